What follows belongs to an exercise in optimizing a design on an open flow for a short achievable clock period and few clock cycles; a production flow would make more cautious choices. Only simulation tests tie the RTL to the original design; equivalence was not proved. Runs are listed by start time; runs that overlapped did not see each other's results, and the first one shown may already differ from the original design. Some runs may be left out. An edit can pass the tests and still lose a function that they never use. Power and IR drop assume default switching activity.

==> design/flow/design.v <==
module RV32I_CPU (
     input         I_CLK
    ,input         I_RST_N
    ,input  [31:0] I_INSTR
    ,input  [31:0] I_MEM_RD_DATA
    ,output [31:0] O_PC
    ,output        O_MEM_WR
    ,output [ 3:0] O_MEM_WR_STRB
    ,output [31:0] O_MEM_ADDR
    ,output [31:0] O_MEM_WR_DATA
);
    reg  [31:0] r_pc_f;      
    reg         r_v_x;       
    reg  [31:0] r_ir_x;
    reg  [31:0] r_pc_x;
    reg         r_m_wr;      
    reg         r_m_ld;      
    reg  [ 4:0] r_m_rd;
    reg  [ 2:0] r_m_f3;
    reg  [31:0] r_m_addr;
    reg  [31:0] r_m_wdata;
    reg  [ 3:0] r_m_strb;
    wire [6:0] w_op  = r_ir_x[6:0];
    wire [2:0] w_f3  = r_ir_x[14:12];
    wire [4:0] w_rd  = r_ir_x[11:7];
    wire [4:0] w_rs1 = r_ir_x[19:15];
    wire [4:0] w_rs2 = r_ir_x[24:20];
    wire w_lui    = (w_op == 7'b0110111);
    wire w_auipc  = (w_op == 7'b0010111);
    wire w_jal    = (w_op == 7'b1101111);
    wire w_jalr   = (w_op == 7'b1100111);
    wire w_br     = (w_op == 7'b1100011);
    wire w_ld     = (w_op == 7'b0000011);
    wire w_st     = (w_op == 7'b0100011);
    wire w_opimm  = (w_op == 7'b0010011);
    wire w_oprr   = (w_op == 7'b0110011);
    wire w_use_rs1 = w_jalr | w_br | w_ld | w_st | w_opimm | w_oprr;
    wire w_use_rs2 = w_br | w_st | w_oprr;
    wire [31:0] w_imm_i = {{20{r_ir_x[31]}}, r_ir_x[31:20]};
    wire [31:0] w_imm_s = {{20{r_ir_x[31]}}, r_ir_x[31:25], r_ir_x[11:7]};
    wire [31:0] w_imm_b = {{19{r_ir_x[31]}}, r_ir_x[31], r_ir_x[7], r_ir_x[30:25], r_ir_x[11:8], 1'b0};
    wire [31:0] w_imm_u = {r_ir_x[31:12], 12'h0};
    wire [31:0] w_imm_j = {{11{r_ir_x[31]}}, r_ir_x[31], r_ir_x[19:12], r_ir_x[20], r_ir_x[30:21], 1'b0};
    wire [1023:0] w_rf;
    assign w_rf[31:0] = 32'h0;
    wire [31:0] w_a = w_rf[32*w_rs1 +: 32];
    wire [31:0] w_b = w_rf[32*w_rs2 +: 32];
    wire w_stall = r_v_x & r_m_ld &
                   ((w_use_rs1 & (w_rs1 == r_m_rd)) | (w_use_rs2 & (w_rs2 == r_m_rd)));
    wire w_go    = r_v_x & ~w_stall;
    wire [31:0] w_op2  = w_opimm ? w_imm_i : w_b;
    wire [31:0] w_sum  = w_a + w_op2;
    wire [31:0] w_diff = w_a - w_op2;
    wire        w_slt  = $signed(w_a) < $signed(w_op2);
    wire        w_sltu = w_a < w_op2;
    wire [ 4:0] w_sh   = w_op2[4:0];
    wire [31:0] w_sll  = w_a << w_sh;
    wire [31:0] w_srl  = w_a >> w_sh;
    wire [31:0] w_sra  = $signed(w_a) >>> w_sh;
    reg  [31:0] w_alu;
    always @(*) begin
        case (w_f3)
            3'd0: w_alu = (w_oprr & r_ir_x[30]) ? w_diff : w_sum;
            3'd1: w_alu = w_sll;
            3'd2: w_alu = {31'h0, w_slt};
            3'd3: w_alu = {31'h0, w_sltu};
            3'd4: w_alu = w_a ^ w_op2;
            3'd5: w_alu = r_ir_x[30] ? w_sra : w_srl;
            3'd6: w_alu = w_a | w_op2;
            default: w_alu = w_a & w_op2;
        endcase
    end
    wire [31:0] w_res_x = w_lui            ? w_imm_u :
                          w_auipc          ? r_pc_x + w_imm_u :
                          (w_jal | w_jalr) ? r_pc_x + 32'd4 :
                          w_alu;
    wire w_we_x = w_go & (w_rd != 5'd0) & (w_lui | w_auipc | w_jal | w_jalr | w_opimm | w_oprr);
    wire w_beq  = (w_a == w_b);
    wire w_blt  = $signed(w_a) < $signed(w_b);
    wire w_bltu = w_a < w_b;
    reg  w_cond;
    always @(*) begin
        case (w_f3)
            3'd0: w_cond = w_beq;
            3'd1: w_cond = ~w_beq;
            3'd4: w_cond = w_blt;
            3'd5: w_cond = ~w_blt;
            3'd6: w_cond = w_bltu;
            3'd7: w_cond = ~w_bltu;
            default: w_cond = 1'b0;
        endcase
    end
    wire        w_redirect = w_go & (w_jal | w_jalr | (w_br & w_cond));
    wire [31:0] w_jalr_t   = w_a + w_imm_i;
    wire [31:0] w_target   = w_jalr ? {w_jalr_t[31:1], 1'b0} :
                             w_jal  ? r_pc_x + w_imm_j :
                                      r_pc_x + w_imm_b;
    wire [31:0] w_addr = w_a + (w_st ? w_imm_s : w_imm_i);
    wire        w_ld_sext = ~r_m_f3[2];
    wire [31:0] w_ld_data = (r_m_f3[1:0] == 2'd0) ? {{24{w_ld_sext & I_MEM_RD_DATA[ 7]}}, I_MEM_RD_DATA[ 7:0]} :
                            (r_m_f3[1:0] == 2'd1) ? {{16{w_ld_sext & I_MEM_RD_DATA[15]}}, I_MEM_RD_DATA[15:0]} :
                                                    I_MEM_RD_DATA;
    genvar gi;
    generate
        for (gi = 1; gi < 32; gi = gi + 1) begin : g_rf
            reg [31:0] r_x;
            always @(posedge I_CLK) begin
                if (w_we_x && w_rd == gi)
                    r_x <= w_res_x;
                else if (r_m_ld && r_m_rd == gi)
                    r_x <= w_ld_data;
            end
            assign w_rf[32*gi +: 32] = r_x;
        end
    endgenerate
    always @(posedge I_CLK, negedge I_RST_N) begin
        if (!I_RST_N) begin
            r_pc_f <= 32'h0;
            r_v_x  <= 1'b0;
            r_m_wr <= 1'b0;
            r_m_ld <= 1'b0;
        end else begin
            if (w_redirect) begin
                r_pc_f <= w_target;
                r_v_x  <= 1'b0;
            end else if (!w_stall) begin
                r_pc_f <= r_pc_f + 32'd4;
                r_v_x  <= 1'b1;
            end
            r_m_wr <= w_go & w_st;
            r_m_ld <= w_go & w_ld & (w_rd != 5'd0);
        end
    end
    always @(posedge I_CLK) begin
        if (!w_stall) begin
            r_ir_x <= I_INSTR;
            r_pc_x <= r_pc_f;
        end
        r_m_rd    <= w_rd;
        r_m_f3    <= w_f3;
        r_m_addr  <= w_addr;
        r_m_wdata <= w_b;
        r_m_strb  <= w_f3[1] ? 4'b1111 : w_f3[0] ? 4'b0011 : 4'b0001;
    end
    assign O_PC          = r_pc_f;
    assign O_MEM_WR      = r_m_wr;
    assign O_MEM_WR_STRB = r_m_strb;
    assign O_MEM_ADDR    = r_m_addr;
    assign O_MEM_WR_DATA = r_m_wdata;
endmodule
==> design/flow/run.sh <==
#!/bin/bash
# synth_recipe.tcl (not shown) runs the flow's synth.tcl, then flattens the netlist and writes it again
# the make line also repeats each setting of config.mk as NAME=value (left out here)
make -C /OpenROAD-flow-scripts/flow DESIGN_CONFIG=/design/flow/config.mk WORK_HOME=/design/flow/orfs CLKGATE_MAP_FILE= SYNTH_SCRIPT=/design/flow/synth_recipe.tcl finish
==> design/flow/config.mk <==
export PLATFORM = sky130hd
export DESIGN_NAME = RV32I_CPU
export DESIGN_NICKNAME = RV32I_CPU
export VERILOG_FILES = /design/flow/design.v
export SDC_FILE = /design/flow/constraint.sdc
export NUM_CORES = 4
export LEC_CHECK = 0
export CAP_MARGIN = 20
export CORE_MARGIN = 2
export CORE_UTILIZATION = 30
export SLEW_MARGIN = 20
==> design/flow/constraint.sdc <==
create_clock -name core_clock -period 28.0 [get_ports {I_CLK}]
set_input_delay 5.6000 -clock core_clock [delete_from_list [all_inputs] [get_ports {I_CLK}]]
set_output_delay 5.6000 -clock core_clock [all_outputs]
set_load 0.01 [all_outputs]
==> out/metrics.cfg, run 1 <==
[logic_synthesis]
synth-edff-count=1056
syn-instance-count=7952
synth_area_per_cell_um2=10.1
ys.flop_type=edfxtp_1
ys_ff_latch=1165
async_flop_share_pct=3.00
synth_top_area_share_pct=39.6
netlist_area_um2=80000
synth_commonest_cells=edfxtp_1 (1,056), a21oi_1 (955), nor2_1 (943)
yosysTopAreaCell=edfxtp_1
post-synth-top-count-cell=edfxtp_1
yosysUniqueCellTypes=101
syn_nets=8235
yosys_warnings=1
synthTopCellsByArea=edfxtp_1 (40%), mux4_2 (10%), a21oi_1 (6.0%)
yosysSeqAreaShare_pct=42.6

[setup_path]
endpoint=g_rf[25].r_x[0]
r2r-start=r_ir_x[20]
path_depth=21
crit_chain=buf_4 -> buf_4 -> buf_4 -> mux4_2 -> mux4_2 -> mux2i_1 -> inv_1 -> o21ai_0 -> ha_1 -> inv_1 -> a21oi_1 -> o31ai_1 -> a21oi_1 -> o21bai_1 -> a211oi_1 -> o221ai_1 -> or3_1 -> a211oi_1 -> o31ai_4 -> buf_4 -> o21ai_0
cp.required_ns=28.66
crit-reg2reg-capture=g_rf[25].r_x[0]
critPathTopFamily=compound AO/OA/AOI/OAI gates
cp_max_fo=45
max_stage_delay_ns=1.00
rr_worst_depth=21
ff2ff_setup_slack_ns=18.08
arrival_ns=10.58
end_kind=flip-flop
crit_buf_inv=6
startpoint_type=flip-flop
critPathKind=flip-flop to flip-flop
worst_path_max_delay_cell=edfxtp_1
crit_start=r_ir_x[20]
cpMostUsedCell=buf_4

[timing]
tightest_slew_ns=1.20
hold_viol=0
timing.final.crit_share_pct=35.4
fmaxAchievable_mhz=101
setup_viol_count_final=0
drv_slew=0
fin_crit_ns=9.92
fin_skew_ns=0.0447
tns_ns=0
rsz0062_at_grt=no
slew_headroom_pct=18.9

[place]
place.gp.congestion=1.03
portBuffers=165
dp_hpwl_um=252000

[floorplanning]
die_area_um2=271000
die_x_um=521
design.core.area_um2=265000
start_util_pct=30.2
rows=189
ios=167
fp.dieH_um=521

[clocking]
root_buffer=clkbuf_16
cts_hold_buf=0
clk_pin_slew_ns=0.06
cts.sinks=1165
cts_setup_buffers=0
cts_resized=0
clk_latency_ns=0.84
cts_made_buffers=133
cts_max_level=4
cts_tree=done
cts_max_path_buffers=3

[power_and_ir_drop]
powerDensity_nw_per_um2=63.6
sw_frac_of_total_pct=36.8
switchingPower_uw=2110
ir_worst_vdd_v=0.0000696
p_int_uw=3630
pwr-share-clk_pct=30.9
leakage_uw=0.0326
pwr-share-comb_pct=32.1
pwr-share-seq_pct=37.1

[routing]
routedWlPerCell_um=33.0
wl_met3_um=41300
vias_per_cell=6.19
met2_wirelength_um=167000
drtIter0Drc=11000
firstDrtPassIters=7
via_count=70500
m1WireLength_um=133000
final_antenna_net_count=0
routed_wl_um=376000
drc_errors=0
maxUsedRoutingLayer=met5

[run]
maxCapViolCount=0

[status]
status=complete, no violations

[global_routing]
grt-ovfl-total=0
grt_pass1_vias=67500
grt_max_degree=111
antenna_found_initial=20
grt_pass1_wl_um=520000
grt.total_usage_pct=26.8

[cells_and_area]
multi_input_area_um2=43000
nFillCells=26600
nets=8025
syn_to_final_growth_pct=12.8
regArea_um2=34100
layout-drive-gt1-share_pct=14.6
postLayoutCoreUtil_pct=34.0

[hold_path]
hp-class=flip-flop to flip-flop

==> cell type report <==
| type | count | share of cell area, % |
|---|---|---|
| tap | 3533 | 4.90 |
| timing repair buffer | 433 | 4.12 |
| inverter | 188 | 0.785 |
| multi-input combinational | 5821 | 47.7 |
| sequential | 1165 | 37.7 |
| clock inverter | 59 | 0.726 |
| clock buffer | 175 | 4.02 |
| antenna | 16 | 0.0444 |
==> registers in the layout, summed over array words and instances (netlist names), 2 cells and up <==
| signal | cells |
|---|---|
| r_pc_f | 32 |
| r_pc_x | 32 |
| r_m_rd | 5 |
| g_rf.r_x | 992 |
| r_ir_x | 32 |
| r_m_strb | 2 |
| r_m_addr | 32 |
| r_m_f3 | 3 |
| r_m_wdata | 32 |
==> placed cells by master, fill, tap and decap left out, drive strengths merged, types with 27 or more instances in the layout <==
cell	count
a211oi	48
a21o	113
a21oi	956
a22o	38
a22oi	149
a31oi	33
and3	28
buf	269
clkbuf	175
clkdlybuf4s50	164
clkinv	44
dfrtp	35
dfxtp	74
edfxtp	1056
ha	213
inv	192
mux2	134
mux2i	440
mux4	373
nand2	677
nand3	103
nand4	77
nor2	943
nor2b	50
nor3	79
o211ai	41
o21a	57
o21ai	550
o21bai	39
o22ai	80
o31ai	33
or3	27
xnor2	108
xor2	63
==> layer usage <==
metal  global-route usage (%)  up-vias
met5                        0        -
li1                         -    29400
met4                     20.5       14
met3                     6.08     1391
met1                     32.1    34500
met2                     41.8     5190
==> kinds of logic (layout without fill, tap and decap cells) <==
kind of cell	Yosys count	count (layout)	synth area share, %
AO/OA/AOI/OAI	2354	2354	17.8
AND/OR/NAND/NOR	2131	2131	11.5
flip-flops	1165	1165	42.6
buffers and inverters	966	855	4.99
multiplexers	947	947	17.9
adder cells (fa/ha/maj)	217	217	3.43
XOR/XNOR	171	171	1.87
other	1	17	0.00468
==> metrics by stage <==
step	total power [uW]	cells	hold slack [ns]	setup WS, ns	cell area (um^2)
2_1_floorplan	3200	7952	0.375	20.85	80000
3_3_place_gp	3930	11100	0.363	18.41	85900
3_5_place_dp	3930	11100	0.363	18.28	85900
4_1_cts	5690	11400	0.363	18.26	90200
5_1_grt	5910	11400	0.372	17.71	90200
6_report	5740	11400	0.364	18.08	90300
==> power by group through the flow <==
stage	combinational, uW	clock (uW)	sequential (uW)
2_1_floorplan	1090	0	2100
3_3_place_gp	1770	0	2160
3_5_place_dp	1780	0	2160
4_1_cts	1780	1780	2120
5_1_grt	1940	1840	2130
6_report	1840	1770	2130
==> worst min-delay path by stage <==
stage,from,to,slack [ns],depth (start not counted)
floorplan,r_ir_x[14],r_m_f3[2],0.37,0
global placement,r_ir_x[13],r_m_strb[2],0.36,0
detailed placement,r_ir_x[13],r_m_strb[2],0.36,0
CTS,r_ir_x[13],r_m_strb[2],0.36,0
global route,r_ir_x[13],r_m_strb[2],0.37,0
finish,r_ir_x[13],r_m_strb[2],0.36,0
Testbench counts, summed over its fixed seeds: cycles 89,140.
==> run 2: changes to the inputs <==
==> design/flow/design.v (replaced) <==
module RV32I_CPU (
     input         I_CLK
    ,input         I_RST_N
    ,input  [31:0] I_INSTR
    ,input  [31:0] I_MEM_RD_DATA
    ,output [31:0] O_PC
    ,output        O_MEM_WR
    ,output [ 3:0] O_MEM_WR_STRB
    ,output [31:0] O_MEM_ADDR
    ,output [31:0] O_MEM_WR_DATA
);
    localparam [6:0] OP_LUI   = 7'b0110111;
    localparam [6:0] OP_AUIPC = 7'b0010111;
    localparam [6:0] OP_JAL   = 7'b1101111;
    localparam [6:0] OP_JALR  = 7'b1100111;
    localparam [6:0] OP_BR    = 7'b1100011;
    localparam [6:0] OP_LD    = 7'b0000011;
    localparam [6:0] OP_ST    = 7'b0100011;
    localparam [6:0] OP_IMM   = 7'b0010011;
    localparam [6:0] OP_RR    = 7'b0110011;
    reg  [31:0] r_pc_o;      
    reg  [31:0] r_pc_n;      
    wire [31:0] w_pc_f = ~r_pc_n;
    reg         r_v_x;       
    reg         r_haz_x;     
    reg         r_pred_x;    
    reg  [31:0] r_ir_x;
    reg  [31:0] r_pc_x;
    reg  [31:0] r_rs1_x;     
    reg  [31:0] r_rs2_x;
    reg  [31:0] r_rd_x;      
    reg         r_lui_x, r_auipc_x, r_jal_x, r_jalr_x, r_br_x, r_ld_x, r_st_x, r_imm_x, r_rr_x;
    reg         r_wb_x;      
    reg         r_sub_x;     
    reg         r_m_wr;      
    reg         r_m_ld;      
    reg  [31:0] r_m_rd;      
    reg  [ 2:0] r_m_f3;
    reg  [31:0] r_m_addr;
    reg  [31:0] r_m_wdata;
    reg  [ 3:0] r_m_strb;
    reg         r_w_ld;      
    reg  [31:0] r_w_rd;      
    reg  [ 2:0] r_w_f3;
    reg  [31:0] r_w_raw;     
    reg         r_fwd1_x;    
    reg         r_fwd2_x;
    wire [2:0] w_f3 = r_ir_x[14:12];
    wire [31:0] w_imm_i = {{20{r_ir_x[31]}}, r_ir_x[31:20]};
    wire [31:0] w_imm_s = {{20{r_ir_x[31]}}, r_ir_x[31:25], r_ir_x[11:7]};
    wire [31:0] w_imm_b = {{19{r_ir_x[31]}}, r_ir_x[31], r_ir_x[7], r_ir_x[30:25], r_ir_x[11:8], 1'b0};
    wire [31:0] w_imm_u = {r_ir_x[31:12], 12'h0};
    wire [31:0] w_imm_j = {{11{r_ir_x[31]}}, r_ir_x[31], r_ir_x[19:12], r_ir_x[20], r_ir_x[30:21], 1'b0};
    wire [31:0] w_rf [1:31];
    reg  [31:0] w_rf_a, w_rf_b;
    integer k;
    always @(*) begin
        w_rf_a = 32'h0;
        w_rf_b = 32'h0;
        for (k = 1; k < 32; k = k + 1) begin
            w_rf_a = w_rf_a | ({32{r_rs1_x[k]}} & w_rf[k]);
            w_rf_b = w_rf_b | ({32{r_rs2_x[k]}} & w_rf[k]);
        end
    end
    wire        w_ld_sext = ~r_w_f3[2];
    wire [31:0] w_ld_data = (r_w_f3[1:0] == 2'd0) ? {{24{w_ld_sext & r_w_raw[ 7]}}, r_w_raw[ 7:0]} :
                            (r_w_f3[1:0] == 2'd1) ? {{16{w_ld_sext & r_w_raw[15]}}, r_w_raw[15:0]} :
                                                    r_w_raw;
    wire [31:0] w_a = r_fwd1_x ? w_ld_data : w_rf_a;
    wire [31:0] w_b = r_fwd2_x ? w_ld_data : w_rf_b;
    wire w_go = r_v_x & ~r_haz_x;
    wire [31:0] w_op2  = r_imm_x ? w_imm_i : w_b;
    wire [32:0] w_add  = {1'b0, w_a} + {1'b0, w_op2 ^ {32{r_sub_x}}} + {32'h0, r_sub_x};
    wire [31:0] w_sum  = w_add[31:0];
    wire        w_ltu  = ~w_add[32];
    wire        w_lt   = (w_a[31] ^ w_op2[31]) ? w_a[31] : w_sum[31];
    wire [31:0] w_xor  = w_a ^ w_op2;
    wire        w_eq   = (w_xor == 32'h0);
    wire        w_left = (w_f3 == 3'd1);
    wire [31:0] w_a_rev;
    wire [31:0] w_shr_rev;
    wire [31:0] w_sh_in  = w_left ? w_a_rev : w_a;
    wire        w_fill   = r_ir_x[30] & w_a[31] & ~w_left;
    wire [32:0] w_shr_x  = $signed({w_fill, w_sh_in}) >>> w_op2[4:0];
    wire [31:0] w_shr    = w_shr_x[31:0];
    genvar gr;
    generate
        for (gr = 0; gr < 32; gr = gr + 1) begin : g_rev
            assign w_a_rev[gr]   = w_a[31-gr];
            assign w_shr_rev[gr] = w_shr[31-gr];
        end
    endgenerate
    wire [31:0] w_shift = w_left ? w_shr_rev : w_shr;
    reg  [31:0] w_alu;
    always @(*) begin
        case (w_f3)
            3'd0: w_alu = w_sum;
            3'd2: w_alu = {31'h0, w_lt};
            3'd3: w_alu = {31'h0, w_ltu};
            3'd4: w_alu = w_xor;
            3'd6: w_alu = w_a | w_op2;
            3'd7: w_alu = w_a & w_op2;
            default: w_alu = w_shift;
        endcase
    end
    wire [31:0] w_pc_x4 = r_pc_x + 32'd4;
    wire [31:0] w_res_x = r_lui_x              ? w_imm_u :
                          r_auipc_x            ? r_pc_x + w_imm_u :
                          (r_jal_x | r_jalr_x) ? w_pc_x4 :
                          w_alu;
    wire [31:0] w_addr = w_a + (r_st_x ? w_imm_s : w_imm_i);
    reg  w_cond;
    always @(*) begin
        case (w_f3)
            3'd0: w_cond = w_eq;
            3'd1: w_cond = ~w_eq;
            3'd4: w_cond = w_lt;
            3'd5: w_cond = ~w_lt;
            3'd6: w_cond = w_ltu;
            3'd7: w_cond = ~w_ltu;
            default: w_cond = 1'b0;
        endcase
    end
    wire [31:0] w_jalr_t   = w_addr;         
    wire [31:0] w_target_s = r_pc_x + (r_jal_x ? w_imm_j : w_imm_b);
    wire        w_tgt_ok   = (w_target_s == w_pc_f);     
    wire        w_taken_s  = r_jal_x | (r_br_x & w_cond);
    wire        w_redirect = w_go & (r_jalr_x | (w_taken_s ? ~(r_pred_x & w_tgt_ok) : r_pred_x));
    wire [31:0] w_redir_pc = r_jalr_x  ? {w_jalr_t[31:1], 1'b0} :
                             w_taken_s ? w_target_s : w_pc_x4;
    wire w_we_x = w_go & r_wb_x;
    genvar gi;
    generate
        for (gi = 1; gi < 32; gi = gi + 1) begin : g_rf
            reg [31:0] r_x;
            always @(posedge I_CLK) begin
                if (w_we_x & r_rd_x[gi])
                    r_x <= w_res_x;
                else if (r_w_ld & r_w_rd[gi])
                    r_x <= w_ld_data;
            end
            assign w_rf[gi] = r_x;
        end
    endgenerate
    wire [6:0] w_fop  = I_INSTR[6:0];
    wire [4:0] w_frd  = I_INSTR[11:7];
    wire [4:0] w_frs1 = I_INSTR[19:15];
    wire [4:0] w_frs2 = I_INSTR[24:20];
    wire [2:0] w_ff3  = I_INSTR[14:12];
    wire f_lui   = (w_fop == OP_LUI);
    wire f_auipc = (w_fop == OP_AUIPC);
    wire f_jal   = (w_fop == OP_JAL);
    wire f_jalr  = (w_fop == OP_JALR);
    wire f_br    = (w_fop == OP_BR);
    wire f_ld    = (w_fop == OP_LD);
    wire f_st    = (w_fop == OP_ST);
    wire f_imm   = (w_fop == OP_IMM);
    wire f_rr    = (w_fop == OP_RR);
    wire f_use1  = f_jalr | f_br | f_ld | f_st | f_imm | f_rr;
    wire f_use2  = f_br | f_st | f_rr;
    wire f_wb    = (w_frd != 5'd0) & (f_lui | f_auipc | f_jal | f_jalr | f_imm | f_rr);
    wire f_sub   = f_br | ((f_imm | f_rr) & (w_ff3 == 3'd2 || w_ff3 == 3'd3)) |
                   (f_rr & (w_ff3 == 3'd0) & I_INSTR[30]);
    wire [31:0] w_frs1_oh = 32'd1 << w_frs1;
    wire [31:0] w_frs2_oh = 32'd1 << w_frs2;
    wire [31:0] w_frd_oh  = (32'd1 << w_frd) & 32'hFFFF_FFFE;
    wire w_fhaz = w_go & r_ld_x &
                  (((r_rd_x & w_frs1_oh) != 32'h0 && f_use1) || ((r_rd_x & w_frs2_oh) != 32'h0 && f_use2));
    wire w_m_live = r_m_ld & ~(w_we_x & ((r_rd_x & r_m_rd) != 32'h0));
    localparam BTB_IW = 4;
    localparam BTB_N  = 1 << BTB_IW;
    reg  [BTB_N-1:0]   r_btb_v;
    reg  [11:BTB_IW+2] r_btb_tag [0:BTB_N-1];
    reg  [11:1]        r_btb_tgt [0:BTB_N-1];
    wire [BTB_IW-1:0] w_idx_f  = w_pc_f[BTB_IW+1:2];
    wire              w_bpred  = r_btb_v[w_idx_f] & (r_btb_tag[w_idx_f] == w_pc_f[11:BTB_IW+2]);
    wire [BTB_IW-1:0] w_idx_x  = r_pc_x[BTB_IW+1:2];
    reg                r_bu_v;       
    reg                r_bu_taken;
    reg  [BTB_IW-1:0]  r_bu_idx;
    reg  [11:BTB_IW+2] r_bu_tag;
    reg  [11:1]        r_bu_tgt;
    always @(posedge I_CLK) begin
        r_bu_taken <= w_taken_s;
        r_bu_idx   <= w_idx_x;
        r_bu_tag   <= r_pc_x[11:BTB_IW+2];
        r_bu_tgt   <= w_target_s[11:1];
        if (r_bu_v & r_bu_taken) begin
            r_btb_tag[r_bu_idx] <= r_bu_tag;
            r_btb_tgt[r_bu_idx] <= r_bu_tgt;
        end
    end
    wire [31:0] w_npc_f = w_bpred ? {w_pc_f[31:12], r_btb_tgt[w_idx_f], 1'b0} : w_pc_f + 32'd4;
    wire        w_hold  = r_v_x & r_haz_x;       
    wire [31:0] w_next_pc = w_redirect ? w_redir_pc : w_hold ? w_pc_f : w_npc_f;
    always @(posedge I_CLK, negedge I_RST_N) begin
        if (!I_RST_N) begin
            r_pc_o  <= 32'h0;
            r_pc_n  <= 32'hFFFF_FFFF;
            r_v_x   <= 1'b0;
            r_haz_x <= 1'b0;
            r_m_wr  <= 1'b0;
            r_m_ld  <= 1'b0;
            r_w_ld  <= 1'b0;
            r_btb_v <= {BTB_N{1'b0}};
            r_bu_v  <= 1'b0;
        end else begin
            r_pc_o <= w_next_pc;
            r_pc_n <= ~w_next_pc;
            if (w_redirect) begin
                r_v_x   <= 1'b0;
                r_haz_x <= 1'b0;
            end else if (!w_hold) begin
                r_v_x   <= 1'b1;
                r_haz_x <= w_fhaz;
            end else begin
                r_haz_x <= 1'b0;
            end
            r_w_ld <= w_m_live;
            r_m_wr <= w_go & r_st_x;
            r_m_ld <= w_go & r_ld_x & (r_rd_x != 32'h0);
            r_bu_v <= w_go & (r_br_x | r_jal_x);
            if (r_bu_v)
                r_btb_v[r_bu_idx] <= r_bu_taken;
        end
    end
    always @(posedge I_CLK) begin
        if (!w_hold) begin
            r_ir_x    <= I_INSTR;
            r_pc_x    <= w_pc_f;
            r_pred_x  <= w_bpred;
            r_rs1_x   <= w_frs1_oh;
            r_rs2_x   <= w_frs2_oh;
            r_rd_x    <= w_frd_oh;
            r_lui_x   <= f_lui;
            r_auipc_x <= f_auipc;
            r_jal_x   <= f_jal;
            r_jalr_x  <= f_jalr;
            r_br_x    <= f_br;
            r_ld_x    <= f_ld;
            r_st_x    <= f_st;
            r_imm_x   <= f_imm;
            r_rr_x    <= f_rr;
            r_wb_x    <= f_wb;
            r_sub_x   <= f_sub;
        end
        if (!w_hold) begin
            r_fwd1_x <= w_m_live & ((w_frs1_oh & r_m_rd) != 32'h0);
            r_fwd2_x <= w_m_live & ((w_frs2_oh & r_m_rd) != 32'h0);
        end else begin
            r_fwd1_x <= r_m_ld & ((r_rs1_x & r_m_rd) != 32'h0);
            r_fwd2_x <= r_m_ld & ((r_rs2_x & r_m_rd) != 32'h0);
        end
        r_w_rd    <= r_m_rd;
        r_w_f3    <= r_m_f3;
        r_w_raw   <= I_MEM_RD_DATA;
        r_m_rd    <= r_rd_x;
        r_m_f3    <= w_f3;
        r_m_addr  <= w_addr;
        r_m_wdata <= w_b;
        r_m_strb  <= w_f3[1] ? 4'b1111 : w_f3[0] ? 4'b0011 : 4'b0001;
    end
    assign O_PC          = r_pc_o;
    assign O_MEM_WR      = r_m_wr;
    assign O_MEM_WR_STRB = r_m_strb;
    assign O_MEM_ADDR    = r_m_addr;
    assign O_MEM_WR_DATA = r_m_wdata;
endmodule
==> design/flow/flow/run.sh (new file) <==
#!/bin/bash
# Layout: the standard flow (standard.sh), with two changes to how the
# resizer works; the clock, the constraints and every step stay the same:
#  - timing repair aims at a shorter period than the 28 ns clock the design is
#    laid out and signed off at (a setup slack margin), so that it works on the
#    design's critical paths;
#  - ports are buffered with buf_4 cells rather than the resizer's default pick.
# make's full output goes to make.log here; ORFS's own per-step logs stay
# under orfs/logs/.
set -o pipefail
bash standard.sh SETUP_SLACK_MARGIN=21 TNS_END_PERCENT=100 \
    "BUFFER_PORTS_ARGS=-buffer_cell sky130_fd_sc_hd__buf_4" finish > make.log 2>&1
==> design/flow/standard.sh (new file) <==
#!/bin/bash
# synth_recipe.tcl (not shown) runs the flow's synth.tcl, then flattens the netlist and writes it again
# the make line also repeats each setting of config.mk as NAME=value (left out here)
make -C /OpenROAD-flow-scripts/flow DESIGN_CONFIG=/design/flow/config.mk WORK_HOME=/design/flow/orfs CLKGATE_MAP_FILE= SYNTH_SCRIPT=/design/flow/synth_recipe.tcl "${@:-finish}"
--- a/design/flow/config.mk
+++ b/design/flow/config.mk
@@ -5,7 +5,11 @@
 export SDC_FILE = /design/flow/constraint.sdc
 export NUM_CORES = 4
 export LEC_CHECK = 0
+export ABC_CLOCK_PERIOD_IN_PS = 5000
 export CAP_MARGIN = 20
+export CELL_PAD_IN_SITES_DETAIL_PLACEMENT = 1
+export CELL_PAD_IN_SITES_GLOBAL_PLACEMENT = 2
 export CORE_MARGIN = 2
-export CORE_UTILIZATION = 30
+export CORE_UTILIZATION = 35
+export PLACE_DENSITY = 0.5
 export SLEW_MARGIN = 20
removed: design/flow/run.sh
==> run 2 against run 1 <==
- design area up 20%
- clock power increased by 58%
- first-iteration DRC count is 46% higher
- combinational power grew 3%
- clock-buffer cell count up 100
- largest power group unchanged
- still clean
- worst hold slack lost 0.036 ns
==> out/metrics.cfg, run 2 <==
[status]
status=complete, no violations

[global_routing]
grt.total_usage_pct=42.7
grt_use_met1_pct=59.1
grt-ovfl-total=0
top_usage_layer=met1
antenna_found_initial=60
grt_max_degree=68
grtUsageMet3_pct=13.7
grt_pass1_vias=83900
grt_pass1_wl_um=785000
use_met2_pct=58.9

[routing]
drc_errors=0
final_antenna_net_count=0
routed_wl_um=600000
vias_per_cell=7.10
drtIter0Drc=16100
firstDrtPassIters=7
routedWlPerCell_um=47.7
via_count=89300

[floorplanning]
die_x_um=520
start_util_pct=35.2
ios=167
rows=189
fp.dieH_um=520
die_area_um2=270000
design.core.area_um2=265000

[cells_and_area]
largest_reg_flops=992
nFillCells=28500
layout_commonest_cell=edfxtp_1
postLayoutCoreUtil_pct=40.8
multi_input_area_um2=42000
syn_to_final_growth_pct=16.2
layout-drive-gt1-share_pct=15.3
mostFrequentLayoutCells=edfxtp_1 (1,425), nor2_1 (1,001), a21oi_1 (982)
regArea_um2=48900
nets=9106
top_register=g_rf.r_x
largest_registers=g_rf.r_x: 992 flops, r_btb_tgt: 176 flops, r_btb_tag: 96 flops
stdcell_count=12600

[power_and_ir_drop]
sw_frac_of_total_pct=33.8
pwr-share-clk_pct=36.2
switchingPower_uw=2610
ir_worst_vdd_v=0.0000638
leakage_uw=0.0381
powerDensity_nw_per_um2=71.5
pwr-share-comb_pct=24.6
pwr-share-seq_pct=39.2
p_int_uw=5120

[clocking]
cts_max_level=4
clk_pin_slew_ns=0.06
cts.sinks=1701
clk_latency_ns=0.94
root_buffer=clkbuf_16
cts_max_path_buffers=4
cts_hold_buf=0
cts_made_buffers=203
cts_tree=done

[logic_synthesis]
synth-edff-count=1425
post-synth-top-count-cell=edfxtp_1
syn-instance-count=8924
yosysSeqAreaShare_pct=52.4
synthTopCellsByArea=edfxtp_1 (46%), a21oi_1 (5.4%), nor2_1 (4.1%)
ys.flop_type=edfxtp_1
netlist_area_um2=93100
synth_commonest_cells=edfxtp_1 (1,425), nor2_1 (1,018), a21oi_1 (1,009)
async_flop_share_pct=5.06
syn_nets=9177
synth_area_per_cell_um2=10.4
yosysTopAreaCell=edfxtp_1
synth_top_area_share_pct=46.0
ys_ff_latch=1701
yosys_warnings=1
yosysUniqueCellTypes=100

[setup_path]
critPathKind=flip-flop to primary output
cp_max_fo=1
startpoint_type=flip-flop
critPathTopFamily=flip-flops
max_stage_delay_ns=0.46
crit_chain=buf_6
crit_buf_inv=1
cp.required_ns=22.40
worst_path_max_delay_cell=dfxtp_4
end_kind=primary output
arrival_ns=1.51

[place]
place.gp.congestion=1.00
dp_hpwl_um=383000
dp.cells=12100
dp_slack_ns=18.47
portBuffers=165

[hold_path]
hp-class=flip-flop to flip-flop

[timing]
fin_skew_ns=0.0810
slew_headroom_pct=12.2
rsz0062_at_grt=yes
setup_viol_count_final=0
drv_slew=0
hold_viol=0
setup_ws_ns=20.89
fin_crit_ns=7.11
fmaxAchievable_mhz=141
timing.hold.ws_ns=0.328
tightest_slew_ns=1.32
timing.final.crit_share_pct=25.4
tns_ns=0

[run]
maxCapViolCount=0

[run 2: what timing repair did]
item,4_1_cts,5_1_grt
pin swaps,11,38
setup buffers,23,31
resized for setup,249,177
setup endpoints to repair,621,297
gates cloned,4,8
[run 2: routing by layer]
metal	up-vias	part of all wire [%]
met5	-	0.078
met4	19	6.7
met3	1863	12
met2	7147	40
met1	45900	41
li1	34300	-
[run 2: per-stage QoR]
step / power, uW / cell area, um^2
after detailed placement: 4850 / 99000
after global routing: 7930 / 108000
after floorplan: 4030 / 93100
after CTS: 7650 / 107000
after global placement: 4830 / 98900
final: 7740 / 108000
[run 2: logic make-up after synthesis]
group / synth area share (%)
AO/OA/AOI/OAI: 23.0
multiplexers: 4.47
other: 0.00403
AND/OR/NAND/NOR: 11.4
adder cells (fa/ha/maj): 2.55
buffers and inverters: 4.18
XOR/XNOR: 2.02
flip-flops: 52.4
[run 2: cell type report]
class / count / area share, %
well taps: 3533 / 4.09
diodes: 25 / 0.0578
flip-flops and latches: 1701 / 45.2
repair buffers: 585 / 5.05
multi-input cells: 6212 / 38.8
clock buffers: 275 / 5.19
clock inverters: 98 / 1.10
inverters: 150 / 0.532
[run 2: path summary, 6_finish.rpt]
path,startpoint,to,slack (ns),depth (start not counted)
setup / recovery,r_m_wdata[7],O_MEM_WR_DATA[7],20.89,1
hold / removal,r_m_f3[2],r_w_f3[2],0.33,0
setup reg to reg,r_fwd1_x,r_pc_o[9],20.94,25
hold reg to reg,r_m_f3[2],r_w_f3[2],0.33,0
max in group asynchronous,I_RST_N,r_btb_v[5],22.15,2
min in group asynchronous,I_RST_N,r_pc_o[15],4.68,1
[run 2: power by group through the flow]
stage               clock network [uW]  logic, uW  registers [uW]
floorplan                            0       1020            3000
global placement                     0       1760            3080
detailed placement                   0       1770            3080
CTS                               2810       1810            3030
global route                      2900       1980            3050
finish                            2800       1900            3030
Testbench counts for the RTL of run 2, summed over its fixed seeds: cycles 83,468.
==> run 3: changes to the inputs <==
--- a/design/flow/design.v
+++ b/design/flow/design.v
@@ -51,17 +51,10 @@
     wire [31:0] w_imm_b = {{19{r_ir_x[31]}}, r_ir_x[31], r_ir_x[7], r_ir_x[30:25], r_ir_x[11:8], 1'b0};
     wire [31:0] w_imm_u = {r_ir_x[31:12], 12'h0};
     wire [31:0] w_imm_j = {{11{r_ir_x[31]}}, r_ir_x[31], r_ir_x[19:12], r_ir_x[20], r_ir_x[30:21], 1'b0};
-    wire [31:0] w_rf [1:31];
-    reg  [31:0] w_rf_a, w_rf_b;
-    integer k;
-    always @(*) begin
-        w_rf_a = 32'h0;
-        w_rf_b = 32'h0;
-        for (k = 1; k < 32; k = k + 1) begin
-            w_rf_a = w_rf_a | ({32{r_rs1_x[k]}} & w_rf[k]);
-            w_rf_b = w_rf_b | ({32{r_rs2_x[k]}} & w_rf[k]);
-        end
-    end
+    wire [31:0] w_rf [0:31];
+    assign w_rf[0] = 32'h0;
+    wire [31:0] w_rf_a = w_rf[r_ir_x[19:15]];
+    wire [31:0] w_rf_b = w_rf[r_ir_x[24:20]];
     wire        w_ld_sext = ~r_w_f3[2];
     wire [31:0] w_ld_data = (r_w_f3[1:0] == 2'd0) ? {{24{w_ld_sext & r_w_raw[ 7]}}, r_w_raw[ 7:0]} :
                             (r_w_f3[1:0] == 2'd1) ? {{16{w_ld_sext & r_w_raw[15]}}, r_w_raw[15:0]} :
==> run 3 against run 2 <==
- area after synthesis up 5.2%
- global-route usage grew 3.1 points
- worst setup slack worse by 0.16 ns
- worst hold slack barely moved
- clock power hardly changed
- sequential power barely moved
- maximum frequency down 2.2%
- largest cell class unchanged
- highest routed layer unchanged
==> out/metrics.cfg, run 3 <==
[routing]
drc_errors=0
via_count=99600
vias_per_cell=7.10
met2_wirelength_um=283000
final_antenna_net_count=0
drtIter0Drc=17700
wl_met3_um=78800
firstDrtPassIters=7
routedWlPerCell_um=48.3
routed_wl_um=677000
maxUsedRoutingLayer=met5
m1WireLength_um=250000

[setup_path]
cp_max_fo=40
startpoint_type=flip-flop
rr_worst_depth=25
crit-reg2reg-capture=r_pc_o[19]
critPathKind=flip-flop to flip-flop
worst_path_max_delay_cell=nor2_4
max_stage_delay_ns=0.58
critPathTopFamily=compound AO/OA/AOI/OAI gates
cp.required_ns=28.74
ff2ff_setup_slack_ns=20.73
r2r-start=r_ir_x[16]
crit_buf_inv=6
cpMostUsedCell=buf_12
arrival_ns=8.01
end_kind=flip-flop

[floorplanning]
fp.dieH_um=533
ios=167
die_area_um2=284000
start_util_pct=35.1
rows=194
design.core.area_um2=279000
die_x_um=533

[power_and_ir_drop]
powerDensity_nw_per_um2=67.1
pwr-share-seq_pct=38.3
pwr-share-comb_pct=26.4
ir_worst_vdd_v=0.0000647
pwr-share-clk_pct=35.3
switchingPower_uw=2730
sw_frac_of_total_pct=34.5
leakage_uw=0.0442
p_int_uw=5170

[cells_and_area]
layout-drive-gt1-share_pct=19.3
nFillCells=30200
largest_registers=g_rf.r_x: 992 flops, r_btb_tgt: 176 flops, r_btb_tag: 96 flops
layout_commonest_cell=edfxtp_1
largest_reg_flops=992
syn_to_final_growth_pct=20.1
top_register=g_rf.r_x
mostFrequentLayoutCells=edfxtp_1 (1,425), nor2_1 (985), nand2_1 (878)
nets=10300

[logic_synthesis]
synth_top_area_share_pct=43.7
yosysUniqueCellTypes=127
yosysSeqAreaShare_pct=49.8
synthTopCellsByArea=edfxtp_1 (44%), a21oi_1 (4.3%), nor2_1 (4.2%)
netlist_area_um2=98000
ys_ff_latch=1701
post-synth-top-count-cell=edfxtp_1
syn-instance-count=9992
synth_commonest_cells=edfxtp_1 (1,425), nor2_1 (1,086), nand2_1 (942)
synth_area_per_cell_um2=9.81
syn_nets=10200
ys.flop_type=edfxtp_1
yosysTopAreaCell=edfxtp_1
async_flop_share_pct=5.06
yosys_warnings=1
synth-edff-count=1425

[clocking]
cts_max_level=4
cts_tree=done
cts_made_buffers=203
clk_pin_slew_ns=0.06
cts.sinks=1701
clk_latency_ns=0.96
cts_hold_buf=0
root_buffer=clkbuf_16
cts_max_path_buffers=4

[global_routing]
grt-ovfl-total=0
grt_pass1_wl_um=881000
grt.total_usage_pct=45.7
antenna_found_initial=79
grt_pass1_vias=93400
grt_max_degree=73

[timing]
fin_crit_ns=7.27
setup_viol_count_final=0
fin_skew_ns=0.0912
slew_headroom_pct=7.71
timing.final.crit_share_pct=26.0
timing.hold.ws_ns=0.328
tightest_slew_ns=1.38
setup_ws_ns=20.73
hold_viol=0
fmaxAchievable_mhz=138
drv_slew=0
rsz0062_at_grt=yes
tns_ns=0

[hold_path]
hp-class=flip-flop to flip-flop
hold_end=r_w_f3[0]
worstHoldPathCells=0
hold_start=r_m_f3[0]

[place]
dp_hpwl_um=434000
portBuffers=165
dp_slack_ns=17.08
place.gp.congestion=1.00

[run]
maxCapViolCount=0

[status]
status=complete, no violations

run 3: repair_timing:
item                       4_1_cts  5_1_grt
setup endpoints to repair     1111      695
pin swaps                       80       83
buffers inserted               157       97
resized for setup              601      232
cloned                          22       12
run 3: layout make-up:
type	count	area (um^2)	area share, %
antenna	67	168	0.143
clock buffer	275	5750	4.89
clock inverter	98	1010	0.856
inverter	149	586	0.498
multi-input combinational	7171	48000	40.8
sequential	1701	48800	41.5
tap	3724	4660	3.96
timing repair buffer	841	8610	7.31
run 3: cell families after synthesis:
family	share of synthesized area (%)
AO/OA/AOI/OAI	21.0
XOR/XNOR	1.87
adder cells (fa/ha/maj)	2.42
buffers and inverters	4.67
flip-flops	49.8
multiplexers	3.77
other	0.00383
AND/OR/NAND/NOR	16.5
run 3: layer usage:
layer / up-vias / global-route usage [%]
met1: 50400 / 57.0
met4: 28 / 35.8
met5: - / 0.550
met2: 8284 / 66.6
li1: 38200 / -
met3: 2667 / 12.9
run 3: how the worst max path moves through the flow:
stage | cells past startpoint | to | start | slack [ns]
floorplan | 8 | r_haz_x | I_INSTR[20] | 21.00
global placement | 26 | r_pc_o[31] | r_ir_x[22] | 16.58
detailed placement | 25 | r_pc_o[31] | r_ir_x[22] | 17.08
CTS | 1 | O_PC[3] | r_pc_o[3] | 20.93
global route | 30 | g_rf[10].r_x[20] | r_ir_x[20] | 20.91
finish | 25 | r_pc_o[19] | r_ir_x[16] | 20.73
run 3: power groups by stage:
stage          logic, uW  clock network [uW]  registers [uW]
2_1_floorplan       1040                   0            2990
3_3_place_gp        1800                   0            3070
3_5_place_dp        1820                   0            3080
4_1_cts             1950                2790            3030
5_1_grt             2140                2880            3040
6_report            2080                2790            3030
run 3: stage by stage:
stage / power (uW) / util [%] / cell area, um^2 / instances
2_1_floorplan: 4040 / - / 98000 / 9992
3_3_place_gp: 4880 / 37.3 / 104000 / 13300
3_5_place_dp: 4890 / 37.3 / 104000 / 13300
4_1_cts: 7770 / 41.3 / 115000 / 13800
5_1_grt: 8060 / 42.1 / 118000 / 14000
6_report: 7900 / 42.2 / 118000 / 14000
Testbench counts for the RTL of run 3, summed over its fixed seeds: cycles 83,468.
==> run 4: changes to the inputs <==
--- a/design/flow/design.v
+++ b/design/flow/design.v
@@ -28,6 +28,8 @@
     reg  [31:0] r_pc_x;
     reg  [31:0] r_rs1_x;     
     reg  [31:0] r_rs2_x;
+    reg  [31:0] r_rs1n_x;    
+    reg  [31:0] r_rs2n_x;    
     reg  [31:0] r_rd_x;      
     reg         r_lui_x, r_auipc_x, r_jal_x, r_jalr_x, r_br_x, r_ld_x, r_st_x, r_imm_x, r_rr_x;
     reg         r_wb_x;      
@@ -51,10 +53,17 @@
     wire [31:0] w_imm_b = {{19{r_ir_x[31]}}, r_ir_x[31], r_ir_x[7], r_ir_x[30:25], r_ir_x[11:8], 1'b0};
     wire [31:0] w_imm_u = {r_ir_x[31:12], 12'h0};
     wire [31:0] w_imm_j = {{11{r_ir_x[31]}}, r_ir_x[31], r_ir_x[19:12], r_ir_x[20], r_ir_x[30:21], 1'b0};
-    wire [31:0] w_rf [0:31];
-    assign w_rf[0] = 32'h0;
-    wire [31:0] w_rf_a = w_rf[r_ir_x[19:15]];
-    wire [31:0] w_rf_b = w_rf[r_ir_x[24:20]];
+    wire [31:0] w_rf [1:31];
+    reg  [31:0] w_rf_a, w_rf_b;
+    integer k;
+    always @(*) begin
+        w_rf_a = 32'h0;
+        w_rf_b = 32'h0;
+        for (k = 1; k < 32; k = k + 1) begin
+            w_rf_a = w_rf_a | ({{16{~r_rs1n_x[k]}}, {16{r_rs1_x[k]}}} & w_rf[k]);
+            w_rf_b = w_rf_b | ({{16{~r_rs2n_x[k]}}, {16{r_rs2_x[k]}}} & w_rf[k]);
+        end
+    end
     wire        w_ld_sext = ~r_w_f3[2];
     wire [31:0] w_ld_data = (r_w_f3[1:0] == 2'd0) ? {{24{w_ld_sext & r_w_raw[ 7]}}, r_w_raw[ 7:0]} :
                             (r_w_f3[1:0] == 2'd1) ? {{16{w_ld_sext & r_w_raw[15]}}, r_w_raw[15:0]} :
@@ -224,6 +233,8 @@
             r_pred_x  <= w_bpred;
             r_rs1_x   <= w_frs1_oh;
             r_rs2_x   <= w_frs2_oh;
+            r_rs1n_x  <= ~w_frs1_oh;
+            r_rs2n_x  <= ~w_frs2_oh;
             r_rd_x    <= w_frd_oh;
             r_lui_x   <= f_lui;
             r_auipc_x <= f_auipc;
==> run 4 against run 3 <==
- power is 2.7% lower
- flip-flop and latch count up 62
- sequential power up 3%
- die area fell by 1.6%
- largest cell class unchanged
- synthesized cell count decreased by 9.4%
- area after synthesis is 1.6% lower
- worst setup slack better by 0.12 ns
==> out/metrics.cfg, run 4 <==
[setup_path]
crit_chain=buf_4 -> inv_1 -> buf_4 -> a2111o_1 -> a2111oi_0 -> a32oi_1 -> buf_4 -> mux2i_1 -> mux2i_1 -> mux2i_1 -> mux2i_1 -> mux2i_1 -> a21oi_1 -> a2111oi_0 -> o31a_1 -> or2_2 -> a21oi_1
worst_path_max_delay_cell=a2111oi_0
end_kind=flip-flop
cpMostUsedCell=mux2i_1
max_stage_delay_ns=0.69
startpoint_type=flip-flop
cp.required_ns=28.63
critPathKind=flip-flop to flip-flop
cp_max_fo=31
arrival_ns=7.78

[place]
place.gp.congestion=0.997
dp.cells=12400
portBuffers=165
dp_slack_ns=19.20
dp_hpwl_um=396000

[logic_synthesis]
ys.flop_type=edfxtp_1
synth_area_per_cell_um2=10.6
synth_commonest_cells=edfxtp_1 (1,487), nor2_1 (927), a21oi_1 (748)
yosysSeqAreaShare_pct=52.5
yosysTopAreaCell=edfxtp_1
synth-edff-count=1487
synth_top_area_share_pct=46.3
syn-instance-count=9057
syn_nets=9310
post-synth-top-count-cell=edfxtp_1
netlist_area_um2=96400
async_flop_share_pct=4.88
yosysUniqueCellTypes=120
yosys_warnings=1
ys_ff_latch=1763
synthTopCellsByArea=edfxtp_1 (46%), dfxtp_1 (3.9%), a21oi_1 (3.9%)

[cells_and_area]
top_register=g_rf.r_x
layout_commonest_cell=edfxtp_1
nets=9363
syn_to_final_growth_pct=15.2
layout-drive-gt1-share_pct=16.0
largest_registers=g_rf.r_x: 992 flops, r_btb_tgt: 176 flops, r_btb_tag: 96 flops
stdcell_count=12900
largest_reg_flops=992
postLayoutCoreUtil_pct=40.5
mostFrequentLayoutCells=edfxtp_1 (1,487), nor2_1 (893), a21oi_1 (736)
nFillCells=29400

[timing]
fin_crit_ns=7.15
fmaxAchievable_mhz=140
hold_viol=0
drv_slew=0
setup_ws_ns=20.85
tns_ns=0
timing.final.crit_share_pct=25.5
setup_viol_count_final=0
fin_skew_ns=0.0914
tightest_slew_ns=1.34
timing.hold.ws_ns=0.394
rsz0062_at_grt=yes
slew_headroom_pct=8.42

[floorplanning]
start_util_pct=35.2
rows=192
die_area_um2=280000
fp.dieH_um=529
ios=167
design.core.area_um2=274000
die_x_um=529

[global_routing]
antenna_found_initial=70
grt.total_usage_pct=43.1
grt-ovfl-total=0
grt_max_degree=113
grt_pass1_wl_um=808000
grt_pass1_vias=85300

[routing]
routedWlPerCell_um=48.3
via_count=89400
drtIter0Drc=15100
vias_per_cell=6.93
final_antenna_net_count=0
routed_wl_um=623000
firstDrtPassIters=9
drc_errors=0

[clocking]
cts.sinks=1763
cts_made_buffers=208
cts_tree=done
clk_pin_slew_ns=0.08
cts_max_path_buffers=4
cts_hold_buf=0
root_buffer=clkbuf_16
cts_max_level=4
clk_latency_ns=0.94

[power_and_ir_drop]
leakage_uw=0.0412
ir_worst_vdd_v=0.0000649
powerDensity_nw_per_um2=69.2

[status]
status=complete, no violations

[hold_path]
hp-class=flip-flop to flip-flop

[run]
maxCapViolCount=0

-- run 4: metrics by stage --
step	power, uW	cell area, um^2
after floorplan	4060	96400
after global placement	4830	102000
after detailed placement	4850	103000
after CTS	7650	110000
after global routing	7870	111000
final	7690	111000
-- run 4: cell type report --
cell class,count,area (um^2),share of cell area (%)
well taps,3589,4490,4.04
repair inverters,1,11.3,0.0101
clock inverters,79,871,0.784
clock buffers,303,5890,5.30
multi-input cells,6155,42300,38.1
flip-flops and latches,1763,50700,45.7
diodes,35,87.6,0.0789
inverters,350,1400,1.26
repair buffers,631,5310,4.78
-- run 4: logic make-up (layout without fill, tap and decap cells) --
family                   count (synthesis)  after routing  share of synthesized area (%)
flip-flops                            1763           1763                           52.5
multiplexers                           396            396                           5.49
adder cells (fa/ha/maj)                187            187                           2.46
AND/OR/NAND/NOR                       2544           2544                           12.4
other                                    1             36                        0.00389
XOR/XNOR                               205            205                           1.97
AO/OA/AOI/OAI                         2822           2822                           20.4
buffers and inverters                 1139           1364                           4.77
-- run 4: critical path: cells and delay by family, from the launching register on --
family / cells / cell delay, ns
multiplexers: 5 / 1.70
AO/OA/AOI/OAI: 7 / 2.87
flip-flops: 1 / 0.34
buffers and inverters: 4 / 1.27
AND/OR/NAND/NOR: 1 / 0.64
-- run 4: worst paths after layout --
path                             start             end  slack [ns]  depth (start not counted)
setup / recovery           r_rs1n_x[7]  g_rf[4].r_x[8]       20.85                         17
hold reg to reg              r_m_f3[2]       r_w_f3[2]        0.39                          0
setup reg to reg           r_rs1n_x[7]  g_rf[4].r_x[8]       20.85                         17
max in group asynchronous      I_RST_N      r_pc_o[24]       22.12                          2
hold / removal               r_m_f3[2]       r_w_f3[2]        0.39                          0
min in group asynchronous      I_RST_N     r_btb_v[14]        4.62                          1
-- run 4: per-layer routing --
layer  part of all wire (%)  global-route usage [%]
met2                     42                    63.1
met4                    7.4                    25.3
met1                     39                    55.5
met3                     12                    14.1
met5                   0.10                   0.571
-- run 4: power breakdown --
group	switching (uW)	internal (uW)
clock	1210	1590
sequential	156	2970
combinational	1160	599
-- run 4: what timing repair did --
item / in CTS / in global routing
gates resized for setup: 142 / 123
endpoints found under the setup margin: 707 / 483
setup buffers: 20 / 38
cloned: 1 / 1
pin swaps: 9 / 21
Testbench counts for the RTL of run 4, summed over its fixed seeds: cycles 83,468.
==> run 5: changes to the inputs <==
--- a/design/flow/design.v
+++ b/design/flow/design.v
@@ -37,6 +37,8 @@
     reg         r_m_wr;      
     reg         r_m_ld;      
     reg  [31:0] r_m_rd;      
+    reg  [ 4:0] r_m_rdb;     
+    reg         r_ldw_x;     
     reg  [ 2:0] r_m_f3;
     reg  [31:0] r_m_addr;
     reg  [31:0] r_m_wdata;
@@ -166,8 +168,8 @@
     wire [31:0] w_frs1_oh = 32'd1 << w_frs1;
     wire [31:0] w_frs2_oh = 32'd1 << w_frs2;
     wire [31:0] w_frd_oh  = (32'd1 << w_frd) & 32'hFFFF_FFFE;
-    wire w_fhaz = w_go & r_ld_x &
-                  (((r_rd_x & w_frs1_oh) != 32'h0 && f_use1) || ((r_rd_x & w_frs2_oh) != 32'h0 && f_use2));
+    wire w_fhaz = w_go & r_ldw_x &
+                  (((w_frs1 == r_ir_x[11:7]) & f_use1) | ((w_frs2 == r_ir_x[11:7]) & f_use2));
     wire w_m_live = r_m_ld & ~(w_we_x & ((r_rd_x & r_m_rd) != 32'h0));
     localparam BTB_IW = 4;
     localparam BTB_N  = 1 << BTB_IW;
@@ -246,11 +248,12 @@
             r_imm_x   <= f_imm;
             r_rr_x    <= f_rr;
             r_wb_x    <= f_wb;
+            r_ldw_x   <= f_ld & (w_frd != 5'd0);
             r_sub_x   <= f_sub;
         end
         if (!w_hold) begin
-            r_fwd1_x <= w_m_live & ((w_frs1_oh & r_m_rd) != 32'h0);
-            r_fwd2_x <= w_m_live & ((w_frs2_oh & r_m_rd) != 32'h0);
+            r_fwd1_x <= w_m_live & (w_frs1 == r_m_rdb);
+            r_fwd2_x <= w_m_live & (w_frs2 == r_m_rdb);
         end else begin
             r_fwd1_x <= r_m_ld & ((r_rs1_x & r_m_rd) != 32'h0);
             r_fwd2_x <= r_m_ld & ((r_rs2_x & r_m_rd) != 32'h0);
@@ -259,6 +262,7 @@
         r_w_f3    <= r_m_f3;
         r_w_raw   <= I_MEM_RD_DATA;
         r_m_rd    <= r_rd_x;
+        r_m_rdb   <= r_ir_x[11:7];
         r_m_f3    <= w_f3;
         r_m_addr  <= w_addr;
         r_m_wdata <= w_b;
==> run 5 against run 4 <==
- largest power group unchanged
- worst setup slack better by 0.0033 ns
- routed wire length grew 1.8%
- combinational power hardly changed
- critical endpoint is now O_MEM_WR_DATA[5]
- first-iteration DRC count increased by 2.7%
- still clean on timing, DRC and antenna
- flip-flop and latch count up 6
- sequential power is essentially flat
- via count grew 1.3%
- register-to-register slack better by 0.24 ns
- clock power about the same
- die area is 0.19% higher
- global-route usage increased by 0.91 points
- synthesized cell count grew 1.7%
==> out/metrics.cfg, run 5 <==
[status]
status=complete, no violations

[timing]
hold_viol=0
drv_slew=0
slew_headroom_pct=14.7
setup_viol_count_final=0
setup_ws_ns=20.86
fin_crit_ns=7.14
timing.final.crit_share_pct=25.5
timing.hold.ws_ns=0.330
tns_ns=0
fin_skew_ns=0.0727
rsz0062_at_grt=yes
tightest_slew_ns=1.27
fmaxAchievable_mhz=140

[routing]
final_antenna_net_count=0
firstDrtPassIters=9
via_count=90600
routedWlPerCell_um=48.4
drc_errors=0
vias_per_cell=6.91
routed_wl_um=634000
drtIter0Drc=15600

[hold_path]
hp-class=flip-flop to flip-flop

[logic_synthesis]
synth_area_per_cell_um2=10.5
netlist_area_um2=96600
syn-instance-count=9207
yosysTopAreaCell=edfxtp_1
yosysUniqueCellTypes=112
syn_nets=9460
async_flop_share_pct=4.86
post-synth-top-count-cell=edfxtp_1
synth-edff-count=1488
synth_commonest_cells=edfxtp_1 (1,488), nor2_1 (901), nand2_1 (817)
ys.flop_type=edfxtp_1
yosysSeqAreaShare_pct=52.6
synthTopCellsByArea=edfxtp_1 (46%), dfxtp_1 (4.0%), a21oi_1 (4.0%)
synth_top_area_share_pct=46.3
yosys_warnings=1
ys_ff_latch=1769

[cells_and_area]
postLayoutCoreUtil_pct=40.4
mostFrequentLayoutCells=edfxtp_1 (1,488), nor2_1 (879), nand2_1 (784)
layout_commonest_cell=edfxtp_1
top_register=g_rf.r_x
largest_registers=g_rf.r_x: 992 flops, r_btb_tgt: 176 flops, r_btb_tag: 96 flops
layout-drive-gt1-share_pct=15.6
nets=9466
syn_to_final_growth_pct=14.5
nFillCells=29700
largest_reg_flops=992
regArea_um2=50800
multi_input_area_um2=42300

[global_routing]
grt-ovfl-total=0
antenna_found_initial=60
grt.total_usage_pct=44.1
grt_pass1_wl_um=824000
grt_max_degree=75
grt_pass1_vias=86000

[clocking]
clk_pin_slew_ns=0.06
root_buffer=clkbuf_16
cts_max_path_buffers=4
cts.sinks=1769
cts_tree=done
cts_made_buffers=210
cts_hold_buf=0
clk_latency_ns=0.94
cts_max_level=4

[setup_path]
critPathKind=flip-flop to primary output
critPathTopFamily=flip-flops
cp.required_ns=22.40
max_stage_delay_ns=0.47
end_kind=primary output
startpoint_type=flip-flop
arrival_ns=1.54
crit_chain=buf_6
crit_buf_inv=1
cp_max_fo=1
worst_path_max_delay_cell=dfxtp_4

[run]
maxCapViolCount=0

[place]
place.gp.congestion=1.01
dp_hpwl_um=409000
dp_slack_ns=18.37
portBuffers=165

[floorplanning]
die_x_um=529
die_area_um2=280000
rows=192
start_util_pct=35.2
fp.dieH_um=529
design.core.area_um2=274000
ios=167

[power_and_ir_drop]
powerDensity_nw_per_um2=69.4
leakage_uw=0.0414
ir_worst_vdd_v=0.0000584

==> run 5: final timing paths <==
kind,start,end,cells past startpoint,slack (ns)
max,r_m_wdata[5],O_MEM_WR_DATA[5],1,20.86
min,r_m_f3[0],r_w_f3[0],0,0.33
max reg2reg,r_rs2n_x[20],r_pc_o[6],23,21.09
min reg2reg,r_m_f3[0],r_w_f3[0],0,0.33
max in group asynchronous,I_RST_N,r_pc_o[9],2,22.09
min in group asynchronous,I_RST_N,r_pc_o[24],1,4.67
==> run 5: cell type report <==
class                           instances  share of cell area (%)
Clock buffer                          282                    5.28
Clock inverter                        104                   0.795
Multi-Input combinational cell       6311                    38.2
Tap cell                             3686                    4.17
Antenna cell                           34                  0.0769
Sequential cell                      1769                    46.0
Timing Repair Buffer                  605                    4.37
Inverter                              316                    1.10
==> run 5: timing repair <==
item	CTS	global route
endpoints found under the setup margin	615	226
gates resized for setup	145	39
setup buffers	9	6
pin swaps	4	4
cloned	1	0
==> run 5: where the power goes <==
part	leakage, uW	switching, uW	internal, uW
Combinational	0.0214	1170	585
Sequential	0.0166	150	2980
Clock	0.00332	1230	1560
Total	0.0414	2550	5130
==> run 5: logic make-up after synthesis <==
family / after synthesis / synth area share (%)
AO/OA/AOI/OAI: 2863 / 20.3
AND/OR/NAND/NOR: 2720 / 13.1
flip-flops: 1769 / 52.6
buffers and inverters: 1127 / 4.69
multiplexers: 320 / 4.84
XOR/XNOR: 220 / 2.07
adder cells (fa/ha/maj): 187 / 2.45
other: 1 / 0.00388
==> run 5: metal layers <==
metal  vias up  wire, um  track usage (%)
li1      34700         -                -
met1     46400    237000             55.2
met2      7274    266000             64.7
met3      2108     78000             13.8
met4        28     52700             29.9
met5         -       257            0.225
==> run 5: through the flow <==
stage	std cells	power, uW	area, um^2
finish	13100	7680	111000
global route	13100	7850	111000
detailed placement	12700	4860	103000
floorplan	9207	4070	96600
CTS	13100	7640	110000
global placement	12700	4850	103000
==> run 5: worst reg2reg max path: stages (launching register included) <==
cell,delay [ns]
edfxtp_1,0.32
inv_1,0.42
buf_4,0.42
a22o_1,0.28
a221oi_1,0.22
nand4_1,0.24
o21ai_4,0.57
o21ai_0,0.34
inv_1,0.13
ha_1,0.25
nor4_1,0.41
nand4_1,0.36
o21ai_0,0.27
a21oi_1,0.13
o21a_1,0.20
nor2_2,0.24
inv_1,0.14
and4_1,0.22
mux2i_2,0.35
a2111oi_4,0.17
a211oi_4,0.31
buf_4,0.20
buf_16,0.25
mux2i_1,0.30
Testbench counts for the RTL of run 5, summed over its fixed seeds: cycles 83,468.
==> run 6: changes to the inputs <==
--- a/design/flow/design.v
+++ b/design/flow/design.v
@@ -80,21 +80,10 @@
     wire        w_lt   = (w_a[31] ^ w_op2[31]) ? w_a[31] : w_sum[31];
     wire [31:0] w_xor  = w_a ^ w_op2;
     wire        w_eq   = (w_xor == 32'h0);
-    wire        w_left = (w_f3 == 3'd1);
-    wire [31:0] w_a_rev;
-    wire [31:0] w_shr_rev;
-    wire [31:0] w_sh_in  = w_left ? w_a_rev : w_a;
-    wire        w_fill   = r_ir_x[30] & w_a[31] & ~w_left;
-    wire [32:0] w_shr_x  = $signed({w_fill, w_sh_in}) >>> w_op2[4:0];
+    wire [31:0] w_shl    = w_a << w_op2[4:0];
+    wire        w_fill   = r_ir_x[30] & w_a[31];
+    wire [32:0] w_shr_x  = $signed({w_fill, w_a}) >>> w_op2[4:0];
     wire [31:0] w_shr    = w_shr_x[31:0];
-    genvar gr;
-    generate
-        for (gr = 0; gr < 32; gr = gr + 1) begin : g_rev
-            assign w_a_rev[gr]   = w_a[31-gr];
-            assign w_shr_rev[gr] = w_shr[31-gr];
-        end
-    endgenerate
-    wire [31:0] w_shift = w_left ? w_shr_rev : w_shr;
     reg  [31:0] w_alu;
     always @(*) begin
         case (w_f3)
@@ -104,7 +93,8 @@
             3'd4: w_alu = w_xor;
             3'd6: w_alu = w_a | w_op2;
             3'd7: w_alu = w_a & w_op2;
-            default: w_alu = w_shift;
+            3'd1: w_alu = w_shl;
+            default: w_alu = w_shr;
         endcase
     end
     wire [31:0] w_pc_x4 = r_pc_x + 32'd4;
==> run 6 against run 5 <==
- still clean
- critical path depth is the same
- global-route usage shrank 1.3 points
- flip-flop and latch count unchanged
- worst hold slack worse by 0.0059 ns
- clock skew up 0.017 ns
==> out/metrics.cfg, run 6 <==
[timing]
tightest_slew_ns=1.45
timing.final.crit_share_pct=25.5
tns_ns=0
fmaxAchievable_mhz=140
drv_slew=0
fin_skew_ns=0.0899
fin_crit_ns=7.13
setup_viol_count_final=0
slew_headroom_pct=2.84
rsz0062_at_grt=yes
hold_viol=0

[logic_synthesis]
synth_area_per_cell_um2=10.3
syn-instance-count=9359
yosysSeqAreaShare_pct=52.5
ys.flop_type=edfxtp_1
async_flop_share_pct=4.86
ys_ff_latch=1769
synth_top_area_share_pct=46.2
yosysTopAreaCell=edfxtp_1
netlist_area_um2=96700
yosys_warnings=1
yosysUniqueCellTypes=112
synthTopCellsByArea=edfxtp_1 (46%), dfxtp_1 (4.0%), a21oi_1 (3.9%)
synth_commonest_cells=edfxtp_1 (1,488), nor2_1 (873), nand2_1 (775)
syn_nets=9613
post-synth-top-count-cell=edfxtp_1
synth-edff-count=1488

[place]
dp_hpwl_um=395000
portBuffers=165
place.gp.congestion=0.982

[setup_path]
ff2ff_setup_slack_ns=20.97
startpoint_type=flip-flop
critPathTopFamily=flip-flops
cp_max_fo=1
crit_buf_inv=1
max_stage_delay_ns=0.45
worst_path_max_delay_cell=dfrtp_1
arrival_ns=1.53
cp.required_ns=22.40
critPathKind=flip-flop to primary output
crit_chain=buf_6
end_kind=primary output

[cells_and_area]
nets=9572
largest_registers=g_rf.r_x: 992 flops, r_btb_tgt: 176 flops, r_btb_tag: 96 flops
largest_reg_flops=992
layout_commonest_cell=edfxtp_1
mostFrequentLayoutCells=edfxtp_1 (1,488), nor2_1 (855), a21oi_1 (755)
syn_to_final_growth_pct=15.3
layout-drive-gt1-share_pct=14.8
postLayoutCoreUtil_pct=40.4
top_register=g_rf.r_x

[floorplanning]
die_x_um=530
rows=193
fp.dieH_um=530
ios=167
die_area_um2=281000
design.core.area_um2=276000
start_util_pct=35.1

[global_routing]
grt_pass1_vias=85800
grt_pass1_wl_um=807000
grt_max_degree=97
grt-ovfl-total=0
grt.total_usage_pct=42.8
antenna_found_initial=64

[routing]
firstDrtPassIters=8
drtIter0Drc=14800
via_count=91200
routedWlPerCell_um=46.8
routed_wl_um=620000
vias_per_cell=6.89
final_antenna_net_count=0
drc_errors=0

[run]
maxCapViolCount=0

[clocking]
cts_made_buffers=212
clk_pin_slew_ns=0.06
cts_tree=done
cts_max_level=4
clk_latency_ns=0.95
cts_hold_buf=0
cts.sinks=1769
root_buffer=clkbuf_16
cts_max_path_buffers=4

[hold_path]
hp-class=flip-flop to flip-flop

[power_and_ir_drop]
ir_worst_vdd_v=0.0000555
leakage_uw=0.0413
powerDensity_nw_per_um2=71.0

[status]
status=complete, no violations

==> run 6: changes by cell type in the layout (fill, tap and decap cells not counted), moves of 57 or more <==
cell | previous run | this run
a22o_1 | 246 | 303
nand3_1 | 98 | 181
a22oi_1 | 295 | 201
a31oi_1 | 26 | 154
nand2b_1 | 92 | 161
o21ai_0 | 477 | 547
nor2b_1 | 314 | 230
==> run 6: layer usage <==
layer  vias up  routed length (um)  GRT usage (%)
met2      7154              267000           64.4
met4        34               45700           25.5
met5         -                 603         0.0855
met3      2068               69900           11.9
li1      35300                   -              -
met1     46700              237000           54.5
==> run 6: cells by family (layout without fill, tap and decap cells) <==
family / Yosys count / after routing / synth area share [%]
other cells: 1 / 41 / 0.00388
xor+xnor: 240 / 240 / 2.22
buf+inv: 1217 / 1356 / 5.06
fa+ha+maj: 188 / 188 / 2.46
simple gates: 2693 / 2693 / 12.9
compound gates: 3000 / 3004 / 21.0
flops: 1769 / 1769 / 52.5
mux: 251 / 251 / 3.84
==> run 6: through the flow <==
stage / area [um^2] / cells / hold WS (ns) / worst slack [ns] / total power (uW)
after floorplan: 96700 / 9359 / 0.310 / 21.38 / 4120
after global placement: 103000 / 12800 / 0.311 / 19.35 / 4910
after detailed placement: 103000 / 12800 / 0.316 / 19.31 / 4920
after CTS: 111000 / 13200 / 0.326 / 20.84 / 7870
after global routing: 111000 / 13200 / 0.331 / 20.86 / 8110
final: 112000 / 13200 / 0.325 / 20.87 / 7920
==> run 6: what timing repair did <==
item                                    CTS  global route
pin swaps                                 3            10
endpoints found under the setup margin  559           381
gates cloned                              2             2
setup buffers                            11            28
resized for setup                       156            70
==> run 6: area by class of cell <==
cell class                      count  area, um^2
Fill cell                       29800      164000
Sequential cell                  1769       50800
Multi-Input combinational cell   6377       42300
Clock buffer                      289        6020
Timing Repair Buffer              611        5060
Tap cell                         3705        4640
Inverter                          347        1370
Clock inverter                    109        1230
Antenna cell                       40         100
==> run 6: power breakdown <==
part           switching [uW]  internal (uW)  total, uW
combinational            1220            602       1830
sequential                160           2990       3150
clock                    1240           1700       2940
==> run 6: worst paths after layout <==
| kind | cells past startpoint | start | endpoint |
|---|---|---|---|
| worst min-delay path | 0 | r_m_f3[0] | r_w_f3[0] |
| max in group asynchronous | 2 | I_RST_N | r_pc_o[25] |
| min in group asynchronous | 1 | I_RST_N | r_m_ld |
| worst min register to register | 0 | r_m_f3[0] | r_w_f3[0] |
| worst max-delay path | 1 | r_pc_o[6] | O_PC[6] |
| worst max register to register | 22 | r_rs1n_x[30] | r_pc_o[30] |
Testbench counts for the RTL of run 6, summed over its fixed seeds: cycles 83,468.
==> run 7: changes to the inputs <==
--- a/design/flow/flow/run.sh
+++ b/design/flow/flow/run.sh
@@ -8,5 +8,5 @@
 # make's full output goes to make.log here; ORFS's own per-step logs stay
 # under orfs/logs/.
 set -o pipefail
-bash standard.sh SETUP_SLACK_MARGIN=21 TNS_END_PERCENT=100 \
+bash standard.sh SETUP_SLACK_MARGIN=21.5 TNS_END_PERCENT=100 \
     "BUFFER_PORTS_ARGS=-buffer_cell sky130_fd_sc_hd__buf_4" finish > make.log 2>&1
==> run 7 against run 6 <==
- still clean
- worst hold slack worse by 0.00056 ns
- non-clock buffer count up 59
- global-route usage up 0.61 points
- final cell count up 0.32%
- maximum frequency up 0.23%
- clock skew down 0.010 ns
- clock-buffer cell count up 1
- die area unchanged
- highest routed layer unchanged
==> out/metrics.cfg, run 7 <==
[status]
status=complete, no violations

[power_and_ir_drop]
fin_total_pwr_uw=7950
powerDensity_nw_per_um2=70.0
leakage_uw=0.0419
ir_worst_vdd_v=0.0000620

[clocking]
cts_max_path_buffers=4
cts.sinks=1769
cts_tree=done
clk_latency_ns=0.94
root_buffer=clkbuf_16
clk_pin_slew_ns=0.06
cts_made_buffers=209
cts_max_level=4
cts_hold_buf=0

[cells_and_area]
stdcell_count=13300
postLayoutCoreUtil_pct=41.2
layout-drive-gt1-share_pct=16.9
largest_registers=g_rf.r_x: 992 flops, r_btb_tgt: 176 flops, r_btb_tag: 96 flops
nets=9627
largest_reg_flops=992
top_register=g_rf.r_x
syn_to_final_growth_pct=17.5
mostFrequentLayoutCells=edfxtp_1 (1,488), nor2_1 (850), a21oi_1 (747)
layout_commonest_cell=edfxtp_1

[timing]
fin_crit_ns=7.11
fmaxAchievable_mhz=141
drv_slew=0
tightest_slew_ns=1.32
tns_ns=0
rsz0062_at_grt=yes
timing.final.crit_share_pct=25.4
setup_viol_count_final=0
hold_viol=0
fin_skew_ns=0.0797
slew_headroom_pct=12.2

[logic_synthesis]
ys.flop_type=edfxtp_1
netlist_area_um2=96700
syn-instance-count=9359
yosysUniqueCellTypes=112
post-synth-top-count-cell=edfxtp_1
synth_commonest_cells=edfxtp_1 (1,488), nor2_1 (873), nand2_1 (775)
synth-edff-count=1488
async_flop_share_pct=4.86
synth_area_per_cell_um2=10.3
synth_top_area_share_pct=46.2
syn_nets=9613
synthTopCellsByArea=edfxtp_1 (46%), dfxtp_1 (4.0%), a21oi_1 (3.9%)
yosys_warnings=1
yosysTopAreaCell=edfxtp_1
ys_ff_latch=1769
yosysSeqAreaShare_pct=52.5

[floorplanning]
die_area_um2=281000
die_x_um=530
start_util_pct=35.1
fp.dieH_um=530
rows=193
ios=167
design.core.area_um2=276000

[global_routing]
grt_pass1_vias=87500
grt_pass1_wl_um=819000
grt.total_usage_pct=43.4
grt-ovfl-total=0
antenna_found_initial=59
grt_max_degree=72

[routing]
routed_wl_um=628000
via_count=91600
firstDrtPassIters=7
drc_errors=0
drtIter0Drc=14400
final_antenna_net_count=0
routedWlPerCell_um=47.3
vias_per_cell=6.89

[setup_path]
max_stage_delay_ns=0.44
end_kind=primary output
critPathTopFamily=flip-flops
cp_max_fo=1
crit_chain=buf_6
cp.required_ns=22.40
arrival_ns=1.51
startpoint_type=flip-flop
critPathKind=flip-flop to primary output
worst_path_max_delay_cell=dfrtp_1
crit_buf_inv=1

[hold_path]
hp-class=flip-flop to flip-flop

[run]
maxCapViolCount=0

[place]
place.gp.congestion=0.985
portBuffers=165
dp_hpwl_um=400000
dp.cells=12700

[run 7: cell types whose count changed in the layout (fill, tap and decap cells not counted), sizes merged]
| cell | change |
|---|---|
| buf | +53 |
| clkinvlp | +12 |
| inv | -12 |
| bufinv | -7 |
| clkinv | -7 |
| clkbuf | +5 |
| diode | -3 |
| bufbuf | +2 |
| a211o | -1 |
[run 7: what timing repair did]
item	4_1_cts	5_1_grt
hold endpoints to repair	0	0
pin swaps	26	44
gates cloned	7	6
setup endpoints to repair	948	474
gates resized for setup	443	178
buffers inserted	73	41
[run 7: worst paths after layout]
path,slack [ns],cells after the start,to,startpoint
setup reg to reg,21.52,23,r_pc_o[28],r_rs1n_x[19]
min in group asynchronous,4.67,1,r_m_wr,I_RST_N
setup / recovery,20.89,1,O_PC[7],r_pc_o[7]
max in group asynchronous,22.22,2,r_pc_o[5],I_RST_N
hold reg to reg,0.32,0,r_w_f3[2],r_m_f3[2]
hold / removal,0.32,0,r_w_f3[2],r_m_f3[2]
[run 7: power breakdown]
group          internal [uW]  total (uW)  leakage [uW]  switching, uW
sequential              2990        3150        0.0166            154
clock                   1640        2870       0.00345           1230
combinational            658        1930        0.0218           1270
total                   5300        7950        0.0419           2650
[run 7: final cells by class]
cell class / instances / area (um^2)
Multi-Input combinational cell: 6376 / 43100
Sequential cell: 1769 / 50900
Clock inverter: 95 / 976
Fill cell: 29700 / 162000
Inverter: 347 / 1420
Antenna cell: 37 / 92.6
Tap cell: 3705 / 4640
Clock buffer: 290 / 6070
Timing Repair Buffer: 670 / 6430
[run 7: per-stage QoR]
step / area, um^2 / hold WS (ns) / worst slack, ns
2_1_floorplan: 96800 / 0.310 / 21.47
3_3_place_gp: 103000 / 0.311 / 19.05
3_5_place_dp: 103000 / 0.315 / 19.10
4_1_cts: 112000 / 0.328 / 20.86
5_1_grt: 114000 / 0.335 / 20.87
6_report: 114000 / 0.324 / 20.89
[run 7: kinds of logic (layout without fill, tap and decap cells)]
kind of cell / after synthesis / after routing / synth area share (%)
fa+ha+maj: 188 / 188 / 2.46
buf+inv: 1217 / 1402 / 5.06
other cells: 1 / 38 / 0.00388
mux: 251 / 251 / 3.84
compound gates: 3000 / 3003 / 21.0
xor+xnor: 240 / 240 / 2.22
flops: 1769 / 1769 / 52.5
simple gates: 2693 / 2693 / 12.9
[run 7: metal layers]
layer  routed length, um  vias to the layer above  GRT usage, %
met5                 223                        -         0.120
met4               50300                       30          27.6
met3               73200                     2247          13.0
met2              268000                     7121          65.0
met1              236000                    46800          54.4
li1                    -                    35400             -

[port drivers added, routing unchanged]
How much do the figures lean on ideal ports? The routed layouts below were timed once more, with nothing changed but the port constraints.
Step 1 (the two cells are an assumption about what drives the block):
set clk [get_ports {I_CLK}]
set_driving_cell -lib_cell sky130_fd_sc_hd__clkbuf_16 $clk
set_driving_cell -lib_cell sky130_fd_sc_hd__buf_2 [delete_from_list [all_inputs] $clk]
Step 2 moves the port delays by t, midway between the first and last clock arrival at a register: inputs arrive t later, outputs are due t later. That takes back most of the time a late clock gives input paths.
Three values: ideal, step 1, step 2; two values: the first two.
run	t, ns	setup slack, ns	worst setup path after step 2	slew at the worst register clock pin (ns)	worst data-port slew with drivers (ns)
run 1	0.912	18.076 / 18.076 / 18.076	register to register	0.07 / 0.07	0.12
run 2	1.004	20.890 / 20.783 / 20.154	input to register	0.07 / 0.07	0.17
run 3	1.019	20.731 / 20.731 / 19.919	input to register	0.08 / 0.08	0.20
run 4	1.004	20.854 / 20.775 / 19.988	input to register	0.08 / 0.08	0.13
run 5	1.024	20.857 / 20.741 / 20.447	input to register	0.07 / 0.07	0.12
run 6	1.010	20.870 / 20.763 / 20.317	input to register	0.07 / 0.07	0.11
run 7	1.007	20.887 / 20.783 / 20.493	input to register	0.07 / 0.07	0.17
After both steps every run listed still meets setup and hold. The setup slack of run 4, which loses most, moves by -0.079 ns with the drivers and by -0.866 ns with both steps.
